This design comes from an exercise in tuning for small area, a short achievable clock period and few clock cycles per item on the open sky130 flow, not from production work. At most, simulation tests tie the RTL to the original design; equivalence was not proved. Runs are listed by start time; runs that overlapped did not see each other's results, and the first one shown may already differ from the original design. The series may have gaps, and a smaller design here may also do less where the tests do not look. The RTL of runs 2 to 4 was laid out without a check of its function.

$ cat design/flow/design.v
module R2FFT
  #(
    parameter FFT_LENGTH = 1024,
    parameter FFT_DW = 16,
    parameter PL_DEPTH = 3,
    parameter FFT_N = $clog2( FFT_LENGTH )
    )
   (
    input wire                      clk,
    input wire                      rst,
    input wire                      autorun,
    input wire                      run,
    input wire                      fin,
    input wire                      ifft,
    output wire                     done,
    output wire [2:0]               status,
    output wire signed [7:0]        bfpexp,
    input wire                      sact_istream,
    input wire signed [FFT_DW-1:0]  sdw_istream_real,
    input wire signed [FFT_DW-1:0]  sdw_istream_imag,
    input wire                      dmaact,
    input wire [FFT_N-1:0]          dmaa,
    output wire signed [FFT_DW-1:0] dmadr_real,
    output wire signed [FFT_DW-1:0] dmadr_imag,
    output wire                     twact,
    output wire [FFT_N-1-2:0]       twa,
    input wire [FFT_DW-1:0]         twdr_cos,
    output wire                     ract_ram0,
    output wire [FFT_N-1-1:0]       ra_ram0,
    input wire [FFT_DW*2-1:0]       rdr_ram0,
    output wire                     wact_ram0,
    output wire [FFT_N-1-1:0]       wa_ram0,
    output wire [FFT_DW*2-1:0]      wdw_ram0,
    output wire                     ract_ram1,
    output wire [FFT_N-1-1:0]       ra_ram1,
    input wire [FFT_DW*2-1:0]       rdr_ram1,
    output wire                     wact_ram1,
    output wire [FFT_N-1-1:0]       wa_ram1,
    output wire [FFT_DW*2-1:0]      wdw_ram1
    );
   function automatic [8:0] bitrev9(input [8:0] x);
      integer i;
      for (i = 0; i < 9; i = i + 1) bitrev9[i] = x[8-i];
   endfunction
   function automatic [7:0] bitrev8(input [7:0] x);
      integer i;
      for (i = 0; i < 8; i = i + 1) bitrev8[i] = x[7-i];
   endfunction
   function automatic [9:0] pnext(input [9:0] p, input [3:0] s);
      reg [9:0] m;
      begin
         m = 10'd1 << s;
         pnext = ((p | m) + 10'd1) & ~m;
      end
   endfunction
   function automatic [15:0] neg16(input [15:0] x);
      neg16 = ~x + 16'd1;
   endfunction
   function automatic [15:0] sat17(input [16:0] x);
      sat17 = (x[16] == x[15]) ? x[15:0] : {x[16], {15{~x[16]}}};
   endfunction
   reg [2:0]  st;
   reg [9:0]  icnt;
   wire       fin_fft;
   assign status = st;
   assign done = (st == 3'd4);
   assign bfpexp = 8'sd0;
   always @(posedge clk) begin
      if (rst) begin
         st <= 3'd0;
      end else begin
         case (st)
           3'd0: st <= 3'd1;
           3'd1: if (sact_istream && (&icnt)) st <= autorun ? 3'd3 : 3'd2;
           3'd2: if (run) st <= 3'd3;
           3'd3: if (fin_fft) st <= 3'd4;
           3'd4: if (fin) st <= 3'd1;
           default: st <= 3'd0;
         endcase
      end
   end
   always @(posedge clk) begin
      if (st != 3'd1) icnt <= 10'd0;
      else if (sact_istream) icnt <= icnt + 10'd1;
   end
   wire run3 = (st == 3'd3);
   reg [3:0]  rs;
   reg [8:0]  rk;
   reg [8:0]  ru;
   wire [8:0] rmask = (9'd1 << rs) - 9'd1;
   wire [7:0] tpair = bitrev8(ru[8:1]);
   always @(posedge clk) begin
      if (!run3) begin
         rs <= 4'd0;
         rk <= 9'd0;
         ru <= 9'd0;
      end else begin
         rk <= rk + 9'd1;
         if (&rk) begin
            rs <= rs + 4'd1;
            ru <= 9'd0;
         end else if ((rk & rmask) == rmask) begin
            ru <= ru + 9'd1;
         end
      end
   end
   assign twact = run3;
   assign twa = rk[0] ? (8'd0 - tpair) : tpair;
   reg [15:0] c_hold;
   reg        i_msb, i_szero, i_rot;
   reg signed [15:0] wr_r, wi_r;
   wire [15:0] s_eff = i_szero ? 16'd0 : twdr_cos;
   always @(posedge clk) begin
      if (rk[0]) begin
         c_hold <= twdr_cos;
         i_msb <= (rs == 4'd0) ? 1'b0 : ru[0];
         i_szero <= (ru[8:1] == 8'd0);
         i_rot <= (rs == 4'd0);
         if (i_rot) begin
            wr_r <= ifft ? neg16(wi_r) : wi_r;
            wi_r <= ifft ? wr_r : neg16(wr_r);
         end
      end else begin
         if (!i_msb) begin
            wr_r <= c_hold;
            wi_r <= ifft ? s_eff : neg16(s_eff);
         end else begin
            wr_r <= neg16(s_eff);
            wi_r <= ifft ? c_hold : neg16(c_hold);
         end
      end
   end
   reg        ion;
   reg [3:0]  is_;
   reg [9:0]  ip;
   wire       iv = run3 && ion && (is_ < 4'd10);
   wire [9:0] iq = ip | (10'd1 << is_);
   wire       ibank = ^ip;
   always @(posedge clk) begin
      ion <= run3;
      if (!run3) begin
         is_ <= 4'd0;
         ip <= 10'd0;
      end else if (iv) begin
         ip <= pnext(ip, is_);
         if (&(ip | iq)) is_ <= is_ + 4'd1;
      end
   end
   wire [8:0] ra_fft0 = ibank ? iq[9:1] : ip[9:1];
   wire [8:0] ra_fft1 = ibank ? ip[9:1] : iq[9:1];
   reg        v1, v2, v3;
   reg        bank1;
   always @(posedge clk) begin
      if (rst || !run3) begin
         v1 <= 1'b0;
         v2 <= 1'b0;
         v3 <= 1'b0;
      end else begin
         v1 <= iv;
         v2 <= v1;
         v3 <= v2;
      end
      bank1 <= ibank;
   end
   wire [31:0] opA = bank1 ? rdr_ram1 : rdr_ram0;
   wire [31:0] opB = bank1 ? rdr_ram0 : rdr_ram1;
   wire [15:0] a_re = opA[15:0];
   wire [15:0] a_im = opA[31:16];
   wire [15:0] b_re = opB[15:0];
   wire [15:0] b_im = opB[31:16];
   wire [16:0] s_re = {a_re[15], a_re} + {b_re[15], b_re};
   wire [16:0] s_im = {a_im[15], a_im} + {b_im[15], b_im};
   wire [16:0] d_re = {a_re[15], a_re} - {b_re[15], b_re};
   wire [16:0] d_im = {a_im[15], a_im} - {b_im[15], b_im};
   reg [15:0] sr1, si1;
   reg signed [15:0] dr1, di1;
   always @(posedge clk) begin
      sr1 <= s_re[16:1];
      si1 <= s_im[16:1];
      dr1 <= {d_re[16] ^ (b_re == 16'h8000), d_re[15:1]};
      di1 <= {d_im[16] ^ (b_im == 16'h8000), d_im[15:1]};
   end
   wire signed [15:0] m1w, m2w, m3w, m4w;
   fixed_point_multiplier um1 (.a(wr_r), .b(dr1), .m(m1w));
   fixed_point_multiplier um2 (.a(wi_r), .b(di1), .m(m2w));
   fixed_point_multiplier um3 (.a(wr_r), .b(di1), .m(m3w));
   fixed_point_multiplier um4 (.a(wi_r), .b(dr1), .m(m4w));
   reg signed [15:0] m1, m2, m3, m4;
   reg [15:0] sr2, si2;
   always @(posedge clk) begin
      m1 <= m1w;
      m2 <= m2w;
      m3 <= m3w;
      m4 <= m4w;
      sr2 <= sr1;
      si2 <= si1;
   end
   wire [16:0] x_re = {m1[15], m1} - {m2[15], m2};
   wire [16:0] x_im = {m3[15], m3} + {m4[15], m4};
   wire [31:0] outP = {si2, sr2};
   wire [31:0] outQ = {sat17(x_im), sat17(x_re)};
   reg [3:0]  ws;
   reg [9:0]  wp;
   wire [9:0] wq = wp | (10'd1 << ws);
   wire       wbank = ^wp;
   reg        wlast;
   always @(posedge clk) begin
      if (!run3) begin
         ws <= 4'd0;
         wp <= 10'd0;
      end else if (v3) begin
         wp <= pnext(wp, ws);
         if (&(wp | wq)) ws <= ws + 4'd1;
      end
      wlast <= run3 && v3 && (ws == 4'd9) && (&(wp | wq));
   end
   assign fin_fft = wlast;
   reg        wact0_r, wact1_r;
   reg [8:0]  wa0_r, wa1_r;
   reg [31:0] wdw0_r, wdw1_r;
   wire       in_wr = (st == 3'd1) && sact_istream;
   wire [8:0] in_a = bitrev9(icnt[8:0]);
   always @(posedge clk) begin
      if (rst) begin
         wact0_r <= 1'b0;
         wact1_r <= 1'b0;
      end else if (in_wr) begin
         wact0_r <= ~^icnt;
         wact1_r <= ^icnt;
      end else begin
         wact0_r <= v3;
         wact1_r <= v3;
      end
      if (in_wr) begin
         wa0_r <= in_a;
         wa1_r <= in_a;
         wdw0_r <= {sdw_istream_imag, sdw_istream_real};
         wdw1_r <= {sdw_istream_imag, sdw_istream_real};
      end else begin
         wa0_r <= wbank ? wq[9:1] : wp[9:1];
         wa1_r <= wbank ? wp[9:1] : wq[9:1];
         wdw0_r <= wbank ? outQ : outP;
         wdw1_r <= wbank ? outP : outQ;
      end
   end
   assign wact_ram0 = wact0_r;
   assign wact_ram1 = wact1_r;
   assign wa_ram0 = wa0_r;
   assign wa_ram1 = wa1_r;
   assign wdw_ram0 = wdw0_r;
   assign wdw_ram1 = wdw1_r;
   wire dmode = (st == 3'd4);
   reg  dsel;
   always @(posedge clk) dsel <= ^dmaa;
   assign ract_ram0 = dmode | iv;
   assign ract_ram1 = dmode | iv;
   assign ra_ram0 = dmode ? dmaa[9:1] : ra_fft0;
   assign ra_ram1 = dmode ? dmaa[9:1] : ra_fft1;
   assign {dmadr_imag, dmadr_real} = dsel ? rdr_ram1 : rdr_ram0;
endmodule
module fixed_point_multiplier (
    input  wire signed [15:0] a,
    input  wire signed [15:0] b,
    output wire signed [15:0] m
);
   wire signed [31:0] p = a * b;
   assign m = (p[31:30] == 2'b01) ? 16'sh7fff : p[30:15];
endmodule
$ cat design/flow/constraint.sdc
create_clock -name core_clock -period 10.0 [get_ports {clk}]
set_input_delay 2.0000 -clock core_clock [delete_from_list [all_inputs] [get_ports {clk}]]
set_output_delay 2.0000 -clock core_clock [all_outputs]
set_load 0.01 [all_outputs]
$ cat design/flow/run.sh
#!/bin/bash
# synth_recipe.tcl (not shown) runs the flow's synth.tcl, then flattens the netlist and writes it again
# the make line also repeats each setting of config.mk as NAME=value (left out here)
make -C /OpenROAD-flow-scripts/flow DESIGN_CONFIG=/design/flow/config.mk WORK_HOME=/design/flow/orfs CLKGATE_MAP_FILE= SYNTH_SCRIPT=/design/flow/synth_recipe.tcl finish
$ cat design/flow/config.mk
export PLATFORM = sky130hd
export DESIGN_NAME = R2FFT
export DESIGN_NICKNAME = R2FFT
export VERILOG_FILES = /design/flow/design.v
export SDC_FILE = /design/flow/constraint.sdc
export NUM_CORES = 8
export LEC_CHECK = 0
export CAP_MARGIN = 20
export CORE_MARGIN = 2
export CORE_UTILIZATION = 40
export SLEW_MARGIN = 20
==> summary.md, run 1 <==
| Metric | Value |
|---|---|
| Status | `finished clean` |
| Drt drc | `0` |
| Layout cell share with drive strength beyond 1 | `around 3.8%` |
| Category of the worst setup path capture point | `flip-flop` |
| Number of enable-type register cells in the synthesized netlist | `51` |
| Via count of the first global-routing pass | `46075` |
| Source-to-sink clock delay at the later pin of the worst-skew pair | `~0.63 ns` |
| Slew at the pin closest to its max-slew limit | `1.16 ns` |
| Average cell area after synthesis | `a little under 9 µm²` |
| Dpl hpwl | `around 120000 µm` |
| Post-route clock skew | `around 0.033 ns` |
| Height of the chip | `383 µm` |
| Post-CTS setup buffer count | `0` |
| Relative area change from synthesis to final layout | `10.6%` |
| Nets@finish | `8122` |
| Die width | `around 380 µm` |
| Via/cell ratio | `5.06` |
| Crit share post-route | `79.7%` |
| Number of buffers created by CTS | `44` |
| Number of instances resized during post-cts repair | `0` |
| DR pass1 iterations | `7` |
| Pin count of the biggest net entering global routing | `91` |
| Synth Flop Type | `sky130_fd_sc_hd__dfxtp_1` |
| Worst slew margin relative to its limit | `22.8%` |
| Floorplan core area | `between 100000 and 150000 µm²` |
| Compound-gate portion of the synthesized area | `between 8 and 9%` |
| Yosys cell types | `97` |
| Max-capacitance violation count | `0` |
| Adder and majority gate portion of the synthesized area | `45.6%` |
| Number of H-tree levels | `2` |
| Fmax | `126 MHz` |
| Mapped Area | `between 50000 and 60000 µm²` |
| Endpoint required time on the critical path | `10.51 ns` |
| CTS tree | `yes` |
| Number of antenna violations at the first check in global routing | `1` |
| Gate count after technology mapping | `~6500` |
| Post-Synth Simple-Gate Area | `between 10% and 20%` |
| Number of ports placed on the die boundary | `roughly 290` |
| Final Critical Period | `7.97 ns` |
| Routed WL per cell | `around 18 µm` |
| Vias | `42842` |
| Number of core rows | `139` |
| # setup viols final | `0` |
| Detailed-route wire length | `between 150000 and 200000 µm` |
| CP startpoint kind | `flip-flop` |
| Category of the most critical setup path | `flip-flop to flip-flop` |
| Share of synthesized area spent on multiplexers | `about 1.1%` |
| Clock slew seen by the registers of the worst setup and hold paths | `about 0.07 ns` |
| Fin Setup TNS | `0 ns` |
| Number of buffers on the longest clock path | `3` |
| Proportion of synthesized chip area in sequential cells | `between 10% and 20%` |
| Wire length of the first global-routing pass | `about 250000 µm` |
| Setup repair after global routing missed its margin | `no` |
| Synth Area in XOR/XNOR | `between 4 and 5%` |
| Buffers plus inverters on the worst setup path | `4` |
| ANT nets after route | `0` |
| Fillers | `around 14000` |
| Sink Count | `roughly 370` |
| Final global-route overflow total | `0` |
| CP max stage cell | `sky130_fd_sc_hd__edfxtp_1` |
| Longest individual stage delay on the worst path | `about 1.0 ns` |
| Cell Area, Placed | `about 62000 µm²` |
| Signal arrival time at the worst endpoint | `between 8 and 9 ns` |
| Cell at the root of the clock tree | `sky130_fd_sc_hd__clkbuf_16` |
| Number of warnings issued by yosys | `1` |
| Number of hold-slack violations in the final timing report | `0` |
| Die ar. | `147000 µm²` |
| Crit-path most repeated cell | `sky130_fd_sc_hd__fa_1` |
| Dominant combinational cell family by area after synthesis | `adder cells` |
| Number of slew-limit violations in the final report | `0` |
| Total of buffers placed on input and output ports | `around 280` |
| Registers with the most flip-flops | `wdw0_r x32, wdw1_r x32` |
| Largest delay contributor family on the critical path | `adder cells` |
| Number of violations reported at the end of detailed-routing iteration 0 | `approximately 2100` |
| Synthesized flop and latch total | `roughly 370` |
| Worst Path Max Fanout | `20` |
| Total of hold buffers inserted after clock tree synthesis | `0` |
| Routability cong. | `roughly 0.88` |
| Share of synthesized registers carrying an async set or reset | `0%` |
| Worst Hold Class | `flip-flop to flip-flop` |
| Most frequent cells in the layout | `sky130_fd_sc_hd__inv_1 (1248), sky130_fd_sc_hd__fa_1 (1048), sky130_fd_sc_hd__nand2_1 (738)` |
| Ordered list of cells on the worst path | `buf_4 > nand2_1 > fa_1 > fa_1 > fa_1 > inv_1 > fa_1 > fa_1 > inv_1 > fa_1 > inv_1 > ha_1 > a21o_1 > a21o_1 > a21oi_1 > o21ai_1 > o211ai_1 > a211oi_1 > o21ai_1 > nand2_1 > or2_2` |
| Area of all placed cells without fillers | `approximately 64000 µm²` |
| Commonest non-fill, non-tap cell in the layout | `sky130_fd_sc_hd__inv_1` |
| Global-route total usage across every layer | `between 20% and 30%` |
| Initial core utilization | `roughly two fifths` |
[cells in the mapped netlist (all sizes together), types with 6 or more instances]
cell type	n	share of area (%)
a31oi	26	0.29
and2	479	5.2
a21o	51	0.67
and4	6	0.091
nor4	23	0.25
xor2	87	1.3
inv	1249	8.2
nor2	327	2.1
o22ai	11	0.12
edfxtp	51	2.7
nor3	63	0.56
o31a	10	0.15
a211oi	31	0.41
or3	28	0.31
a221oi	13	0.21
o21a	28	0.37
mux2	33	0.65
fa	1048	37
nor3b	15	0.20
clkbuf	294	1.9
a21oi	201	1.8
nand3	51	0.45
xnor2	196	3.0
o21ai	197	1.7
nand2	739	4.8
ha	417	9.1
o211ai	10	0.13
mux2i	23	0.40
nand2b	76	0.83
or4	8	0.11
o31ai	18	0.24
and3	19	0.21
o221ai	46	0.70
or2	12	0.13
nor2b	62	0.68
dfxtp	314	11
o21bai	14	0.18
nand4	22	0.24
buf	44	0.40
or3b	6	0.096
nand3b	18	0.24
a31o	8	0.12
a21boi	9	0.12
[per-stage QoR]
step | hold slack (ns) | util, % | setup WS (ns) | instances
global placement | 0.312 | 43.3 | 2.06 | 8383
finish | 0.322 | 44.4 | 2.03 | 8466
CTS | 0.319 | 44.4 | 1.97 | 8464
detailed placement | 0.312 | 43.3 | 1.98 | 8383
floorplan | 0.310 | - | 3.52 | 6461
global route | 0.328 | 44.4 | 1.56 | 8465
[metal layers]
metal	part of all wire, %	vias to the layer above	GRT usage, %
met2	50	1027	38.1
met3	4.7	258	2.33
met1	42	21587	26.8
met5	0	-	0
li1	-	19970	-
met4	3.2	0	6.71
[layout make-up]
type | count | area (µm²) | area share (%)
Sequential cell | 365 | 7830 | 12.3
Tap cell | 1903 | 2380 | 3.75
Multi-Input combinational cell | 4508 | 43700 | 68.7
Clock buffer | 58 | 1220 | 1.93
Timing Repair Buffer | 358 | 3400 | 5.35
Antenna cell | 1 | 2.50 | 0.00394
Clock inverter | 23 | 328 | 0.516
Inverter | 1250 | 4690 | 7.39
[path summary, 6_finish.rpt]
path         slack, ns          startpoint  depth (start not counted)               end
max               2.03  wr_r[11]$_DFFE_PP_                         21  m3[6]$_SDFF_PN1_
min               0.32     si1[13]$_DFF_P_                          0   si2[13]$_DFF_P_
min reg2reg       0.32     si1[13]$_DFF_P_                          0   si2[13]$_DFF_P_
max reg2reg       2.03  wr_r[11]$_DFFE_PP_                         21  m3[6]$_SDFF_PN1_
[kinds of logic after synthesis]
logic type / count (synthesis)
simple gates: 1960
buf+inv: 1588
fa+ha+maj: 1468
compound gates: 732
flops: 365
xor+xnor: 283
mux: 57
other cells: 1
Testbench counts, summed over its fixed seeds: cycles 172,160, frames 24.
Power of run 1 is not shown: default switching activity piles up to over one toggle a cycle in this logic, so the estimate is an artifact.
==> inputs of run 2 (changes only) <==
==> design/flow/design.v (replaced) <==
module R2FFT
  #(
    parameter FFT_LENGTH = 1024,
    parameter FFT_DW = 16,
    parameter PL_DEPTH = 3,
    parameter FFT_N = $clog2( FFT_LENGTH )
    )
   (
    input wire                      clk,
    input wire                      rst,
    input wire                      autorun,
    input wire                      run,
    input wire                      fin,
    input wire                      ifft,
    output wire                     done,
    output wire [2:0]               status,
    output wire signed [7:0]        bfpexp,
    input wire                      sact_istream,
    input wire signed [FFT_DW-1:0]  sdw_istream_real,
    input wire signed [FFT_DW-1:0]  sdw_istream_imag,
    input wire                      dmaact,
    input wire [FFT_N-1:0]          dmaa,
    output wire signed [FFT_DW-1:0] dmadr_real,
    output wire signed [FFT_DW-1:0] dmadr_imag,
    output wire                     twact,
    output wire [FFT_N-1-2:0]       twa,
    input wire [FFT_DW-1:0]         twdr_cos,
    output wire                     ract_ram0,
    output wire [FFT_N-1-1:0]       ra_ram0,
    input wire [FFT_DW*2-1:0]       rdr_ram0,
    output wire                     wact_ram0,
    output wire [FFT_N-1-1:0]       wa_ram0,
    output wire [FFT_DW*2-1:0]      wdw_ram0,
    output wire                     ract_ram1,
    output wire [FFT_N-1-1:0]       ra_ram1,
    input wire [FFT_DW*2-1:0]       rdr_ram1,
    output wire                     wact_ram1,
    output wire [FFT_N-1-1:0]       wa_ram1,
    output wire [FFT_DW*2-1:0]      wdw_ram1
    );
   function automatic [8:0] bitrev9(input [8:0] x);
      integer i;
      for (i = 0; i < 9; i = i + 1) bitrev9[i] = x[8-i];
   endfunction
   function automatic [7:0] bitrev8(input [7:0] x);
      integer i;
      for (i = 0; i < 8; i = i + 1) bitrev8[i] = x[7-i];
   endfunction
   function automatic [9:0] pnext(input [9:0] p, input [3:0] s);
      reg [9:0] m;
      begin
         m = 10'd1 << s;
         pnext = ((p | m) + 10'd1) & ~m;
      end
   endfunction
   function automatic [15:0] neg16(input [15:0] x);
      neg16 = ~x + 16'd1;
   endfunction
   function automatic [15:0] sat17(input [16:0] x);
      sat17 = (x[16] == x[15]) ? x[15:0] : {x[16], {15{~x[16]}}};
   endfunction
   function automatic [23:0] booth(input [15:0] w);
      integer i;
      reg [16:0] x;
      begin
         x = {w, 1'b0};
         for (i = 0; i < 8; i = i + 1) begin
            booth[i] = x[2*i+2];
            booth[8+i] = x[2*i+1] ^ x[2*i];
            booth[16+i] = (x[2*i+2] & ~x[2*i+1] & ~x[2*i]) | (~x[2*i+2] & x[2*i+1] & x[2*i]);
         end
      end
   endfunction
   reg [2:0]  st;
   reg [9:0]  cnt;                  
   wire       fin_fft;
   assign status = st;
   assign done = (st == 3'd4);
   assign bfpexp = 8'sd0;
   wire       st1 = (st == 3'd1);
   wire       run3 = (st == 3'd3);
   wire       acc = st1 && sact_istream;
   always @(posedge clk) begin
      if (rst) begin
         st <= 3'd0;
      end else begin
         case (st)
           3'd0: st <= 3'd1;
           3'd1: if (sact_istream && (&cnt)) st <= autorun ? 3'd3 : 3'd2;
           3'd2: if (run) st <= 3'd3;
           3'd3: if (fin_fft) st <= 3'd4;
           3'd4: if (fin) st <= 3'd1;
           default: st <= 3'd0;
         endcase
      end
   end
   always @(posedge clk) begin
      if (!st1) cnt <= 10'd0;
      else if (sact_istream) cnt <= cnt + 10'd1;
   end
   wire [8:0] cnt_a = bitrev9(cnt[8:0]);    
   wire       cnt_par = ^cnt[8:0];
   reg        acc_r;
   reg [15:0] s_keep;
   wire [15:0] s_cur = acc_r ? twdr_cos : s_keep;
   wire [15:0] s_in = (cnt[7:0] == 8'd0) ? 16'd0 : s_cur;
   always @(posedge clk) begin
      acc_r <= acc;
      s_keep <= s_cur;
   end
   reg [3:0]  rs;
   reg [8:0]  rk;
   reg [8:0]  ru;
   wire [8:0] rmask = (9'd1 << rs) - 9'd1;
   wire [7:0] tpair = bitrev8(ru[8:1]);
   always @(posedge clk) begin
      if (!run3) begin
         rs <= 4'd1;
         rk <= 9'd0;
         ru <= 9'd0;
      end else begin
         rk <= rk + 9'd1;
         if (&rk) begin
            rs <= rs + 4'd1;
            ru <= 9'd0;
         end else if ((rk & rmask) == rmask) begin
            ru <= ru + 9'd1;
         end
      end
   end
   assign twact = st1 | run3;
   assign twa = run3 ? (rk[0] ? (8'd0 - tpair) : tpair) :
                cnt[9] ? cnt[7:0] : ~cnt[7:0];
   reg [15:0] c_hold;
   reg        i_msb, i_szero;
   always @(posedge clk) begin
      if (rk[0]) begin
         c_hold <= twdr_cos;
         i_msb <= ru[0];
         i_szero <= (ru[8:1] == 8'd0);
      end
   end
   reg        ion;
   reg [3:0]  is_;
   reg [9:0]  ip;
   wire       iv = run3 && ion && (is_ < 4'd10);
   wire [9:0] iq = ip | (10'd1 << is_);
   wire       ibank = ^ip;
   always @(posedge clk) begin
      ion <= run3;
      if (!run3) begin
         is_ <= 4'd1;
         ip <= 10'd0;
      end else if (iv) begin
         ip <= pnext(ip, is_);
         if (&iq) is_ <= is_ + 4'd1;
      end
   end
   wire [8:0] ra_fft0 = run3 ? (ibank ? iq[9:1] : ip[9:1]) : cnt_a;
   wire [8:0] ra_fft1 = run3 ? (ibank ? ip[9:1] : iq[9:1]) : cnt_a;
   wire       iv0 = acc && cnt[9];       
   reg        v1, v2, v3;
   reg        m0;                        
   reg        selA1, selB0, selB1;
   reg        msb1;
   reg [31:0] b_smp;
   always @(posedge clk) begin
      if (rst) begin
         v1 <= 1'b0;
         v2 <= 1'b0;
         v3 <= 1'b0;
      end else begin
         v1 <= iv | iv0;
         v2 <= v1;
         v3 <= v2;
      end
      m0 <= !run3;
      selA1 <= run3 ? ibank : cnt_par;
      selB0 <= run3 & (run3 ? ibank : cnt_par);
      selB1 <= run3 & ~(run3 ? ibank : cnt_par);
      msb1 <= cnt[8];
      b_smp <= {sdw_istream_imag, sdw_istream_real};
   end
   wire [31:0] rdA = ({32{selA1}} & rdr_ram1) | ({32{~selA1}} & rdr_ram0);
   wire [31:0] rdB = ({32{selA1}} & rdr_ram0) | ({32{~selA1}} & rdr_ram1);
   wire [31:0] opB = ({32{selB0}} & rdr_ram0) | ({32{selB1}} & rdr_ram1) | ({32{m0}} & b_smp);
   wire [15:0] a_re = rdA[15:0];
   wire [15:0] a_im = rdA[31:16];
   wire [15:0] b_re = opB[15:0];
   wire [15:0] b_im = opB[31:16];
   wire [16:0] s_re = {a_re[15], a_re} + {b_re[15], b_re};
   wire [16:0] s_im = {a_im[15], a_im} + {b_im[15], b_im};
   wire [16:0] d_re = {a_re[15], a_re} - {b_re[15], b_re};
   wire [16:0] d_im = {a_im[15], a_im} - {b_im[15], b_im};
   wire [15:0] dr_w = {d_re[16] ^ (b_re == 16'h8000), d_re[15:1]};
   wire [15:0] di_w = {d_im[16] ^ (b_im == 16'h8000), d_im[15:1]};
   function automatic dmin(input [15:0] a, input [15:0] b);
      dmin = ((a == 16'h8000) && (b == 16'h7fff)) ||
             ((b == 16'h8000) && (a[15:1] == 15'h4000));
   endfunction
   wire drmin = dmin(a_re, b_re);
   wire dimin = dmin(a_im, b_im);
   wire [15:0] tw_c = m0 ? twdr_cos : c_hold;
   wire [15:0] tw_s = m0 ? rdB[15:0] : (i_szero ? 16'd0 : twdr_cos);
   wire        tw_m = m0 ? msb1 : i_msb;
   wire [15:0] wr_src = tw_m ? tw_s : tw_c;
   wire [15:0] wi_src = tw_m ? tw_c : tw_s;
   wire        wr_min = (wr_src == 16'h8000);
   wire        wi_min = (wi_src == 16'h8000);
   wire [23:0] wr_bw = booth(wr_src) ^ {16'd0, {8{tw_m & ~wr_min}}};
   wire [23:0] wi_bw = booth(wi_src) ^ {16'd0, {8{~ifft & ~wi_min}}};
   wire        tw_load = m0 || !rk[0];
   reg [23:0] wr_b, wi_b;
   reg        wrmin, wimin;
   always @(posedge clk) begin
      if (tw_load) begin
         wr_b <= wr_bw;
         wi_b <= wi_bw;
         wrmin <= wr_min;
         wimin <= wi_min;
      end
   end
   wire wrmin_n = tw_load ? wr_min : wrmin;
   wire wimin_n = tw_load ? wi_min : wimin;
   reg [15:0] sr1, si1, dr1, di1;
   reg        dr0_wr, dr0_wi, di0_wr, di0_wi;
   always @(posedge clk) begin
      sr1 <= s_re[16:1];
      si1 <= s_im[16:1];
      dr1 <= dr_w;
      di1 <= di_w;
      dr0_wr <= dr_w[0] | (drmin & wrmin_n);
      dr0_wi <= dr_w[0] | (drmin & wimin_n);
      di0_wr <= di_w[0] | (dimin & wrmin_n);
      di0_wi <= di_w[0] | (dimin & wimin_n);
   end
   wire [16:0] hs1w, hc1w, hs2w, hc2w, hs3w, hc3w, hs4w, hc4w;
   wire        hi1w, hi2w, hi3w, hi4w;
   r2mul um1 (.a({dr1[15:1], dr0_wr}), .bn(wr_b[7:0]), .b1(wr_b[15:8]), .b2(wr_b[23:16]),
              .hs(hs1w), .hc(hc1w), .hci(hi1w));
   r2mul um2 (.a({di1[15:1], di0_wi}), .bn(wi_b[7:0]), .b1(wi_b[15:8]), .b2(wi_b[23:16]),
              .hs(hs2w), .hc(hc2w), .hci(hi2w));
   r2mul um3 (.a({di1[15:1], di0_wr}), .bn(wr_b[7:0]), .b1(wr_b[15:8]), .b2(wr_b[23:16]),
              .hs(hs3w), .hc(hc3w), .hci(hi3w));
   r2mul um4 (.a({dr1[15:1], dr0_wi}), .bn(wi_b[7:0]), .b1(wi_b[15:8]), .b2(wi_b[23:16]),
              .hs(hs4w), .hc(hc4w), .hci(hi4w));
   reg [16:0] hs1, hc1, hs2, hc2, hs3, hc3, hs4, hc4;
   reg        hi1, hi2, hi3, hi4;
   reg [15:0] sr2, si2;
   always @(posedge clk) begin
      hs1 <= hs1w; hc1 <= hc1w; hi1 <= hi1w;
      hs2 <= hs2w; hc2 <= hc2w; hi2 <= hi2w;
      hs3 <= hs3w; hc3 <= hc3w; hi3 <= hi3w;
      hs4 <= hs4w; hc4 <= hc4w; hi4 <= hi4w;
      sr2 <= sr1;
      si2 <= si1;
   end
   function automatic [16:0] add4(input [16:0] a, input [16:0] b, input [16:0] c, input [16:0] d,
                                  input k0, input k1, input k2);
      reg [16:0] s1, c1, s2, c2;
      begin
         s1 = a ^ b ^ c;
         c1 = {((a & b) | (a & c) | (b & c)), k0};
         s2 = s1 ^ c1 ^ d;
         c2 = {((s1 & c1) | (s1 & d) | (c1 & d)), k1};
         add4 = s2 + c2 + {16'd0, k2};
      end
   endfunction
   wire [16:0] x_re = add4(hs1, hc1, ~hs2, ~hc2, hi1, ~hi2, 1'b1);
   wire [16:0] x_im = add4(hs3, hc3, hs4, hc4, hi3, hi4, 1'b0);
   wire [31:0] outP = {si2, sr2};
   wire [31:0] outQ = {sat17(x_im), sat17(x_re)};
   reg [3:0]  ws;
   reg [9:0]  wn;
   wire [9:0] wp = (ws == 4'd0) ? {bitrev9(wn[8:0]), 1'b0} : wn;
   wire [9:0] wq = wp | (10'd1 << ws);
   wire       wbank = ^wp;
   wire       wend = (ws == 4'd0) ? (&wn[8:0]) : (&wq);
   reg        wlast;
   always @(posedge clk) begin
      if (st == 3'd0 || st == 3'd4) begin
         ws <= 4'd0;
         wn <= 10'd0;
      end else if (v3) begin
         if (ws == 4'd0) wn <= wend ? 10'd0 : wn + 10'd1;
         else wn <= pnext(wn, ws);
         if (wend) ws <= ws + 4'd1;
      end
      wlast <= run3 && v3 && (ws == 4'd9) && wend;
   end
   assign fin_fft = wlast;
   reg        wact0_r, wact1_r;
   reg [8:0]  wa0_r, wa1_r;
   reg [31:0] wdw0_r, wdw1_r;
   wire       in_wr = acc && !cnt[9];
   wire [31:0] smp = {sdw_istream_imag, sdw_istream_real};
   wire [31:0] swd = {sdw_istream_imag, s_in};
   always @(posedge clk) begin
      if (rst) begin
         wact0_r <= 1'b0;
         wact1_r <= 1'b0;
      end else begin
         wact0_r <= in_wr | v3;
         wact1_r <= in_wr | v3;
      end
      if (in_wr) begin
         wa0_r <= cnt_a;
         wa1_r <= cnt_a;
         wdw0_r <= cnt_par ? swd : smp;
         wdw1_r <= cnt_par ? smp : swd;
      end else begin
         wa0_r <= wbank ? wq[9:1] : wp[9:1];
         wa1_r <= wbank ? wp[9:1] : wq[9:1];
         wdw0_r <= wbank ? outQ : outP;
         wdw1_r <= wbank ? outP : outQ;
      end
   end
   assign wact_ram0 = wact0_r;
   assign wact_ram1 = wact1_r;
   assign wa_ram0 = wa0_r;
   assign wa_ram1 = wa1_r;
   assign wdw_ram0 = wdw0_r;
   assign wdw_ram1 = wdw1_r;
   wire dmode = (st == 3'd4);
   reg  dsel;
   always @(posedge clk) dsel <= ^dmaa;
   wire ract_c = dmode | iv | (st1 & cnt[9]);
   assign ract_ram0 = ract_c;
   assign ract_ram1 = ract_c;
   assign ra_ram0 = dmode ? dmaa[9:1] : ra_fft0;
   assign ra_ram1 = dmode ? dmaa[9:1] : ra_fft1;
   assign {dmadr_imag, dmadr_real} = dsel ? rdr_ram1 : rdr_ram0;
endmodule
module r2mul(input wire [15:0] a, input wire [7:0] bn, input wire [7:0] b1, input wire [7:0] b2, output wire [16:0] hs, output wire [16:0] hc, output wire hci);
  wire neg0 = bn[0]; wire one0 = b1[0]; wire two0 = b2[0];
  wire pp0_0 = (((one0 & a[0]) | (two0 & 1'b0)) ^ neg0);
  wire pp0_1 = (((one0 & a[1]) | (two0 & a[0])) ^ neg0);
  wire pp0_2 = (((one0 & a[2]) | (two0 & a[1])) ^ neg0);
  wire pp0_3 = (((one0 & a[3]) | (two0 & a[2])) ^ neg0);
  wire pp0_4 = (((one0 & a[4]) | (two0 & a[3])) ^ neg0);
  wire pp0_5 = (((one0 & a[5]) | (two0 & a[4])) ^ neg0);
  wire pp0_6 = (((one0 & a[6]) | (two0 & a[5])) ^ neg0);
  wire pp0_7 = (((one0 & a[7]) | (two0 & a[6])) ^ neg0);
  wire pp0_8 = (((one0 & a[8]) | (two0 & a[7])) ^ neg0);
  wire pp0_9 = (((one0 & a[9]) | (two0 & a[8])) ^ neg0);
  wire pp0_10 = (((one0 & a[10]) | (two0 & a[9])) ^ neg0);
  wire pp0_11 = (((one0 & a[11]) | (two0 & a[10])) ^ neg0);
  wire pp0_12 = (((one0 & a[12]) | (two0 & a[11])) ^ neg0);
  wire pp0_13 = (((one0 & a[13]) | (two0 & a[12])) ^ neg0);
  wire pp0_14 = (((one0 & a[14]) | (two0 & a[13])) ^ neg0);
  wire pp0_15 = (((one0 & a[15]) | (two0 & a[14])) ^ neg0);
  wire pp0_16 = ~(((one0 & a[15]) | (two0 & a[15])) ^ neg0);
  wire neg1 = bn[1]; wire one1 = b1[1]; wire two1 = b2[1];
  wire pp1_0 = (((one1 & a[0]) | (two1 & 1'b0)) ^ neg1);
  wire pp1_1 = (((one1 & a[1]) | (two1 & a[0])) ^ neg1);
  wire pp1_2 = (((one1 & a[2]) | (two1 & a[1])) ^ neg1);
  wire pp1_3 = (((one1 & a[3]) | (two1 & a[2])) ^ neg1);
  wire pp1_4 = (((one1 & a[4]) | (two1 & a[3])) ^ neg1);
  wire pp1_5 = (((one1 & a[5]) | (two1 & a[4])) ^ neg1);
  wire pp1_6 = (((one1 & a[6]) | (two1 & a[5])) ^ neg1);
  wire pp1_7 = (((one1 & a[7]) | (two1 & a[6])) ^ neg1);
  wire pp1_8 = (((one1 & a[8]) | (two1 & a[7])) ^ neg1);
  wire pp1_9 = (((one1 & a[9]) | (two1 & a[8])) ^ neg1);
  wire pp1_10 = (((one1 & a[10]) | (two1 & a[9])) ^ neg1);
  wire pp1_11 = (((one1 & a[11]) | (two1 & a[10])) ^ neg1);
  wire pp1_12 = (((one1 & a[12]) | (two1 & a[11])) ^ neg1);
  wire pp1_13 = (((one1 & a[13]) | (two1 & a[12])) ^ neg1);
  wire pp1_14 = (((one1 & a[14]) | (two1 & a[13])) ^ neg1);
  wire pp1_15 = (((one1 & a[15]) | (two1 & a[14])) ^ neg1);
  wire pp1_16 = ~(((one1 & a[15]) | (two1 & a[15])) ^ neg1);
  wire neg2 = bn[2]; wire one2 = b1[2]; wire two2 = b2[2];
  wire pp2_0 = (((one2 & a[0]) | (two2 & 1'b0)) ^ neg2);
  wire pp2_1 = (((one2 & a[1]) | (two2 & a[0])) ^ neg2);
  wire pp2_2 = (((one2 & a[2]) | (two2 & a[1])) ^ neg2);
  wire pp2_3 = (((one2 & a[3]) | (two2 & a[2])) ^ neg2);
  wire pp2_4 = (((one2 & a[4]) | (two2 & a[3])) ^ neg2);
  wire pp2_5 = (((one2 & a[5]) | (two2 & a[4])) ^ neg2);
  wire pp2_6 = (((one2 & a[6]) | (two2 & a[5])) ^ neg2);
  wire pp2_7 = (((one2 & a[7]) | (two2 & a[6])) ^ neg2);
  wire pp2_8 = (((one2 & a[8]) | (two2 & a[7])) ^ neg2);
  wire pp2_9 = (((one2 & a[9]) | (two2 & a[8])) ^ neg2);
  wire pp2_10 = (((one2 & a[10]) | (two2 & a[9])) ^ neg2);
  wire pp2_11 = (((one2 & a[11]) | (two2 & a[10])) ^ neg2);
  wire pp2_12 = (((one2 & a[12]) | (two2 & a[11])) ^ neg2);
  wire pp2_13 = (((one2 & a[13]) | (two2 & a[12])) ^ neg2);
  wire pp2_14 = (((one2 & a[14]) | (two2 & a[13])) ^ neg2);
  wire pp2_15 = (((one2 & a[15]) | (two2 & a[14])) ^ neg2);
  wire pp2_16 = ~(((one2 & a[15]) | (two2 & a[15])) ^ neg2);
  wire neg3 = bn[3]; wire one3 = b1[3]; wire two3 = b2[3];
  wire pp3_0 = (((one3 & a[0]) | (two3 & 1'b0)) ^ neg3);
  wire pp3_1 = (((one3 & a[1]) | (two3 & a[0])) ^ neg3);
  wire pp3_2 = (((one3 & a[2]) | (two3 & a[1])) ^ neg3);
  wire pp3_3 = (((one3 & a[3]) | (two3 & a[2])) ^ neg3);
  wire pp3_4 = (((one3 & a[4]) | (two3 & a[3])) ^ neg3);
  wire pp3_5 = (((one3 & a[5]) | (two3 & a[4])) ^ neg3);
  wire pp3_6 = (((one3 & a[6]) | (two3 & a[5])) ^ neg3);
  wire pp3_7 = (((one3 & a[7]) | (two3 & a[6])) ^ neg3);
  wire pp3_8 = (((one3 & a[8]) | (two3 & a[7])) ^ neg3);
  wire pp3_9 = (((one3 & a[9]) | (two3 & a[8])) ^ neg3);
  wire pp3_10 = (((one3 & a[10]) | (two3 & a[9])) ^ neg3);
  wire pp3_11 = (((one3 & a[11]) | (two3 & a[10])) ^ neg3);
  wire pp3_12 = (((one3 & a[12]) | (two3 & a[11])) ^ neg3);
  wire pp3_13 = (((one3 & a[13]) | (two3 & a[12])) ^ neg3);
  wire pp3_14 = (((one3 & a[14]) | (two3 & a[13])) ^ neg3);
  wire pp3_15 = (((one3 & a[15]) | (two3 & a[14])) ^ neg3);
  wire pp3_16 = ~(((one3 & a[15]) | (two3 & a[15])) ^ neg3);
  wire neg4 = bn[4]; wire one4 = b1[4]; wire two4 = b2[4];
  wire pp4_0 = (((one4 & a[0]) | (two4 & 1'b0)) ^ neg4);
  wire pp4_1 = (((one4 & a[1]) | (two4 & a[0])) ^ neg4);
  wire pp4_2 = (((one4 & a[2]) | (two4 & a[1])) ^ neg4);
  wire pp4_3 = (((one4 & a[3]) | (two4 & a[2])) ^ neg4);
  wire pp4_4 = (((one4 & a[4]) | (two4 & a[3])) ^ neg4);
  wire pp4_5 = (((one4 & a[5]) | (two4 & a[4])) ^ neg4);
  wire pp4_6 = (((one4 & a[6]) | (two4 & a[5])) ^ neg4);
  wire pp4_7 = (((one4 & a[7]) | (two4 & a[6])) ^ neg4);
  wire pp4_8 = (((one4 & a[8]) | (two4 & a[7])) ^ neg4);
  wire pp4_9 = (((one4 & a[9]) | (two4 & a[8])) ^ neg4);
  wire pp4_10 = (((one4 & a[10]) | (two4 & a[9])) ^ neg4);
  wire pp4_11 = (((one4 & a[11]) | (two4 & a[10])) ^ neg4);
  wire pp4_12 = (((one4 & a[12]) | (two4 & a[11])) ^ neg4);
  wire pp4_13 = (((one4 & a[13]) | (two4 & a[12])) ^ neg4);
  wire pp4_14 = (((one4 & a[14]) | (two4 & a[13])) ^ neg4);
  wire pp4_15 = (((one4 & a[15]) | (two4 & a[14])) ^ neg4);
  wire pp4_16 = ~(((one4 & a[15]) | (two4 & a[15])) ^ neg4);
  wire neg5 = bn[5]; wire one5 = b1[5]; wire two5 = b2[5];
  wire pp5_0 = (((one5 & a[0]) | (two5 & 1'b0)) ^ neg5);
  wire pp5_1 = (((one5 & a[1]) | (two5 & a[0])) ^ neg5);
  wire pp5_2 = (((one5 & a[2]) | (two5 & a[1])) ^ neg5);
  wire pp5_3 = (((one5 & a[3]) | (two5 & a[2])) ^ neg5);
  wire pp5_4 = (((one5 & a[4]) | (two5 & a[3])) ^ neg5);
  wire pp5_5 = (((one5 & a[5]) | (two5 & a[4])) ^ neg5);
  wire pp5_6 = (((one5 & a[6]) | (two5 & a[5])) ^ neg5);
  wire pp5_7 = (((one5 & a[7]) | (two5 & a[6])) ^ neg5);
  wire pp5_8 = (((one5 & a[8]) | (two5 & a[7])) ^ neg5);
  wire pp5_9 = (((one5 & a[9]) | (two5 & a[8])) ^ neg5);
  wire pp5_10 = (((one5 & a[10]) | (two5 & a[9])) ^ neg5);
  wire pp5_11 = (((one5 & a[11]) | (two5 & a[10])) ^ neg5);
  wire pp5_12 = (((one5 & a[12]) | (two5 & a[11])) ^ neg5);
  wire pp5_13 = (((one5 & a[13]) | (two5 & a[12])) ^ neg5);
  wire pp5_14 = (((one5 & a[14]) | (two5 & a[13])) ^ neg5);
  wire pp5_15 = (((one5 & a[15]) | (two5 & a[14])) ^ neg5);
  wire pp5_16 = ~(((one5 & a[15]) | (two5 & a[15])) ^ neg5);
  wire neg6 = bn[6]; wire one6 = b1[6]; wire two6 = b2[6];
  wire pp6_0 = (((one6 & a[0]) | (two6 & 1'b0)) ^ neg6);
  wire pp6_1 = (((one6 & a[1]) | (two6 & a[0])) ^ neg6);
  wire pp6_2 = (((one6 & a[2]) | (two6 & a[1])) ^ neg6);
  wire pp6_3 = (((one6 & a[3]) | (two6 & a[2])) ^ neg6);
  wire pp6_4 = (((one6 & a[4]) | (two6 & a[3])) ^ neg6);
  wire pp6_5 = (((one6 & a[5]) | (two6 & a[4])) ^ neg6);
  wire pp6_6 = (((one6 & a[6]) | (two6 & a[5])) ^ neg6);
  wire pp6_7 = (((one6 & a[7]) | (two6 & a[6])) ^ neg6);
  wire pp6_8 = (((one6 & a[8]) | (two6 & a[7])) ^ neg6);
  wire pp6_9 = (((one6 & a[9]) | (two6 & a[8])) ^ neg6);
  wire pp6_10 = (((one6 & a[10]) | (two6 & a[9])) ^ neg6);
  wire pp6_11 = (((one6 & a[11]) | (two6 & a[10])) ^ neg6);
  wire pp6_12 = (((one6 & a[12]) | (two6 & a[11])) ^ neg6);
  wire pp6_13 = (((one6 & a[13]) | (two6 & a[12])) ^ neg6);
  wire pp6_14 = (((one6 & a[14]) | (two6 & a[13])) ^ neg6);
  wire pp6_15 = (((one6 & a[15]) | (two6 & a[14])) ^ neg6);
  wire pp6_16 = ~(((one6 & a[15]) | (two6 & a[15])) ^ neg6);
  wire neg7 = bn[7]; wire one7 = b1[7]; wire two7 = b2[7];
  wire pp7_0 = (((one7 & a[0]) | (two7 & 1'b0)) ^ neg7);
  wire pp7_1 = (((one7 & a[1]) | (two7 & a[0])) ^ neg7);
  wire pp7_2 = (((one7 & a[2]) | (two7 & a[1])) ^ neg7);
  wire pp7_3 = (((one7 & a[3]) | (two7 & a[2])) ^ neg7);
  wire pp7_4 = (((one7 & a[4]) | (two7 & a[3])) ^ neg7);
  wire pp7_5 = (((one7 & a[5]) | (two7 & a[4])) ^ neg7);
  wire pp7_6 = (((one7 & a[6]) | (two7 & a[5])) ^ neg7);
  wire pp7_7 = (((one7 & a[7]) | (two7 & a[6])) ^ neg7);
  wire pp7_8 = (((one7 & a[8]) | (two7 & a[7])) ^ neg7);
  wire pp7_9 = (((one7 & a[9]) | (two7 & a[8])) ^ neg7);
  wire pp7_10 = (((one7 & a[10]) | (two7 & a[9])) ^ neg7);
  wire pp7_11 = (((one7 & a[11]) | (two7 & a[10])) ^ neg7);
  wire pp7_12 = (((one7 & a[12]) | (two7 & a[11])) ^ neg7);
  wire pp7_13 = (((one7 & a[13]) | (two7 & a[12])) ^ neg7);
  wire pp7_14 = (((one7 & a[14]) | (two7 & a[13])) ^ neg7);
  wire pp7_15 = (((one7 & a[15]) | (two7 & a[14])) ^ neg7);
  wire pp7_16 = ~(((one7 & a[15]) | (two7 & a[15])) ^ neg7);
  wire t1 = pp0_10 ^ pp1_8;
  wire t2 = pp0_10 & pp1_8;
  wire t3 = pp0_11 ^ pp1_9;
  wire t4 = pp0_11 & pp1_9;
  wire t5 = pp0_12 ^ pp1_10 ^ pp2_8;
  wire t6 = (pp0_12 & pp1_10) | (pp0_12 & pp2_8) | (pp1_10 & pp2_8);
  wire t7 = pp3_6 ^ pp4_4;
  wire t8 = pp3_6 & pp4_4;
  wire t9 = pp0_13 ^ pp1_11 ^ pp2_9;
  wire t10 = (pp0_13 & pp1_11) | (pp0_13 & pp2_9) | (pp1_11 & pp2_9);
  wire t11 = pp3_7 ^ pp4_5;
  wire t12 = pp3_7 & pp4_5;
  wire t13 = pp0_14 ^ pp1_12 ^ pp2_10;
  wire t14 = (pp0_14 & pp1_12) | (pp0_14 & pp2_10) | (pp1_12 & pp2_10);
  wire t15 = pp3_8 ^ pp4_6 ^ pp5_4;
  wire t16 = (pp3_8 & pp4_6) | (pp3_8 & pp5_4) | (pp4_6 & pp5_4);
  wire t17 = pp6_2 ^ pp7_0;
  wire t18 = pp6_2 & pp7_0;
  wire t19 = pp0_15 ^ pp1_13 ^ pp2_11;
  wire t20 = (pp0_15 & pp1_13) | (pp0_15 & pp2_11) | (pp1_13 & pp2_11);
  wire t21 = pp3_9 ^ pp4_7 ^ pp5_5;
  wire t22 = (pp3_9 & pp4_7) | (pp3_9 & pp5_5) | (pp4_7 & pp5_5);
  wire t23 = pp6_3 ^ pp7_1;
  wire t24 = pp6_3 & pp7_1;
  wire t25 = pp0_16 ^ pp1_14 ^ pp2_12;
  wire t26 = (pp0_16 & pp1_14) | (pp0_16 & pp2_12) | (pp1_14 & pp2_12);
  wire t27 = pp3_10 ^ pp4_8 ^ pp5_6;
  wire t28 = (pp3_10 & pp4_8) | (pp3_10 & pp5_6) | (pp4_8 & pp5_6);
  wire t29 = pp6_4 ^ pp7_2 ^ 1'b1;
  wire t30 = (pp6_4 & pp7_2) | (pp6_4 & 1'b1) | (pp7_2 & 1'b1);
  wire t31 = pp1_15 ^ pp2_13 ^ pp3_11;
  wire t32 = (pp1_15 & pp2_13) | (pp1_15 & pp3_11) | (pp2_13 & pp3_11);
  wire t33 = pp4_9 ^ pp5_7 ^ pp6_5;
  wire t34 = (pp4_9 & pp5_7) | (pp4_9 & pp6_5) | (pp5_7 & pp6_5);
  wire t35 = pp7_3 ^ 1'b1;
  wire t36 = pp7_3 & 1'b1;
  wire t37 = pp1_16 ^ pp2_14 ^ pp3_12;
  wire t38 = (pp1_16 & pp2_14) | (pp1_16 & pp3_12) | (pp2_14 & pp3_12);
  wire t39 = pp4_10 ^ pp5_8 ^ pp6_6;
  wire t40 = (pp4_10 & pp5_8) | (pp4_10 & pp6_6) | (pp5_8 & pp6_6);
  wire t41 = pp2_15 ^ pp3_13 ^ pp4_11;
  wire t42 = (pp2_15 & pp3_13) | (pp2_15 & pp4_11) | (pp3_13 & pp4_11);
  wire t43 = pp5_9 ^ pp6_7;
  wire t44 = pp5_9 & pp6_7;
  wire t45 = pp2_16 ^ pp3_14 ^ pp4_12;
  wire t46 = (pp2_16 & pp3_14) | (pp2_16 & pp4_12) | (pp3_14 & pp4_12);
  wire t47 = pp3_15 ^ pp4_13;
  wire t48 = pp3_15 & pp4_13;
  wire t49 = pp0_6 ^ pp1_4;
  wire t50 = pp0_6 & pp1_4;
  wire t51 = pp0_7 ^ pp1_5;
  wire t52 = pp0_7 & pp1_5;
  wire t53 = pp0_8 ^ pp1_6 ^ pp2_4;
  wire t54 = (pp0_8 & pp1_6) | (pp0_8 & pp2_4) | (pp1_6 & pp2_4);
  wire t55 = pp3_2 ^ pp4_0;
  wire t56 = pp3_2 & pp4_0;
  wire t57 = pp0_9 ^ pp1_7 ^ pp2_5;
  wire t58 = (pp0_9 & pp1_7) | (pp0_9 & pp2_5) | (pp1_7 & pp2_5);
  wire t59 = pp3_3 ^ pp4_1;
  wire t60 = pp3_3 & pp4_1;
  wire t61 = pp2_6 ^ pp3_4 ^ pp4_2;
  wire t62 = (pp2_6 & pp3_4) | (pp2_6 & pp4_2) | (pp3_4 & pp4_2);
  wire t63 = pp5_0 ^ neg5 ^ t1;
  wire t64 = (pp5_0 & neg5) | (pp5_0 & t1) | (neg5 & t1);
  wire t65 = pp2_7 ^ pp3_5 ^ pp4_3;
  wire t66 = (pp2_7 & pp3_5) | (pp2_7 & pp4_3) | (pp3_5 & pp4_3);
  wire t67 = pp5_1 ^ t3 ^ t2;
  wire t68 = (pp5_1 & t3) | (pp5_1 & t2) | (t3 & t2);
  wire t69 = pp5_2 ^ pp6_0 ^ neg6;
  wire t70 = (pp5_2 & pp6_0) | (pp5_2 & neg6) | (pp6_0 & neg6);
  wire t71 = t5 ^ t7 ^ t4;
  wire t72 = (t5 & t7) | (t5 & t4) | (t7 & t4);
  wire t73 = pp5_3 ^ pp6_1 ^ t9;
  wire t74 = (pp5_3 & pp6_1) | (pp5_3 & t9) | (pp6_1 & t9);
  wire t75 = t11 ^ t6 ^ t8;
  wire t76 = (t11 & t6) | (t11 & t8) | (t6 & t8);
  wire t77 = neg7 ^ t13 ^ t15;
  wire t78 = (neg7 & t13) | (neg7 & t15) | (t13 & t15);
  wire t79 = t17 ^ t10 ^ t12;
  wire t80 = (t17 & t10) | (t17 & t12) | (t10 & t12);
  wire t81 = t19 ^ t21 ^ t23;
  wire t82 = (t19 & t21) | (t19 & t23) | (t21 & t23);
  wire t83 = t14 ^ t16 ^ t18;
  wire t84 = (t14 & t16) | (t14 & t18) | (t16 & t18);
  wire t85 = t25 ^ t27 ^ t29;
  wire t86 = (t25 & t27) | (t25 & t29) | (t27 & t29);
  wire t87 = t20 ^ t22 ^ t24;
  wire t88 = (t20 & t22) | (t20 & t24) | (t22 & t24);
  wire t89 = t31 ^ t33 ^ t35;
  wire t90 = (t31 & t33) | (t31 & t35) | (t33 & t35);
  wire t91 = t26 ^ t28 ^ t30;
  wire t92 = (t26 & t28) | (t26 & t30) | (t28 & t30);
  wire t93 = pp7_4 ^ t37 ^ t39;
  wire t94 = (pp7_4 & t37) | (pp7_4 & t39) | (t37 & t39);
  wire t95 = t32 ^ t34 ^ t36;
  wire t96 = (t32 & t34) | (t32 & t36) | (t34 & t36);
  wire t97 = pp7_5 ^ 1'b1 ^ t41;
  wire t98 = (pp7_5 & 1'b1) | (pp7_5 & t41) | (1'b1 & t41);
  wire t99 = t43 ^ t38 ^ t40;
  wire t100 = (t43 & t38) | (t43 & t40) | (t38 & t40);
  wire t101 = pp5_10 ^ pp6_8 ^ pp7_6;
  wire t102 = (pp5_10 & pp6_8) | (pp5_10 & pp7_6) | (pp6_8 & pp7_6);
  wire t103 = t45 ^ t42 ^ t44;
  wire t104 = (t45 & t42) | (t45 & t44) | (t42 & t44);
  wire t105 = pp5_11 ^ pp6_9 ^ pp7_7;
  wire t106 = (pp5_11 & pp6_9) | (pp5_11 & pp7_7) | (pp6_9 & pp7_7);
  wire t107 = 1'b1 ^ t47 ^ t46;
  wire t108 = (1'b1 & t47) | (1'b1 & t46) | (t47 & t46);
  wire t109 = pp3_16 ^ pp4_14 ^ pp5_12;
  wire t110 = (pp3_16 & pp4_14) | (pp3_16 & pp5_12) | (pp4_14 & pp5_12);
  wire t111 = pp6_10 ^ pp7_8 ^ t48;
  wire t112 = (pp6_10 & pp7_8) | (pp6_10 & t48) | (pp7_8 & t48);
  wire t113 = pp4_15 ^ pp5_13 ^ pp6_11;
  wire t114 = (pp4_15 & pp5_13) | (pp4_15 & pp6_11) | (pp5_13 & pp6_11);
  wire t115 = pp7_9 ^ 1'b1;
  wire t116 = pp7_9 & 1'b1;
  wire t117 = pp4_16 ^ pp5_14 ^ pp6_12;
  wire t118 = (pp4_16 & pp5_14) | (pp4_16 & pp6_12) | (pp5_14 & pp6_12);
  wire t119 = pp5_15 ^ pp6_13;
  wire t120 = pp5_15 & pp6_13;
  wire t121 = pp0_4 ^ pp1_2;
  wire t122 = pp0_4 & pp1_2;
  wire t123 = pp0_5 ^ pp1_3;
  wire t124 = pp0_5 & pp1_3;
  wire t125 = pp2_2 ^ pp3_0 ^ neg3;
  wire t126 = (pp2_2 & pp3_0) | (pp2_2 & neg3) | (pp3_0 & neg3);
  wire t127 = pp2_3 ^ pp3_1 ^ t51;
  wire t128 = (pp2_3 & pp3_1) | (pp2_3 & t51) | (pp3_1 & t51);
  wire t129 = neg4 ^ t53 ^ t55;
  wire t130 = (neg4 & t53) | (neg4 & t55) | (t53 & t55);
  wire t131 = t57 ^ t59 ^ t54;
  wire t132 = (t57 & t59) | (t57 & t54) | (t59 & t54);
  wire t133 = t61 ^ t63 ^ t58;
  wire t134 = (t61 & t63) | (t61 & t58) | (t63 & t58);
  wire t135 = t65 ^ t67 ^ t62;
  wire t136 = (t65 & t67) | (t65 & t62) | (t67 & t62);
  wire t137 = t69 ^ t71 ^ t66;
  wire t138 = (t69 & t71) | (t69 & t66) | (t71 & t66);
  wire t139 = t73 ^ t75 ^ t70;
  wire t140 = (t73 & t75) | (t73 & t70) | (t75 & t70);
  wire t141 = t77 ^ t79 ^ t74;
  wire t142 = (t77 & t79) | (t77 & t74) | (t79 & t74);
  wire t143 = t81 ^ t83 ^ t78;
  wire t144 = (t81 & t83) | (t81 & t78) | (t83 & t78);
  wire t145 = t85 ^ t87 ^ t82;
  wire t146 = (t85 & t87) | (t85 & t82) | (t87 & t82);
  wire t147 = t89 ^ t91 ^ t86;
  wire t148 = (t89 & t91) | (t89 & t86) | (t91 & t86);
  wire t149 = t93 ^ t95 ^ t90;
  wire t150 = (t93 & t95) | (t93 & t90) | (t95 & t90);
  wire t151 = t97 ^ t99 ^ t94;
  wire t152 = (t97 & t99) | (t97 & t94) | (t99 & t94);
  wire t153 = t101 ^ t103 ^ t98;
  wire t154 = (t101 & t103) | (t101 & t98) | (t103 & t98);
  wire t155 = t105 ^ t107 ^ t102;
  wire t156 = (t105 & t107) | (t105 & t102) | (t107 & t102);
  wire t157 = t109 ^ t111 ^ t106;
  wire t158 = (t109 & t111) | (t109 & t106) | (t111 & t106);
  wire t159 = t113 ^ t115 ^ t110;
  wire t160 = (t113 & t115) | (t113 & t110) | (t115 & t110);
  wire t161 = pp7_10 ^ t117 ^ t114;
  wire t162 = (pp7_10 & t117) | (pp7_10 & t114) | (t117 & t114);
  wire t163 = pp7_11 ^ 1'b1 ^ t119;
  wire t164 = (pp7_11 & 1'b1) | (pp7_11 & t119) | (1'b1 & t119);
  wire t165 = pp5_16 ^ pp6_14 ^ pp7_12;
  wire t166 = (pp5_16 & pp6_14) | (pp5_16 & pp7_12) | (pp6_14 & pp7_12);
  wire t167 = pp6_15 ^ pp7_13;
  wire t168 = pp6_15 & pp7_13;
  wire t169 = pp0_2 ^ pp1_0;
  wire t170 = pp0_2 & pp1_0;
  wire t171 = pp0_3 ^ pp1_1;
  wire t172 = pp0_3 & pp1_1;
  wire t173 = pp2_0 ^ neg2 ^ t121;
  wire t174 = (pp2_0 & neg2) | (pp2_0 & t121) | (neg2 & t121);
  wire t175 = pp2_1 ^ t123 ^ t122;
  wire t176 = (pp2_1 & t123) | (pp2_1 & t122) | (t123 & t122);
  wire t177 = t49 ^ t125 ^ t124;
  wire t178 = (t49 & t125) | (t49 & t124) | (t125 & t124);
  wire t179 = t50 ^ t127 ^ t126;
  wire t180 = (t50 & t127) | (t50 & t126) | (t127 & t126);
  wire t181 = t52 ^ t129 ^ t128;
  wire t182 = (t52 & t129) | (t52 & t128) | (t129 & t128);
  wire t183 = t56 ^ t131 ^ t130;
  wire t184 = (t56 & t131) | (t56 & t130) | (t131 & t130);
  wire t185 = t60 ^ t133 ^ t132;
  wire t186 = (t60 & t133) | (t60 & t132) | (t133 & t132);
  wire t187 = t64 ^ t135 ^ t134;
  wire t188 = (t64 & t135) | (t64 & t134) | (t135 & t134);
  wire t189 = t68 ^ t137 ^ t136;
  wire t190 = (t68 & t137) | (t68 & t136) | (t137 & t136);
  wire t191 = t72 ^ t139 ^ t138;
  wire t192 = (t72 & t139) | (t72 & t138) | (t139 & t138);
  wire t193 = t76 ^ t141 ^ t140;
  wire t194 = (t76 & t141) | (t76 & t140) | (t141 & t140);
  wire t195 = t80 ^ t143 ^ t142;
  wire t196 = (t80 & t143) | (t80 & t142) | (t143 & t142);
  wire t197 = t84 ^ t145 ^ t144;
  wire t198 = (t84 & t145) | (t84 & t144) | (t145 & t144);
  wire t199 = t88 ^ t147 ^ t146;
  wire t200 = (t88 & t147) | (t88 & t146) | (t147 & t146);
  wire t201 = t92 ^ t149 ^ t148;
  wire t202 = (t92 & t149) | (t92 & t148) | (t149 & t148);
  wire t203 = t96 ^ t151 ^ t150;
  wire t204 = (t96 & t151) | (t96 & t150) | (t151 & t150);
  wire t205 = t100 ^ t153 ^ t152;
  wire t206 = (t100 & t153) | (t100 & t152) | (t153 & t152);
  wire t207 = t104 ^ t155 ^ t154;
  wire t208 = (t104 & t155) | (t104 & t154) | (t155 & t154);
  wire t209 = t108 ^ t157 ^ t156;
  wire t210 = (t108 & t157) | (t108 & t156) | (t157 & t156);
  wire t211 = t112 ^ t159 ^ t158;
  wire t212 = (t112 & t159) | (t112 & t158) | (t159 & t158);
  wire t213 = t116 ^ t161 ^ t160;
  wire t214 = (t116 & t161) | (t116 & t160) | (t161 & t160);
  wire t215 = t118 ^ t163 ^ t162;
  wire t216 = (t118 & t163) | (t118 & t162) | (t163 & t162);
  wire t217 = t120 ^ t165 ^ t164;
  wire t218 = (t120 & t165) | (t120 & t164) | (t165 & t164);
  wire t219 = 1'b1 ^ t167 ^ t166;
  wire t220 = (1'b1 & t167) | (1'b1 & t166) | (t167 & t166);
  wire t221 = pp6_16 ^ pp7_14 ^ t168;
  wire t222 = (pp6_16 & pp7_14) | (pp6_16 & t168) | (pp7_14 & t168);
  wire t223 = pp7_15 ^ 1'b1;
  wire t224 = pp7_15 & 1'b1;
  wire [15:0] lo = {1'b0, t193, t191, t189, t187, t185, t183, t181, t179, t177, t175, t173, t171, neg1, pp0_1, pp0_0} + {1'b0, t192, t190, t188, t186, t184, t182, t180, t178, t176, t174, t172, t170, t169, 1'b0, neg0};
  assign hci = lo[15];
  assign hs = {1'b1, pp7_16, t223, t221, t219, t217, t215, t213, t211, t209, t207, t205, t203, t201, t199, t197, t195};
  assign hc = {1'b0, t224, t222, t220, t218, t216, t214, t212, t210, t208, t206, t204, t202, t200, t198, t196, t194};
endmodule
--- a/design/flow/config.mk
+++ b/design/flow/config.mk
@@ -8,4 +8,5 @@
 export CAP_MARGIN = 20
 export CORE_MARGIN = 2
 export CORE_UTILIZATION = 40
+export SETUP_SLACK_MARGIN = 5.0
 export SLEW_MARGIN = 20
==> summary.md, run 2 <==
| Metric | Value |
|---|---|
| Total of hold buffers inserted after clock tree synthesis | `0 (unchanged)` |
| Via/cell ratio | `5.70 (+13%)` |
| Sink Count | `504 (+38%)` |
| Startpoint of the worst setup timing path | `dmaa[1]` |
| Routed WL per cell | `23.0 µm (+28%)` |
| Number of ports placed on the die boundary | `287 (unchanged)` |
| Worst Hold Path Cells | `0 (unchanged)` |
| Category of the most critical setup path | `input pin to output port` |
| Sequential standard cell area | `10800 µm² (+37%)` |
| Initial core utilization | `40.4% (+0.21 points)` |
| Top-area cell type share of the netlist area | `19.0% (-18 points)` |
| Clock slew seen by the registers of the worst setup and hold paths | `0.06 ns (about the same)` |
| Commonest non-fill, non-tap cell in the layout | `sky130_fd_sc_hd__inv_1` |
| Gate count after technology mapping | `5099 (-21%)` |
| Synth cell count leaders | `sky130_fd_sc_hd__inv_1 (662), sky130_fd_sc_hd__a22oi_1 (484), sky130_fd_sc_hd__xnor2_1 (448)` |
| Fmax | `201 MHz (+60%)` |
| R2R Path Start | `hs1[0]$_DFF_P_` |
| Height of the chip | `344 µm (-10%)` |
| CP startpoint kind | `input pin` |
| Number of warnings issued by yosys | `1 (unchanged)` |
| Average cell area after synthesis | `9.05 µm² (+1.6%)` |
| Worst Hold Class | `flip-flop to flip-flop` |
| Pin count of the biggest net entering global routing | `85 (-6.6%)` |
| Longest individual stage delay on the worst path | `0.51 ns (-0.51 ns)` |
| Endpoint required time on the critical path | `8.00 ns (-2.51 ns)` |
| Path depth of the worst reg2reg path | `17 (-19%)` |
| Die ar. | `118000 µm² (-20%)` |
| Number of enable-type register cells in the synthesized netlist | `66 (+29%)` |
| Relative area change from synthesis to final layout | `13.8%` |
| Final global-route overflow total | `0 (unchanged)` |
| Number of slew-limit violations in the final report | `0 (unchanged)` |
| CTS tree | `yes` |
| CP max stage cell | `sky130_fd_sc_hd__clkdlybuf4s50_1` |
| Worst slew margin relative to its limit | `23.8% (+0.98 points)` |
| Number of buffers on the longest clock path | `3 (unchanged)` |
| Fin Setup TNS | `0 ns (unchanged)` |
| Crit share post-route | `49.8% (-30 points)` |
| Global-route total usage across every layer | `25.9% (+4.6 points)` |
| Max-capacitance violation count | `0 (unchanged)` |
| Number of hold-slack violations in the final timing report | `0 (unchanged)` |
| Synthesized flop and latch total | `504 (+38%)` |
| Floorplan core area | `114000 µm² (-20%)` |
| Fillers | `10920 (-21%)` |
| Source of the worst hold timing path | `si1[4]$_DFF_P_` |
| Layout cell share with drive strength beyond 1 | `8.44% (+4.7 points)` |
| Share of synthesized registers carrying an async set or reset | `0% (unchanged)` |
| Number of core rows | `124 (-11%)` |
| Drt drc | `0 (unchanged)` |
| Proportion of synthesized chip area in sequential cells | `23.3% (+9.7 points)` |
| Nets@finish | `5964 (-27%)` |
| Vias | `38325 (-11%)` |
| Number of buffers created by CTS | `60 (+36%)` |
| ANT nets after route | `0 (unchanged)` |
| Category of the worst setup path capture point | `output port` |
| Final Critical Period | `4.98 ns (-2.98 ns)` |
| Wire length of the first global-routing pass | `236000 µm (-5.3%)` |
| Yosys cell types | `89 (-8.2%)` |
| Number of antenna violations at the first check in global routing | `7 (+6)` |
| Most numerous cell in the Yosys netlist | `sky130_fd_sc_hd__inv_1` |
| Routability cong. | `0.947 (+7.7%)` |
| Mapped Area | `46100 µm² (-20%)` |
| DR pass1 iterations | `8 (+1)` |
| Via count of the first global-routing pass | `38528 (-16%)` |
| # setup viols final | `0 (unchanged)` |
| Synth Flop Type | `sky130_fd_sc_hd__dfxtp_1` |
| Slew at the pin closest to its max-slew limit | `1.14 ns (-0.0147 ns)` |
| Cell at the root of the clock tree | `sky130_fd_sc_hd__clkbuf_16` |
| Registers with the most flip-flops | `b_smp x32, wdw0_r x32, wdw1_r x32` |
| Status | `finished clean` |
| Synth top area cells | `sky130_fd_sc_hd__dfxtp_1 (19%), sky130_fd_sc_hd__fa_1 (17%), sky130_fd_sc_hd__xnor2_1 (8.5%)` |
| Yosys top cell by area | `sky130_fd_sc_hd__dfxtp_1` |
| Detailed-route wire length | `155000 µm (+1.5%)` |
| Die width | `344 µm (-10%)` |
| Number of H-tree levels | `2 (unchanged)` |
| Setup repair after global routing missed its margin | `yes` |
| Source-to-sink clock delay at the later pin of the worst-skew pair | `0.67 ns (+0.04 ns)` |
| Multi-input gate area | `31500 µm² (-28%)` |
| Post-route clock skew | `0.0377 ns (+0.00455 ns)` |
| Most frequent cells in the layout | `sky130_fd_sc_hd__inv_1 (658), sky130_fd_sc_hd__a22oi_1 (483), sky130_fd_sc_hd__xnor2_1 (444)` |
| Worst Path Max Fanout | `2 (-90%)` |
| Number of violations reported at the end of detailed-routing iteration 0 | `3554 (+66%)` |
| Total of buffers placed on input and output ports | `277 (unchanged)` |
| Dpl hpwl | `109000 µm (-11%)` |
| Ordered list of cells on the worst path | `clkdlybuf4s50_1 > nand2_1 > o21ai_0 > clkdlybuf4s15_2` |
| Signal arrival time at the worst endpoint | `2.98 ns (-5.49 ns)` |
==> run 2: changes by cell type in the layout (fill, tap and decap cells not counted), moves of 67 or more <==
cell	before	now
sky130_fd_sc_hd__a22oi_1	5	483
sky130_fd_sc_hd__and2_1	478	9
sky130_fd_sc_hd__clkdlybuf4s50_1	276	168
sky130_fd_sc_hd__dfxtp_1	304	429
sky130_fd_sc_hd__dlygate4sd2_1	0	67
sky130_fd_sc_hd__fa_1	1048	398
sky130_fd_sc_hd__ha_1	417	273
sky130_fd_sc_hd__inv_1	1248	658
sky130_fd_sc_hd__mux2_2	33	105
sky130_fd_sc_hd__nand2_1	738	216
sky130_fd_sc_hd__nor2_1	327	236
sky130_fd_sc_hd__xnor2_1	195	444
sky130_fd_sc_hd__xor2_1	86	264
==> run 2: path summary, 6_finish.rpt <==
path	slack (ns)	endpoint
hold reg to reg	0.33	si2[4]$_DFF_P_
setup reg to reg	5.09	wdw0_r[5]$_DFF_P_
hold / removal	0.33	si2[4]$_DFF_P_
setup / recovery	5.02	ra_ram1[0]
==> run 2: cell type report <==
type / count / share of cell area [%]
clock inverter: 32 / 0.841
timing repair inverter: 1 / 0.0143
antenna: 2 / 0.00953
timing repair buffer: 407 / 6.99
tap: 1512 / 3.60
multi-input combinational: 3523 / 60.0
sequential: 504 / 20.5
clock buffer: 81 / 3.30
inverter: 665 / 4.78
==> run 2: cells by family (layout without fill, tap and decap cells) <==
family,after synthesis,after routing,share of synthesized area (%)
adder cells (fa/ha/maj),683,683,24.9
AO/OA/AOI/OAI,1207,1207,17.8
multiplexers,151,151,3.57
buffers and inverters,1079,1186,8.92
XOR/XNOR,716,716,13.6
AND/OR/NAND/NOR,758,758,7.89
other,1,10,0.00813
flip-flops,504,504,23.3
==> run 2: repair_timing <==
item                                    CTS  global route
resized for setup                       175            52
endpoints found under the setup margin   96            49
pin swaps                                 4             2
endpoints found under the hold margin     0             0
buffers inserted                          9             6
cloned                                    1             0
==> run 2: per-layer routing <==
layer / up-vias / part of all wire [%] / global-route usage, %
li1: 17296 / - / -
met2: 1865 / 46 / 42.1
met1: 18751 / 41 / 33.2
met4: 10 / 4.7 / 10.7
met3: 403 / 8.9 / 5.64
met5: - / 0.045 / 0
==> run 2: per-stage QoR <==
stage          setup slack (ns)  utilization (%)  hold slack (ns)  instances  cell area [µm²]
2_1_floorplan              5.36                -            0.310       5106            46200
3_3_place_gp               4.08             43.8            0.312       6595            50100
3_5_place_dp               4.07             43.8            0.314       6595            50100
4_1_cts                    4.90             45.8            0.326       6718            52400
5_1_grt                    4.94             45.9            0.330       6726            52500
6_report                   5.02             45.9            0.325       6727            52500
==> run 2: worst max-delay path: cells and delay by family <==
kind,cells,cell delay [ns]
compound gates,1,0.10
simple gates,1,0.11
buf+inv,2,0.77
Power of run 2 is left out for the same reason.
==> inputs of run 3 (changes only) <==
--- a/design/flow/config.mk
+++ b/design/flow/config.mk
@@ -8,5 +8,4 @@
 export CAP_MARGIN = 20
 export CORE_MARGIN = 2
 export CORE_UTILIZATION = 40
-export SETUP_SLACK_MARGIN = 5.0
 export SLEW_MARGIN = 20
==> summary.md, run 3 <==
| Metric | Value |
|---|---|
| Largest delay contributor family on the critical path | `buffers and inverters` |
| Ordered list of cells on the worst path | `nand2b_1 > inv_1 > nand2_1 > inv_1 > o21ai_0 > o21ai_0 > clkdlybuf4s50_1` |
| Global-route total usage across every layer | `25.8% (-0.069 points)` |
| Source-to-sink clock delay at the later pin of the worst-skew pair | `0.68 ns (about the same)` |
| Number of antenna violations at the first check in global routing | `6 (-1)` |
| Most numerous cell in the Yosys netlist | `sky130_fd_sc_hd__inv_1` |
| Synthesized flop and latch total | `504 (unchanged)` |
| Number of ports placed on the die boundary | `287 (unchanged)` |
| Final Critical Period | `5.73 ns (+0.750 ns)` |
| Number of warnings issued by yosys | `1 (unchanged)` |
| Clock slew seen by the registers of the worst setup and hold paths | `0.06 ns (about the same)` |
| Status | `finished clean` |
| Total of hold buffers inserted after clock tree synthesis | `0 (unchanged)` |
| Post-route clock skew | `0.0406 ns (+0.00290 ns)` |
| Endpoint required time on the critical path | `8.00 ns (about the same)` |
| Initial core utilization | `40.4% (unchanged)` |
| Category of the most critical setup path | `flip-flop to output port` |
| Proportion of synthesized chip area in sequential cells | `23.3% (unchanged)` |
| Relative area change from synthesis to final layout | `13.4%` |
| Number of slew-limit violations in the final report | `0 (unchanged)` |
| Signal arrival time at the worst endpoint | `3.73 ns (+0.75 ns)` |
| Height of the chip | `344 µm (unchanged)` |
| Number of placed cells counting well taps | `6595 (unchanged)` |
| CTS tree | `yes` |
| Worst Path Max Fanout | `23 (+21)` |
| Worst path setup slack after routing | `4.27 ns (-0.750 ns)` |
| Category of the worst setup path capture point | `output port` |
| Cell at the root of the clock tree | `sky130_fd_sc_hd__clkbuf_16` |
| Detailed-route wire length | `154000 µm (-0.45%)` |
| Vias | `38175 (-0.39%)` |
| Number of violations reported at the end of detailed-routing iteration 0 | `3489 (-1.8%)` |
| Number of enable-type register cells in the synthesized netlist | `66 (unchanged)` |
| Gate count after technology mapping | `5099 (unchanged)` |
| CP startpoint kind | `flip-flop` |
| Number of instances resized during post-cts repair | `0 (-100%)` |
| Routability cong. | `0.947 (unchanged)` |
| Top-area cell type share of the netlist area | `19.0% (unchanged)` |
| Most frequent cells in the layout | `sky130_fd_sc_hd__inv_1 (661), sky130_fd_sc_hd__a22oi_1 (484), sky130_fd_sc_hd__xnor2_1 (446)` |
| Synth cell count leaders | `sky130_fd_sc_hd__inv_1 (662), sky130_fd_sc_hd__a22oi_1 (484), sky130_fd_sc_hd__xnor2_1 (448)` |
| Via count of the first global-routing pass | `38468 (-0.16%)` |
| Synth top area cells | `sky130_fd_sc_hd__dfxtp_1 (19%), sky130_fd_sc_hd__fa_1 (17%), sky130_fd_sc_hd__xnor2_1 (8.5%)` |
| Number of H-tree levels | `2 (unchanged)` |
| CP max stage cell | `sky130_fd_sc_hd__clkdlybuf4s50_1` |
| Number of core rows | `124 (unchanged)` |
| Number of buffers on the longest clock path | `3 (unchanged)` |
| Wire length of the first global-routing pass | `235000 µm (-0.25%)` |
| Number of buffers created by CTS | `60 (unchanged)` |
| Max-capacitance violation count | `0 (unchanged)` |
| Longest individual stage delay on the worst path | `0.64 ns (+0.13 ns)` |
| Floorplan core area | `114000 µm² (unchanged)` |
| Total of buffers placed on input and output ports | `277 (unchanged)` |
| Final Instance Count excl. Fillers | `6711 (-0.24%)` |
| Yosys cell types | `89 (unchanged)` |
| Number of hold-slack violations in the final timing report | `0 (unchanged)` |
| Final global-route overflow total | `0 (unchanged)` |
| Share of synthesized registers carrying an async set or reset | `0% (unchanged)` |
| Setup repair after global routing missed its margin | `no` |
| # setup viols final | `0 (unchanged)` |
| Fraction of the core area covered by cells at the end of the flow | `45.8% (-0.15 points)` |
| Nets@finish | `5948 (-0.27%)` |
| Buffers plus inverters on the worst setup path | `3 (+1)` |
| Die ar. | `118000 µm² (unchanged)` |
| Dpl hpwl | `109000 µm (unchanged)` |
| Die width | `344 µm (unchanged)` |
| Worst Hold Class | `flip-flop to flip-flop` |
| Fin Setup TNS | `0 ns (unchanged)` |
| Average cell area after synthesis | `9.05 µm² (unchanged)` |
| Slew at the pin closest to its max-slew limit | `1.11 ns (-0.0380 ns)` |
| Yosys top cell by area | `sky130_fd_sc_hd__dfxtp_1` |
| Drt drc | `0 (unchanged)` |
| Worst slack at placement | `4.07 ns (unchanged)` |
| Via/cell ratio | `5.69 (-0.15%)` |
| Crit share post-route | `57.3% (+7.5 points)` |
| Fmax | `174 MHz (-13%)` |
| DR pass1 iterations | `9 (+1)` |
| ANT nets after route | `0 (unchanged)` |
| Pin count of the biggest net entering global routing | `85 (unchanged)` |
| Sink Count | `504 (unchanged)` |
| Post-CTS setup buffer count | `0 (-9)` |
| Commonest non-fill, non-tap cell in the layout | `sky130_fd_sc_hd__inv_1` |
| Registers with the most flip-flops | `b_smp x32, wdw0_r x32, wdw1_r x32` |
| Worst slew margin relative to its limit | `26.3% (+2.5 points)` |
| Mapped Area | `46100 µm² (unchanged)` |
| Synth Flop Type | `sky130_fd_sc_hd__dfxtp_1` |
| Routed WL per cell | `23.0 µm (-0.22%)` |
| Layout cell share with drive strength beyond 1 | `7.10% (-1.3 points)` |
-- run 3: cell counts after synthesis --
No cell type changed its count.
-- run 3: worst paths after layout --
kind	slack [ns]	cells past startpoint	from	end
min reg2reg	0.33	0	si1[4]$_DFF_P_	si2[4]$_DFF_P_
min	0.33	0	si1[4]$_DFF_P_	si2[4]$_DFF_P_
max	4.27	7	st[0]$_SDFFE_PP0P_	ra_ram0[6]
max reg2reg	4.55	15	hs1[0]$_DFF_P_	wdw0_r[5]$_DFF_P_
-- run 3: area by class of cell --
cell class	instances	area (µm²)
Clock buffer	81	1730
Antenna cell	2	5.00
Fill cell	10909	62000
Sequential cell	504	10800
Inverter	665	2500
Timing Repair Buffer	392	3640
Clock inverter	32	442
Multi-Input combinational cell	3523	31400
Tap cell	1512	1890
-- run 3: metal layers --
metal  part of all wire, %  global-route usage [%]
met1                    41                    33.2
met4                   4.5                    10.8
met5                 0.034                       0
met2                    46                    41.9
met3                   9.0                    5.68
-- run 3: metrics by stage --
stage               instance area [µm²]  hold slack (ns)
floorplan                         46200            0.310
global placement                  50100            0.312
detailed placement                50100            0.314
CTS                               52300            0.326
global route                      52300            0.330
finish                            52300            0.327
-- run 3: worst reg2reg max path: cells and delay by family, from the launching register on --
| kind | cells | cell delay [ns] |
|---|---|---|
| adders and majority gates | 5 | 2.19 |
| AOI/OAI and AO/OA | 5 | 1.71 |
| and+or+nand+nor | 2 | 0.84 |
| DFF | 1 | 0.31 |
| xor gates and xnor gates | 1 | 0.17 |
| buffers and inverters | 2 | 0.14 |
-- run 3: cell families (layout without fill, tap and decap cells) --
logic type,after synthesis,count (layout),synth area share [%]
buffers and inverters,1079,1170,8.92
AND/OR/NAND/NOR,758,758,7.89
adder cells (fa/ha/maj),683,683,24.9
multiplexers,151,151,3.57
XOR/XNOR,716,716,13.6
other,1,10,0.00813
AO/OA/AOI/OAI,1207,1207,17.8
flip-flops,504,504,23.3
Power of run 3 is left out for the same reason.
==> inputs of run 4 (changes only) <==
==> design/flow/flow/run.sh (new file) <==
#!/bin/bash
# Standard synthesis, then the standard ORFS layout steps with a tighter
# internal setup target for repair_timing (the SDC is unchanged).
bash standard.sh synth > synth.log 2>&1 || exit 1
bash standard.sh SETUP_SLACK_MARGIN=5.6 finish > layout.log 2>&1
==> design/flow/standard.sh (new file) <==
#!/bin/bash
# synth_recipe.tcl (not shown) runs the flow's synth.tcl, then flattens the netlist and writes it again
# the make line also repeats each setting of config.mk as NAME=value (left out here)
make -C /OpenROAD-flow-scripts/flow DESIGN_CONFIG=/design/flow/config.mk WORK_HOME=/design/flow/orfs CLKGATE_MAP_FILE= SYNTH_SCRIPT=/design/flow/synth_recipe.tcl "${@:-finish}"
removed: design/flow/run.sh
==> summary.md, run 4 <==
| Metric | Value |
|---|---|
| Layout cell share with drive strength beyond 1 | `14.8% (+7.7 points)` |
| Pin count of the biggest net entering global routing | `85 (unchanged)` |
| Number of warnings issued by yosys | `1 (unchanged)` |
| Fmax | `220 MHz (+26%)` |
| Die ar. | `118000 µm² (unchanged)` |
| Detailed-route wire length | `158000 µm (+2.3%)` |
| ANT nets after route | `0 (unchanged)` |
| Total of buffers placed on input and output ports | `277 (unchanged)` |
| Cell at the root of the clock tree | `sky130_fd_sc_hd__clkbuf_16` |
| Share of synthesized area spent on multiplexers | `3.57% (unchanged)` |
| # setup viols final | `0 (unchanged)` |
| Registers with the most flip-flops | `b_smp x32, wdw0_r x32, wdw1_r x32` |
| Post-Synth Simple-Gate Area | `7.89% (unchanged)` |
| Worst slew margin relative to its limit | `27.0% (+0.74 points)` |
| Commonest non-fill, non-tap cell in the layout | `sky130_fd_sc_hd__inv_1` |
| Yosys cell types | `89 (unchanged)` |
| Gate count after technology mapping | `5099 (unchanged)` |
| Clock slew seen by the registers of the worst setup and hold paths | `0.06 ns (about the same)` |
| Number of core rows | `124 (unchanged)` |
| Number of antenna violations at the first check in global routing | `0 (-6)` |
| Routability cong. | `0.965 (+1.9%)` |
| Top-area cell type share of the netlist area | `19.0% (unchanged)` |
| Vias | `38941 (+2.0%)` |
| Source-to-sink clock delay at the later pin of the worst-skew pair | `0.68 ns (about the same)` |
| Signal arrival time at the worst endpoint | `2.56 ns (-1.17 ns)` |
| Status | `finished clean` |
| Compound-gate portion of the synthesized area | `17.8% (unchanged)` |
| Routed WL per cell | `23.0 µm (+0.28%)` |
| Post-route clock skew | `0.0553 ns (+0.0147 ns)` |
| Category of the most critical setup path | `flip-flop to output port` |
| Dominant combinational cell family by area after synthesis | `adder cells` |
| Mapped Area | `46100 µm² (unchanged)` |
| Slew at the pin closest to its max-slew limit | `1.09 ns (-0.0111 ns)` |
| Number of placed cells counting well taps | `6598 (+0.045%)` |
| Nets@finish | `6082 (+2.3%)` |
| Most frequent cells in the layout | `sky130_fd_sc_hd__inv_1 (654), sky130_fd_sc_hd__a22oi_1 (478), sky130_fd_sc_hd__xnor2_1 (433)` |
| Setup repair after global routing missed its margin | `yes` |
| DR pass1 iterations | `6 (-3)` |
| Wire length of the first global-routing pass | `238000 µm (+1.3%)` |
| Final Critical Period | `4.56 ns (-1.18 ns)` |
| Synthesized flop and latch total | `504 (unchanged)` |
| Global-route total usage across every layer | `26.1% (+0.29 points)` |
| CP startpoint kind | `flip-flop` |
| Worst Path Max Fanout | `4 (-83%)` |
| Synth Flop Type | `sky130_fd_sc_hd__dfxtp_1` |
| Floorplan core area | `114000 µm² (unchanged)` |
| Most numerous cell in the Yosys netlist | `sky130_fd_sc_hd__inv_1` |
| Number of enable-type register cells in the synthesized netlist | `66 (unchanged)` |
| Category of the worst setup path capture point | `output port` |
| Number of slew-limit violations in the final report | `0 (unchanged)` |
| Average cell area after synthesis | `9.05 µm² (unchanged)` |
| Number of buffers on the longest clock path | `3 (unchanged)` |
| Synth top area cells | `sky130_fd_sc_hd__dfxtp_1 (19%), sky130_fd_sc_hd__fa_1 (17%), sky130_fd_sc_hd__xnor2_1 (8.5%)` |
| Max-capacitance violation count | `0 (unchanged)` |
| Fin Setup TNS | `0 ns (unchanged)` |
| Slack of the worst reg-to-reg path | `5.68 ns (+1.13 ns)` |
| Number of ports placed on the die boundary | `287 (unchanged)` |
| Number of H-tree levels | `2 (unchanged)` |
| Dpl hpwl | `108000 µm (-0.61%)` |
| Die width | `344 µm (unchanged)` |
| Relative area change from synthesis to final layout | `19.6%` |
| Yosys top cell by area | `sky130_fd_sc_hd__dfxtp_1` |
| Initial core utilization | `40.4% (unchanged)` |
| Endpoint required time on the critical path | `8.00 ns (about the same)` |
| Fillers | `10557 (-3.2%)` |
| Hold_ws | `0.328 ns (+0.00109 ns)` |
| Via count of the first global-routing pass | `39317 (+2.2%)` |
| Proportion of synthesized chip area in sequential cells | `23.3% (unchanged)` |
| Final global-route overflow total | `0 (unchanged)` |
| Synth cell count leaders | `sky130_fd_sc_hd__inv_1 (662), sky130_fd_sc_hd__a22oi_1 (484), sky130_fd_sc_hd__xnor2_1 (448)` |
| Number of buffers created by CTS | `59 (-1.7%)` |
| Drt drc | `0 (unchanged)` |
| Via/cell ratio | `5.69 (about the same)` |
| Sink Count | `504 (unchanged)` |
| Crit share post-route | `45.6% (-12 points)` |
| Number of violations reported at the end of detailed-routing iteration 0 | `3858 (+11%)` |
| Worst Hold Class | `flip-flop to flip-flop` |
| Height of the chip | `344 µm (unchanged)` |
| CTS tree | `yes` |
| Share of synthesized registers carrying an async set or reset | `0% (unchanged)` |
| Adder and majority gate portion of the synthesized area | `24.9% (unchanged)` |
| Final Instance Count excl. Fillers | `6844 (+2.0%)` |
| Synth Area in XOR/XNOR | `13.6% (unchanged)` |
| Number of hold-slack violations in the final timing report | `0 (unchanged)` |
run 4: cell counts after synthesis:
Identical to the previous run, type by type.
run 4: metal layers:
metal  vias to the layer above  wire length, µm  global-route usage [%]
met2                      1847            73100                    42.7
met1                     19200            63700                    33.7
met4                         0             7050                    10.8
met3                       382            13700                    5.07
met5                         -                0                       0
li1                      17512                -                       -
run 4: final timing paths:
kind                       from              end  depth (start not counted)
max          ip[9]$_SDFFE_PN0P_       ra_ram0[8]                          9
max reg2reg      dr1[1]$_DFF_P_      hi4$_DFF_P_                         14
min             sr1[11]$_DFF_P_  sr2[11]$_DFF_P_                          0
min reg2reg     sr1[11]$_DFF_P_  sr2[11]$_DFF_P_                          0
run 4: worst max-delay path: stages (launching register included):
cell and delay, ns:
sky130_fd_sc_hd__dfxtp_4 0.37, sky130_fd_sc_hd__xnor2_4 0.15, sky130_fd_sc_hd__xnor2_2 0.15, sky130_fd_sc_hd__xnor2_2 0.14, sky130_fd_sc_hd__buf_4 0.16, sky130_fd_sc_hd__xor2_4 0.19, sky130_fd_sc_hd__buf_6 0.14, sky130_fd_sc_hd__a211oi_4 0.34
sky130_fd_sc_hd__o21ai_4 0.12, sky130_fd_sc_hd__buf_6 0.14
run 4: stage by stage:
stage               worst slack, ns  cell area (µm²)  util (%)
floorplan                      5.55            46300         -
global placement               4.37            50300      43.9
detailed placement             4.35            50300      43.9
CTS                            5.42            54100      47.3
global route                   5.41            55200      48.3
finish                         5.44            55200      48.3
run 4: layout make-up:
type	instances	area, µm²	share of cell area, %
antenna	2	5.00	0.00907
clock buffer	78	1690	3.06
clock inverter	33	459	0.832
inverter	665	2520	4.56
multi-input combinational	3523	32400	58.8
sequential	504	10800	19.6
tap	1512	1890	3.43
timing repair buffer	527	5380	9.74
run 4: repair_timing:
| item | 4_1_cts | 5_1_grt |
|---|---|---|
| buffers inserted | 77 | 49 |
| cloned | 2 | 5 |
| resized for setup | 922 | 155 |
| endpoints found under the setup margin | 158 | 142 |
| pin swaps | 26 | 59 |
| hold buffers | 0 | 0 |
run 4: cells by family (layout without fill, tap and decap cells):
family          count (synthesis)  in the layout
flops                         504            504
buf+inv                      1079           1303
mux                           151            151
other cells                     1             10
fa+ha+maj                     683            683
simple gates                  758            758
compound gates               1207           1207
xor+xnor                      716            716
Power of run 4 is left out for the same reason.

==> what the ideal ports hide <==
The results above use ideal ports. As a check the final layouts listed here were re-extracted and re-timed, cells and wires unchanged.
Step 1 assumes that a clkbuf_16 drives the clock port and a buf_2 every other input.
Step 2, shift: input delay + t, output delay - t, t = (earliest + latest rising clock arrival at the registers) / 2. This alone moves slack from input paths to output paths.
Slacks: ideal / step 1 / step 2; pairs: ideal / step 1.
| run | t (ns) | slack for setup (ns) | latest minus earliest clock arrival (ns) | slew at the worst register clock pin (ns) | cell pins on the clock port's net |
|---|---|---|---|---|---|
| run 1 | 0.683 | 2.033 / 2.033 / 2.033 | 0.038 / 0.038 | 0.07 / 0.07 | 1 |
| run 2 | 0.728 | 5.015 / 4.991 / 4.557 | 0.037 / 0.037 | 0.07 / 0.07 | 1 |
| run 3 | 0.728 | 4.266 / 4.195 / 4.108 | 0.041 / 0.042 | 0.08 / 0.08 | 1 |
| run 4 | 0.720 | 5.445 / 5.375 / 5.021 | 0.057 / 0.057 | 0.07 / 0.07 | 1 |
After both steps every run listed still meets setup and hold. The setup slack of run 2, which loses most, moves by -0.024 ns with the drivers and by -0.458 ns with both steps.
